Source: an optimization exercise on an open RTL-to-GDS flow (aim: small area and a short achievable clock period). Production flows keep margins and buffers that such runs may drop. The RTL was checked by simulation tests, not by an equivalence proof against the original design. Order is by start time. A run may have started before the one above it ended, and the first run may already hold edits. Some runs may be left out. An edit can pass the tests and still lose a function that they never use.

<file path="flow/run.sh">
#!/bin/bash
# synth_recipe.tcl (not shown) runs the flow's synth.tcl, then flattens the netlist and writes it again
# the make line also repeats each setting of config.mk as NAME=value (left out here)
make -C /OpenROAD-flow-scripts/flow DESIGN_CONFIG=/design/flow/config.mk WORK_HOME=/design/flow/orfs CLKGATE_MAP_FILE= SYNTH_SCRIPT=/design/flow/synth_recipe.tcl finish
</file>
<file path="flow/config.mk">
export PLATFORM = sky130hd
export DESIGN_NAME = switch_router_dsb
export DESIGN_NICKNAME = switch_router_dsb
export VERILOG_FILES = /design/flow/design.v
export SDC_FILE = /design/flow/constraint.sdc
export NUM_CORES = 8
export LEC_CHECK = 0
export CAP_MARGIN = 20
export CORE_MARGIN = 2
export CORE_UTILIZATION = 40
export SLEW_MARGIN = 20
</file>
<file path="flow/constraint.sdc">
create_clock -name core_clock -period 10.0 [get_ports {clk}]
set_input_delay 2.0000 -clock core_clock [delete_from_list [all_inputs] [get_ports {clk}]]
set_output_delay 2.0000 -clock core_clock [all_outputs]
set_load 0.01 [all_outputs]
</file>
<file path="flow/design.v">
`timescale 1ns/10ps
 `timescale 1ns/10ps
module switch_router_dsb (
    clk, rst, lx, ly,
    P_datain, P_dataout, P_reqin, P_ackout, P_ackin, P_reqout,
    S_datain, S_dataout, S_reqin, S_ackout, S_ackin, S_reqout,
    W_datain, W_dataout, W_reqin, W_ackout, W_ackin, W_reqout,
    N_datain, N_dataout, N_reqin, N_ackout, N_ackin, N_reqout,
    E_datain, E_dataout, E_reqin, E_ackout, E_ackin, E_reqout
);
input clk, rst;
input [2:0] lx, ly;
input P_reqin, P_ackout;
input S_reqin, S_ackout;
input W_reqin, W_ackout;
input N_reqin, N_ackout;
input E_reqin, E_ackout;
output P_ackin, P_reqout;
output S_ackin, S_reqout;
output W_ackin, W_reqout;
output N_ackin, N_reqout;
output E_ackin, E_reqout;
input [72-1:0] P_datain;
input [72-1:0] S_datain;
input [72-1:0] W_datain;
input [72-1:0] N_datain;
input [72-1:0] E_datain;
output [72-1:0] P_dataout;
output [72-1:0] S_dataout;
output [72-1:0] W_dataout;
output [72-1:0] N_dataout;
output [72-1:0] E_dataout;
localparam DW = 70;    
function [4:0] route;
    input [5:0] dest;
    input [2:0] x0, y0;
    begin
        if (dest[2:0] == x0) begin
            if (dest[5:3] == y0)     route = 5'b10000;
            else if (dest[5:3] > y0) route = 5'b00001;
            else                     route = 5'b00100;
        end else if (dest[2:0] > x0) route = 5'b01000;
        else                         route = 5'b00010;
    end
endfunction
function [4:0] rr;
    input [4:0] req, mask;
    reg [4:0] m, u;
    begin
        m  = req & mask;
        u  = (|m) ? m : req;
        rr = u & ~{|u[3:0], |u[2:0], |u[1:0], u[0], 1'b0};
    end
endfunction
function [4:0] above;
    input [4:0] g;
    begin
        above = {|g[3:0], |g[2:0], |g[1:0], g[0], 1'b0};
    end
endfunction
wire [5*72-1:0] din = {P_datain, E_datain, N_datain, W_datain, S_datain};
wire [4:0] reqin  = {P_reqin, E_reqin, N_reqin, W_reqin, S_reqin};
wire [4:0] ackout = {P_ackout, E_ackout, N_ackout, W_ackout, S_ackout};
wire [24:0]     hroute;    
wire [4:0]      ifull;
wire [5*DW-1:0] ihead;     
wire [24:0]     occ;       
wire [4:0]      mfull;
wire [5*DW-1:0] mhead;
reg  [24:0]     gnt;       
reg  [24:0]     omask;     
reg  [24:0]     imask;     
reg  [24:0] compat, ig, fin;
reg  [4:0]  taken, ipop, mpush;
reg  [24:0] wroute;        
reg  [5*DW-1:0] wdata;     
integer i, j, k;
always @* begin
    for (i = 0; i < 5; i = i + 1)
        for (j = 0; j < 5; j = j + 1)
            compat[i*5+j] = ~mfull[j] & (|hroute[i*5+:5]) &
                            ((~|occ[j*5+:5]) | (|(occ[j*5+:5] & hroute[i*5+:5])));
    for (i = 0; i < 5; i = i + 1)
        ig[i*5+:5] = rr(compat[i*5+:5], imask[i*5+:5]);
    taken = 5'b0;
    for (i = 0; i < 5; i = i + 1) begin
        fin[i*5+:5] = ig[i*5+:5] & ~taken;
        taken = taken | ig[i*5+:5];
    end
    for (i = 0; i < 5; i = i + 1)
        ipop[i] = |fin[i*5+:5];
    for (j = 0; j < 5; j = j + 1) begin
        mpush[j] = 1'b0;
        wroute[j*5+:5] = 5'b0;
        wdata[j*DW+:DW] = {DW{1'b0}};
        for (i = 0; i < 5; i = i + 1) begin
            mpush[j] = mpush[j] | fin[i*5+j];
            wroute[j*5+:5] = wroute[j*5+:5] | ({5{fin[i*5+j]}} & hroute[i*5+:5]);
            wdata[j*DW+:DW] = wdata[j*DW+:DW] | ({DW{fin[i*5+j]}} & ihead[i*DW+:DW]);
        end
    end
end
always @(posedge clk or posedge rst) begin
    if (rst) imask <= 25'b0;
    else
        for (i = 0; i < 5; i = i + 1)
            if (|compat[i*5+:5]) imask[i*5+:5] <= above(ig[i*5+:5]);
end
genvar gi, gr;
generate
for (gi = 0; gi < 5; gi = gi + 1) begin : IN
    reg [3:0] cnt;
    reg [7:0] rp, wp;        
    reg [4:0] hr;
    wire push = reqin[gi] & ~cnt[3];
    wire pop  = ipop[gi];
    wire [DW-1:0] d = din[gi*72 +: DW];
    wire [7:0] rpn = {rp[6:0], rp[7]};
    reg [DW-1:0] head;
    reg [5:0] nxt;           
    wire [DW*8-1:0] mem;
    for (gr = 0; gr < 8; gr = gr + 1) begin : ROW
        reg [DW-1:0] q;
        always @(posedge clk)
            if (wp[gr] & ~cnt[3]) q <= d;
        assign mem[gr*DW +: DW] = q;
    end
    integer r;
    always @* begin
        head = {DW{1'b0}};
        nxt  = 6'b0;
        for (r = 0; r < 8; r = r + 1) begin
            head = head | ({DW{rp[r]}}  & mem[r*DW +: DW]);
            nxt  = nxt  | ({6{rpn[r]}}  & mem[r*DW+58 +: 6]);
        end
    end
    always @(posedge clk or posedge rst) begin
        if (rst) begin
            cnt <= 4'd0;
            rp  <= 8'b1;
            wp  <= 8'b1;
            hr  <= 5'b0;
        end else begin
            cnt <= cnt + {3'b0, push} - {3'b0, pop};
            if (push) wp <= {wp[6:0], wp[7]};
            if (pop)  rp <= rpn;
            if (pop) begin
                if (cnt == 4'd1) hr <= push ? route(d[63:58], lx, ly) : 5'b0;
                else             hr <= route(nxt, lx, ly);
            end else if (cnt == 4'd0)
                hr <= push ? route(d[63:58], lx, ly) : 5'b0;
        end
    end
    assign hroute[gi*5+:5]  = hr;
    assign ifull[gi]        = cnt[3];
    assign ihead[gi*DW+:DW] = head;
end
endgenerate
assign S_ackin = S_reqin & ~ifull[0];
assign W_ackin = W_reqin & ~ifull[1];
assign N_ackin = N_reqin & ~ifull[2];
assign E_ackin = E_reqin & ~ifull[3];
assign P_ackin = P_reqin & ~ifull[4];
reg [4:0] mpop;
always @* begin
    for (j = 0; j < 5; j = j + 1) begin
        mpop[j] = 1'b0;
        for (k = 0; k < 5; k = k + 1)
            mpop[j] = mpop[j] | (gnt[k*5+j] & ackout[k]);
    end
end
wire [24:0] occ_n;
generate
for (gi = 0; gi < 5; gi = gi + 1) begin : MM
    reg [3:0] cnt;
    reg [7:0] rp, wp;
    reg [4:0] oc;
    wire push = mpush[gi];
    wire pop  = mpop[gi];
    reg [DW-1:0] head;
    wire [DW*8-1:0] mem;
    wire [4:0] oc_n = push ? ((|oc) ? oc : wroute[gi*5+:5])
                           : ((pop && cnt == 4'd1) ? 5'b0 : oc);
    for (gr = 0; gr < 8; gr = gr + 1) begin : ROW
        reg [DW-1:0] q;
        always @(posedge clk)
            if (wp[gr] & ~cnt[3]) q <= wdata[gi*DW +: DW];
        assign mem[gr*DW +: DW] = q;
    end
    integer r;
    always @* begin
        head = {DW{1'b0}};
        for (r = 0; r < 8; r = r + 1)
            head = head | ({DW{rp[r]}} & mem[r*DW +: DW]);
    end
    always @(posedge clk or posedge rst) begin
        if (rst) begin
            cnt <= 4'd0;
            rp  <= 8'b1;
            wp  <= 8'b1;
            oc  <= 5'b0;
        end else begin
            cnt <= cnt + {3'b0, push} - {3'b0, pop};
            if (push) wp <= {wp[6:0], wp[7]};
            if (pop)  rp <= {rp[6:0], rp[7]};
            oc <= oc_n;
        end
    end
    assign occ[gi*5+:5]     = oc;
    assign occ_n[gi*5+:5]   = oc_n;
    assign mfull[gi]        = cnt[3];
    assign mhead[gi*DW+:DW] = head;
end
endgenerate
reg [4:0]  oreq_n, omask_n;
reg [24:0] gnt_n, omask_nx;
always @* begin
    for (k = 0; k < 5; k = k + 1) begin
        for (j = 0; j < 5; j = j + 1)
            oreq_n[j] = occ_n[j*5+k];
        omask_n = (|gnt[k*5+:5]) ? above(gnt[k*5+:5]) : omask[k*5+:5];
        omask_nx[k*5+:5] = omask_n;
        gnt_n[k*5+:5] = rr(oreq_n, omask_n);
    end
end
always @(posedge clk or posedge rst) begin
    if (rst) begin
        gnt   <= 25'b0;
        omask <= 25'b0;
    end else begin
        gnt   <= gnt_n;
        omask <= omask_nx;
    end
end
reg [5*DW-1:0] odata;
always @* begin
    for (k = 0; k < 5; k = k + 1) begin
        odata[k*DW+:DW] = {DW{1'b0}};
        for (j = 0; j < 5; j = j + 1)
            odata[k*DW+:DW] = odata[k*DW+:DW] | ({DW{gnt[k*5+j]}} & mhead[j*DW+:DW]);
    end
end
assign S_dataout = {2'b10, odata[0*DW+:DW]};
assign W_dataout = {2'b10, odata[1*DW+:DW]};
assign N_dataout = {2'b10, odata[2*DW+:DW]};
assign E_dataout = {2'b10, odata[3*DW+:DW]};
assign P_dataout = {2'b10, odata[4*DW+:DW]};
assign S_reqout = |gnt[0*5+:5];
assign W_reqout = |gnt[1*5+:5];
assign N_reqout = |gnt[2*5+:5];
assign E_reqout = |gnt[3*5+:5];
assign P_reqout = |gnt[4*5+:5];
endmodule
</file>
==> flow_summary.yaml, run 1 <==
grt:
  track_usage: 0.326
  busiest_layer: "met2"
  grt_first_pass_wirelength_mm: 1330
  grt_start_max_net_pins: 86
  met3_usage: 0.180
  use_met2: 0.436
  overflow: 0
  antenna_found_initial: 246
  grt_use_met1: 0.406
  grt_pass1_vias: 149852
critical_path:
  path_cells: "buf_4 -> a22oi_1 -> nand4_1 -> a222oi_1 -> nand2_1 -> clkdlybuf4s50_1"
  cp-start-kind: "register"
  slowest_stage: "a222oi_1"
  worstPathArrival_ps: 5620
  slowest_delay_ps: 980
  worstSetupPathType: "register to output pin"
  crit_fanout: 44
  required_ps: 8000
  setup.worst_path.end_class: "output pin"
yosys:
  synthArstFlopShare: 0.0541
  synth_cells: 14718
  synth_seq_area_share: 0.753
  syn-cell-area_um2: 234000
  synth_edf_count: 5600
  synth-seq-cells: 5920
  syn_avg_cell_area_um2: 15.9
  synth-main-ff-cell: "edfxtp_1"
  yosys_warnings: 1
  ys_types: 88
placed_design:
  gp_congestion: 1.02
  placed_cell_area_um2: 252000
  portBuffers: 727
  dp_hpwl_mm: 651
finish:
  fin_area_um2: 272000
  nNetsFinal: 15912
  layout_commonest_cell: "edfxtp_1"
  final_cell_mix: "edfxtp_1 (5,600), a22oi_1 (3,666), nand4_1 (731), clkdlybuf4s50_1 (727), clkbuf_16 (620)"
  area_growth_pct: 16.2
  drive_above_1_share: 0.112
  fillCellCount: 49821
routing:
  via_count: 164778
  drt_wl_total_mm: 1010
  drtPass1Iterations: 22
  routedWlPerCell_um: 42.3
  drt_iter0_drc: 35845
  postRouteAntennaNets: 0
  via_per_inst: 6.93
  drc: 0
sta:
  rsz0062_at_grt: "false"
  period_minus_slack_ps: 7620
  hold_violations: 0
  worst_pin_slew_ps: 1350
  fmax_ghz: 0.131
  final.setup.tns_ps: 0
  finalSetupViolCount: 0
  skew_ps: 114
  slew_viol_final: 0
  slew_headroom: 0.100
  fin_crit_sh: 0.762
  hold_ws_ps: 467
flow_run:
  maxCapViolCount: 0
die:
  core_um2: 582000
  die_w_um: 769
  die_area_um2: 591000
  rows: 280
  ios: 748
  initial_core_util: 0.402
  die_h_um: 769
clock_tree:
  cts_buffers: 613
  cts-root-buf: "clkbuf_16"
  cts_tree: "done"
  hold_buffers: 0
  cts.sinks: 5920
  cts_htree_levels: 6
  ctsResizeCount: 0
  clk_pin_slew_worst_paths_ps: 60
  insertion_delay_ps: 1230
  cts_setup_buffers: 0
  clock_path_buffers: 4
hold_path:
  hp-class: "register to register"
status:
  status: "finished clean"
-- per-layer routing --
layer  share of wire  vias up  wire [um]
met5          0.0014        -       1440
met4           0.079      158      80000
met3            0.18     3085     180000
met2            0.40    14299     400000
met1            0.34    83476     346000
li1                -    63760          -
-- through the flow --
| stage | util | cells | setup slack [ps] |
|---|---|---|---|
| 2_1_floorplan | - | 14726 | 3750 |
| 3_3_place_gp | 0.432 | 22516 | 3440 |
| 3_5_place_dp | 0.432 | 22524 | 3500 |
| 4_1_cts | 0.466 | 23634 | 2770 |
| 5_1_grt | 0.467 | 23730 | 2540 |
| 6_report | 0.467 | 23791 | 2380 |
-- logic make-up (layout without fill, tap and decap cells) --
| group | count (synthesis) | count (layout) | synth area share |
|---|---|---|---|
| compound gates | 5156 | 5156 | 0.168 |
| xor+xnor | 22 | 22 | 0.000823 |
| fa+ha+maj | 120 | 120 | 0.00674 |
| buf+inv | 1360 | 2543 | 0.0221 |
| flops | 5920 | 5920 | 0.753 |
| mux | 139 | 139 | 0.00666 |
| other cells | 2 | 137 | 0.0000321 |
| simple gates | 1999 | 1999 | 0.0432 |
-- synthesized netlist by cell type (133+ instances only) --
| library cell | n | area share |
|---|---|---|
| edfxtp_1 | 5600 | 0.72 |
| a22oi_1 | 3666 | 0.12 |
| clkbuf_1 | 1107 | 0.018 |
| nand4_1 | 731 | 0.020 |
| nand2_1 | 600 | 0.0096 |
| o21ai_0 | 398 | 0.0085 |
| a222oi_1 | 386 | 0.017 |
| nor2_1 | 358 | 0.0057 |
| dfrtp_1 | 300 | 0.032 |
| a221oi_1 | 294 | 0.011 |
| inv_1 | 167 | 0.0027 |
| mux2_2 | 133 | 0.0064 |
-- registers in the layout, indices dropped and copies added, names as in the netlist, 40 cells and up --
register and flops:
IN.ROW.q 2800, MM.ROW.q 2800, IN.rp 40, IN.wp 40, MM.rp 40, MM.wp 40
-- worst paths after layout --
check                      slack (ps)  cells past startpoint       endpoint         from
setup / recovery                 2380                      6  W_dataout[18]  MM[0].rp[2]
hold / removal                    470                      2    IN[2].wp[0]  IN[2].wp[0]
setup reg to reg                 2970                     14   IN[4].cnt[2]  IN[1].hr[1]
hold reg to reg                   470                      2    IN[2].wp[0]  IN[2].wp[0]
max in group asynchronous        6660                      4    IN[3].rp[5]          rst
min in group asynchronous        1380                      2    MM[0].oc[1]          rst
-- worst max-delay path: cells and delay by family, from the launching register on --
kind | cells | cell delay [ps]
buf+inv | 2 | 1050
compound gates | 2 | 1260
simple gates | 2 | 1220
flops | 1 | 760
-- cell type report --
type                    count  area, um^2  share of cell area
clock inverters           328        3360              0.0123
inverters                 168         634             0.00233
repair buffers           1265       11600              0.0427
multi-input cells        7446       53600               0.197
well taps                7755        9700              0.0357
clock buffers             782       16200              0.0596
diodes                    127         318             0.00117
flip-flops and latches   5920      177000               0.649
Power of run 1 is not shown: the default activity estimate is doubtful for this run.
==> run 2: changes to the inputs <==
==> flow/design.v (replaced) <==
`timescale 1ns/10ps
 `timescale 1ns/10ps
module switch_router_dsb (
    clk, rst, lx, ly,
    P_datain, P_dataout, P_reqin, P_ackout, P_ackin, P_reqout,
    S_datain, S_dataout, S_reqin, S_ackout, S_ackin, S_reqout,
    W_datain, W_dataout, W_reqin, W_ackout, W_ackin, W_reqout,
    N_datain, N_dataout, N_reqin, N_ackout, N_ackin, N_reqout,
    E_datain, E_dataout, E_reqin, E_ackout, E_ackin, E_reqout
);
input clk, rst;
input [2:0] lx, ly;
input P_reqin, P_ackout;
input S_reqin, S_ackout;
input W_reqin, W_ackout;
input N_reqin, N_ackout;
input E_reqin, E_ackout;
output P_ackin, P_reqout;
output S_ackin, S_reqout;
output W_ackin, W_reqout;
output N_ackin, N_reqout;
output E_ackin, E_reqout;
input [72-1:0] P_datain;
input [72-1:0] S_datain;
input [72-1:0] W_datain;
input [72-1:0] N_datain;
input [72-1:0] E_datain;
output [72-1:0] P_dataout;
output [72-1:0] S_dataout;
output [72-1:0] W_dataout;
output [72-1:0] N_dataout;
output [72-1:0] E_dataout;
localparam DW = 70;    
function [4:0] route;
    input [5:0] dest;
    input [2:0] x0, y0;
    begin
        if (dest[2:0] == x0) begin
            if (dest[5:3] == y0)     route = 5'b10000;
            else if (dest[5:3] > y0) route = 5'b00001;
            else                     route = 5'b00100;
        end else if (dest[2:0] > x0) route = 5'b01000;
        else                         route = 5'b00010;
    end
endfunction
function [4:0] rr;
    input [4:0] req, mask;
    reg [4:0] m, u;
    begin
        m  = req & mask;
        u  = (|m) ? m : req;
        rr = u & ~{|u[3:0], |u[2:0], |u[1:0], u[0], 1'b0};
    end
endfunction
function [4:0] above;
    input [4:0] g;
    begin
        above = {|g[3:0], |g[2:0], |g[1:0], g[0], 1'b0};
    end
endfunction
wire [5*72-1:0] din = {P_datain, E_datain, N_datain, W_datain, S_datain};
wire [4:0] reqin  = {P_reqin, E_reqin, N_reqin, W_reqin, S_reqin};
wire [4:0] ackout = {P_ackout, E_ackout, N_ackout, W_ackout, S_ackout};
wire [24:0]     hroute;    
wire [24:0]     hroute_n;  
wire [5*DW-1:0] ihead;     
wire [24:0]     occ;       
wire [24:0]     occ_n;     
wire [4:0]      mfull_n;   
wire [5*DW-1:0] mhead_n;   
wire [4:0]      ackin_w;
reg  [24:0] ig;            
reg  [24:0] imask;         
reg  [24:0] gnt;           
reg  [24:0] omask;         
reg  [24:0] fin;           
reg  [4:0]  taken, ipop, mpush;
reg  [5*DW-1:0] wdata;     
integer i, j, k;
always @* begin
    taken = 5'b0;
    for (i = 0; i < 5; i = i + 1) begin
        fin[i*5+:5] = ig[i*5+:5] & ~taken;
        taken = taken | ig[i*5+:5];
    end
    mpush = taken;
    for (i = 0; i < 5; i = i + 1)
        ipop[i] = |fin[i*5+:5];
    for (j = 0; j < 5; j = j + 1) begin
        wdata[j*DW+:DW] = {DW{1'b0}};
        for (i = 0; i < 5; i = i + 1)
            wdata[j*DW+:DW] = wdata[j*DW+:DW] | ({DW{fin[i*5+j]}} & ihead[i*DW+:DW]);
    end
end
reg [24:0] compat_n, ig_n, imask_n;
always @* begin
    for (i = 0; i < 5; i = i + 1) begin
        imask_n[i*5+:5] = (|ig[i*5+:5]) ? above(ig[i*5+:5]) : imask[i*5+:5];
        for (j = 0; j < 5; j = j + 1)
            compat_n[i*5+j] = ~mfull_n[j] & (|hroute_n[i*5+:5]) &
                              ((~|occ_n[j*5+:5]) | (|(occ_n[j*5+:5] & hroute_n[i*5+:5])));
        ig_n[i*5+:5] = rr(compat_n[i*5+:5], imask_n[i*5+:5]);
    end
end
always @(posedge clk or posedge rst) begin
    if (rst) begin
        ig    <= 25'b0;
        imask <= 25'b0;
    end else begin
        ig    <= ig_n;
        imask <= imask_n;
    end
end
genvar gi, gr;
generate
for (gi = 0; gi < 5; gi = gi + 1) begin : IN
    reg [7:0] th;            
    reg [6:0] rp, wp;        
    reg [DW-1:0] hi;         
    reg [4:0] hr;            
    reg [4:0] nr;            
    wire push = reqin[gi] & ~th[7];
    wire pop  = ipop[gi];
    wire [DW-1:0] d = din[gi*72 +: DW];
    wire [6:0] rpn = {rp[5:0], rp[6]};
    reg [DW-1:0] fhead;
    reg [5:0] nxt;           
    wire [DW*7-1:0] mem;
    for (gr = 0; gr < 7; gr = gr + 1) begin : ROW
        reg [DW-1:0] q;
        always @(posedge clk)
            if (wp[gr] & ~th[7]) q <= d;
        assign mem[gr*DW +: DW] = q;
    end
    integer r;
    always @* begin
        fhead = {DW{1'b0}};
        nxt   = 6'b0;
        for (r = 0; r < 7; r = r + 1) begin
            fhead = fhead | ({DW{rp[r]}}  & mem[r*DW +: DW]);
            nxt   = nxt   | ({6{rpn[r]}}  & mem[r*DW+58 +: 6]);
        end
    end
    wire [4:0] rin  = route(d[63:58], lx, ly);
    wire [4:0] rnxt = route(nxt, lx, ly);
    wire [4:0] hr_n = (pop ? th[1] : th[0]) ? (pop ? nr : hr) : (push ? rin : 5'b0);
    wire [4:0] nr_n = (pop ? th[2] : th[1]) ? (pop ? rnxt : nr) : rin;
    wire fpush = push & (th[1] | th[0] & ~pop);
    wire fpop  = pop & th[1];
    always @(posedge clk)
        if (pop | ~th[0]) hi <= th[1] ? fhead : d;
    always @(posedge clk or posedge rst) begin
        if (rst) begin
            th <= 8'b0;
            rp <= 7'b1;
            wp <= 7'b1;
            hr <= 5'b0;
            nr <= 5'b0;
        end else begin
            if (push & ~pop)      th <= {th[6:0], 1'b1};
            else if (pop & ~push) th <= {1'b0, th[7:1]};
            if (fpush) wp <= {wp[5:0], wp[6]};
            if (fpop)  rp <= rpn;
            hr <= hr_n;
            nr <= nr_n;
        end
    end
    assign hroute[gi*5+:5]   = hr;
    assign hroute_n[gi*5+:5] = hr_n;
    assign ihead[gi*DW+:DW]  = hi;
    assign ackin_w[gi]       = reqin[gi] & ~th[7];
end
endgenerate
assign S_ackin = ackin_w[0];
assign W_ackin = ackin_w[1];
assign N_ackin = ackin_w[2];
assign E_ackin = ackin_w[3];
assign P_ackin = ackin_w[4];
reg [4:0] mpop;
always @* begin
    for (j = 0; j < 5; j = j + 1) begin
        mpop[j] = 1'b0;
        for (k = 0; k < 5; k = k + 1)
            mpop[j] = mpop[j] | (gnt[k*5+j] & ackout[k]);
    end
end
generate
for (gi = 0; gi < 5; gi = gi + 1) begin : MM
    reg [7:0] th;            
    reg [6:0] rp, wp;        
    reg [4:0] oc;
    reg [DW-1:0] hd;
    wire push = mpush[gi];
    wire pop  = mpop[gi];
    wire many = th[1];
    wire lastpop = pop & ~many;
    reg [DW-1:0] fhead;
    wire [DW*7-1:0] mem;
    reg [4:0] wr;
    wire [DW-1:0] w = wdata[gi*DW +: DW];
    always @* begin
        wr = 5'b0;
        for (i = 0; i < 5; i = i + 1)
            wr = wr | ({5{fin[i*5+gi]}} & hroute[i*5+:5]);
    end
    wire [4:0] oc_n = (oc & {5{~lastpop}}) | wr;
    for (gr = 0; gr < 7; gr = gr + 1) begin : ROW
        reg [DW-1:0] q;
        always @(posedge clk)
            if (wp[gr] & ~th[7]) q <= w;
        assign mem[gr*DW +: DW] = q;
    end
    integer r;
    always @* begin
        fhead = {DW{1'b0}};
        for (r = 0; r < 7; r = r + 1)
            fhead = fhead | ({DW{rp[r]}} & mem[r*DW +: DW]);
    end
    wire fpush = push & many | push & th[0] & ~pop;
    wire fpop  = pop & many;
    wire [7:0] th_n = (push & ~pop) ? {th[6:0], 1'b1} :
                      (pop & ~push) ? {1'b0, th[7:1]} : th;
    wire [DW-1:0] hd_n = (many & pop) ? fhead :
                         (push & (~th[0] | pop)) ? w : hd;
    always @(posedge clk) hd <= hd_n;
    always @(posedge clk or posedge rst) begin
        if (rst) begin
            th <= 8'b0;
            rp <= 7'b1;
            wp <= 7'b1;
            oc <= 5'b0;
        end else begin
            th <= th_n;
            if (fpush) wp <= {wp[5:0], wp[6]};
            if (fpop)  rp <= {rp[5:0], rp[6]};
            oc <= oc_n;
        end
    end
    assign occ[gi*5+:5]       = oc;
    assign occ_n[gi*5+:5]     = oc_n;
    assign mfull_n[gi]        = th_n[7];
    assign mhead_n[gi*DW+:DW] = hd_n;
end
endgenerate
reg [4:0]  oreq_n, omask_n;
reg [24:0] gnt_n, omask_nx;
reg [4:0]  oreq, oreq_nx;
reg [5*DW-1:0] odata, odata_n;
always @* begin
    for (k = 0; k < 5; k = k + 1) begin
        for (j = 0; j < 5; j = j + 1)
            oreq_n[j] = occ_n[j*5+k];
        omask_n = (|gnt[k*5+:5]) ? above(gnt[k*5+:5]) : omask[k*5+:5];
        omask_nx[k*5+:5] = omask_n;
        gnt_n[k*5+:5] = rr(oreq_n, omask_n);
        oreq_nx[k] = |oreq_n;
        odata_n[k*DW+:DW] = {DW{1'b0}};
        for (j = 0; j < 5; j = j + 1)
            odata_n[k*DW+:DW] = odata_n[k*DW+:DW] | ({DW{gnt_n[k*5+j]}} & mhead_n[j*DW+:DW]);
    end
end
always @(posedge clk or posedge rst) begin
    if (rst) begin
        gnt   <= 25'b0;
        omask <= 25'b0;
        oreq  <= 5'b0;
    end else begin
        gnt   <= gnt_n;
        omask <= omask_nx;
        oreq  <= oreq_nx;
    end
end
always @(posedge clk) odata <= odata_n;
assign S_dataout = {2'b10, odata[0*DW+:DW]};
assign W_dataout = {2'b10, odata[1*DW+:DW]};
assign N_dataout = {2'b10, odata[2*DW+:DW]};
assign E_dataout = {2'b10, odata[3*DW+:DW]};
assign P_dataout = {2'b10, odata[4*DW+:DW]};
assign S_reqout = oreq[0];
assign W_reqout = oreq[1];
assign N_reqout = oreq[2];
assign E_reqout = oreq[3];
assign P_reqout = oreq[4];
endmodule
==> flow/flow/run.sh (new file) <==
#!/bin/bash
# Layout flow: the standard synthesis, then the standard ORFS flow with a few
# extra make settings that only change how the layout is optimised:
#  - gate sizing is not limited to cells of the same footprint,
#  - ports are buffered with buf_2 instead of the delay cell buffer_ports picks.
# Each step's output goes to a log file of its own in this folder.
set -euo pipefail
SETUP_MARGIN=${SETUP_MARGIN:-5.6}
bash standard.sh synth > synth.log 2>&1
sed 's|"\${@:-finish}"|SETUP_SLACK_MARGIN='"$SETUP_MARGIN"' MATCH_CELL_FOOTPRINT=0 "BUFFER_PORTS_ARGS=-buffer_cell sky130_fd_sc_hd__buf_2" "${@:-finish}"|' standard.sh > layout.sh
grep -q 'MATCH_CELL_FOOTPRINT=0' layout.sh
bash layout.sh finish > layout.log 2>&1
test -s out/final.def
==> flow/standard.sh (new file) <==
#!/bin/bash
# synth_recipe.tcl (not shown) runs the flow's synth.tcl, then flattens the netlist and writes it again
# the make line also repeats each setting of config.mk as NAME=value (left out here)
make -C /OpenROAD-flow-scripts/flow DESIGN_CONFIG=/design/flow/config.mk WORK_HOME=/design/flow/orfs CLKGATE_MAP_FILE= SYNTH_SCRIPT=/design/flow/synth_recipe.tcl "${@:-finish}"
--- a/flow/config.mk
+++ b/flow/config.mk
@@ -8,4 +8,7 @@
 export CAP_MARGIN = 20
 export CORE_MARGIN = 2
 export CORE_UTILIZATION = 40
+export CTS_BUF_LIST = sky130_fd_sc_hd__clkbuf_16
+export CTS_CLUSTER_DIAMETER = 60
+export CTS_CLUSTER_SIZE = 30
 export SLEW_MARGIN = 20
removed: flow/run.sh
==> run 2 against run 1 <==
  * Worst setup slack improved by 3100 ps
  * Critical path type is now input pin to output pin
  * Final cell count up 8.4%
  * Via count grew 3.0%
==> flow_summary.yaml, run 2 <==
clock_tree:
  cts-root-buf: "clkbuf_16"
  cts_htree_levels: 5
  clock_path_buffers: 4
  cts_tree: "done"
  cts_buffers: 415
  clk_pin_slew_worst_paths_ps: 80
  cts.sinks: 6350
  hold_buffers: 0
  insertion_delay_ps: 1140
hold_path:
  hp-class: "register to register"
  hold-path-endpoint: "IN[4].wp[4]"
  holdPathStages: 1
  min_from: "IN[4].wp[3]"
sta:
  slew_viol_final: 0
  slew_headroom: 0.0222
  period_minus_slack_ps: 4560
  hold_ws_ps: 506
  final.setup.tns_ps: 0
  fin_crit_sh: 0.456
  fmax_ghz: 0.220
  worst_pin_slew_ps: 1450
  rsz0062_at_grt: "true"
  finalSetupViolCount: 0
  skew_ps: 105
  hold_violations: 0
critical_path:
  slowest_delay_ps: 290
  critical_path_buf_inv_count: 2
  reg2reg_from: "ig[0]"
  critPathTopFamily: "simple AND/OR/NAND/NOR gates"
  required_ps: 8000
  r2r_end: "odata[298]"
  worstPathArrival_ps: 2560
  crit_fanout: 2
  worstSetupPathType: "input pin to output pin"
  slowest_stage: "nor2b_4"
  path_cells: "buf_12 -> nor2b_4 -> buf_6"
  cp-start-kind: "input pin"
  r2r_slack_ps: 5470
  setup.worst_path.end_class: "output pin"
  rr_worst_depth: 9
yosys:
  synth_top_family_by_area: "compound AO/OA/AOI/OAI gates"
  syn-cell-area_um2: 248000
  synth-main-ff-cell: "edfxtp_1"
  synth_edf_count: 5250
  ys_top_cells_by_count: "edfxtp_1 (5,250), a22oi_1 (1,846), clkbuf_1 (1,091), a222oi_1 (889), nor2_1 (732)"
  synth_cells: 16413
  synth_seq_area_share: 0.734
  yosys_warnings: 1
  synth_xor_area_frac: 0.000106
  syn_avg_cell_area_um2: 15.1
  synth_top_area_frac: 0.637
  ys_types: 110
  synth-compound-area-share: 0.170
  synthMuxAreaShare: 0.0248
  yosys.area.top_type: "edfxtp_1"
  synth_adder_area_share: 0.00364
  synth-simple-area-share: 0.0400
  synth-seq-cells: 6350
  synth_area_leaders: "edfxtp_1 (64%), dfxtp_1 (5.7%), a22oi_1 (5.6%)"
  yosysMostFrequentCell: "edfxtp_1"
  synthArstFlopShare: 0.0630
die:
  die_w_um: 791
  initial_core_util: 0.401
  rows: 289
  die_h_um: 791
  core_um2: 618000
  ios: 748
  die_area_um2: 625000
finish:
  drive_above_1_share: 0.174
  area_growth_pct: 14.4
  nNetsFinal: 17320
  final_cell_mix: "edfxtp_1 (5,250), a22oi_1 (1,839), a222oi_1 (889), nor2_1 (724), buf_2 (713)"
  reg_top3: "IN.ROW.q x2450, MM.ROW.q x2450"
  layout_commonest_cell: "edfxtp_1"
grt:
  grt_pass1_vias: 150236
  grt_start_max_net_pins: 155
  antenna_found_initial: 356
  grt_first_pass_wirelength_mm: 1280
  overflow: 0
  track_usage: 0.293
flow_run:
  maxCapViolCount: 0
routing:
  via_count: 169764
  drtPass1Iterations: 12
  via_per_inst: 6.58
  routedWlPerCell_um: 37.5
  postRouteAntennaNets: 0
  drt_iter0_drc: 32024
  drt_wl_total_mm: 967
  drc: 0
placed_design:
  gp_congestion: 0.984
  portBuffers: 727
  dp_hpwl_mm: 637
status:
  status: "finished clean"
## run 2: changes by cell type after synthesis, sizes merged, moves of 378 or more
cell and delta:
a22oi -1823, nor2 +378, mux2i +440, dfxtp +700
nand4 -720, nand3 +395, a222oi +503, o221ai +429
o21ai +394
## run 2: worst reg2reg max path: cells and delay by family, from the launching register on
family                 cells  cell delay, ps
AO/OA/AOI/OAI              4            1530
buffers and inverters      2            1050
flip-flops                 1             650
multiplexers               1             170
AND/OR/NAND/NOR            2            1030
## run 2: kinds of logic (layout without fill, tap and decap cells)
| kind of cell | Yosys count | in the layout |
|---|---|---|
| muxes | 591 | 591 |
| other | 2 | 413 |
| DFF | 6350 | 6350 |
| AOI/OAI and AO/OA | 5453 | 5453 |
| and+or+nand+nor | 2187 | 2195 |
| xor gates and xnor gates | 3 | 3 |
| buffers and inverters | 1755 | 2565 |
| adders and majority gates | 72 | 72 |
## run 2: through the flow
stage / area, um^2 / cells / util / worst slack, ps
finish: 283000 / 25790 / 0.458 / 5440
global route: 283000 / 25638 / 0.458 / 5460
CTS: 280000 / 25294 / 0.453 / 5480
detailed placement: 262000 / 24411 / 0.424 / 2960
global placement: 262000 / 24409 / 0.424 / 3010
floorplan: 249000 / 16421 / - / 2630
## run 2: per-layer routing
metal | track usage | up-vias | share of wire
met3 | 0.127 | 2271 | 0.16
met2 | 0.419 | 12424 | 0.42
li1 | - | 69039 | -
met1 | 0.380 | 85878 | 0.36
met5 | 0 | - | 0.0014
met4 | 0.146 | 152 | 0.064
## run 2: worst max path at each step
stage	start	cells after the start	end	slack [ps]
final	S_reqin	3	S_ackin	5440
after floorplan	rst	1	IN[0].hr[0]	2630
after global placement	N_ackout	13	odata[187]	3010
after global routing	S_reqin	3	S_ackin	5460
after detailed placement	N_ackout	13	odata[187]	2960
after CTS	P_ackout	14	odata[187]	5480
## run 2: area by class of cell
type	instances	area, um^2
clock inverters	361	4910
multi-input cells	8324	63300
inverters	445	1770
flip-flops and latches	6350	182000
repair buffers	1333	9660
fillers	53407	335000
clock buffers	425	10600
diodes	403	1010
well taps	8148	10200
repair inverters	1	8.76
## run 2: repair_timing
item / 4_1_cts / 5_1_grt
endpoints found under the hold margin: 0 / 0
buffers inserted: 86 / 76
cloned: 11 / 16
pin swaps: 43 / 66
gates resized for setup: 314 / 250
endpoints found under the setup margin: 506 / 371
Power of run 2 is not shown: the default activity estimate is doubtful for this run.
==> run 3: changes to the inputs <==
--- a/flow/design.v
+++ b/flow/design.v
@@ -114,61 +114,76 @@
 genvar gi, gr;
 generate
 for (gi = 0; gi < 5; gi = gi + 1) begin : IN
-    reg [7:0] th;            
-    reg [6:0] rp, wp;        
+    reg [3:0] cnt;           
+    reg       room;          
+    reg [6:0] rp;            
+    reg [2:0] wp;            
     reg [DW-1:0] hi;         
     reg [4:0] hr;            
     reg [4:0] nr;            
-    wire push = reqin[gi] & ~th[7];
+    wire full = cnt[3];
+    wire ne   = |cnt;                                    
+    wire ge2  = cnt[3] | cnt[2] | cnt[1];                
+    wire ge3  = cnt[3] | cnt[2] | (cnt[1] & cnt[0]);     
+    wire push = reqin[gi] & room;
     wire pop  = ipop[gi];
     wire [DW-1:0] d = din[gi*72 +: DW];
     wire [6:0] rpn = {rp[5:0], rp[6]};
-    reg [DW-1:0] fhead;
+    wire [2:0] wpn = (wp == 3'd6) ? 3'd0 : wp + 3'd1;
     reg [5:0] nxt;           
     wire [DW*7-1:0] mem;
     for (gr = 0; gr < 7; gr = gr + 1) begin : ROW
         reg [DW-1:0] q;
         always @(posedge clk)
-            if (wp[gr] & ~th[7]) q <= d;
+            if (wp == gr && !full) q <= d;
         assign mem[gr*DW +: DW] = q;
     end
     integer r;
     always @* begin
-        fhead = {DW{1'b0}};
         nxt   = 6'b0;
         for (r = 0; r < 7; r = r + 1) begin
-            fhead = fhead | ({DW{rp[r]}}  & mem[r*DW +: DW]);
             nxt   = nxt   | ({6{rpn[r]}}  & mem[r*DW+58 +: 6]);
         end
     end
     wire [4:0] rin  = route(d[63:58], lx, ly);
     wire [4:0] rnxt = route(nxt, lx, ly);
-    wire [4:0] hr_n = (pop ? th[1] : th[0]) ? (pop ? nr : hr) : (push ? rin : 5'b0);
-    wire [4:0] nr_n = (pop ? th[2] : th[1]) ? (pop ? rnxt : nr) : rin;
-    wire fpush = push & (th[1] | th[0] & ~pop);
-    wire fpop  = pop & th[1];
+    wire [4:0] hr_n = (pop ? ge2 : ne) ? (pop ? nr : hr) : (push ? rin : 5'b0);
+    wire [4:0] nr_n = (pop ? ge3 : ge2) ? (pop ? rnxt : nr) : rin;
+    wire fpush = push & (ge2 | ne & ~pop);
+    wire fpop  = pop & ge2;
+    reg [DW-1:0] hi_n;
+    always @* begin
+        hi_n = {DW{~ge2}} & d;
+        for (r = 0; r < 7; r = r + 1)
+            hi_n = hi_n | ({DW{rp[r] & ge2}} & mem[r*DW +: DW]);
+    end
     always @(posedge clk)
-        if (pop | ~th[0]) hi <= th[1] ? fhead : d;
+        if (pop | ~ne) hi <= hi_n;
+    always @(posedge clk) nr <= nr_n;
     always @(posedge clk or posedge rst) begin
         if (rst) begin
-            th <= 8'b0;
-            rp <= 7'b1;
-            wp <= 7'b1;
-            hr <= 5'b0;
-            nr <= 5'b0;
+            cnt  <= 4'd0;
+            room <= 1'b1;
+            rp   <= 7'b1;
+            wp   <= 3'd0;
+            hr   <= 5'b0;
         end else begin
-            if (push & ~pop)      th <= {th[6:0], 1'b1};
-            else if (pop & ~push) th <= {1'b0, th[7:1]};
-            if (fpush) wp <= {wp[5:0], wp[6]};
+            if (push & ~pop) begin
+                cnt  <= cnt + 4'd1;
+                room <= (cnt != 4'd7);
+            end else if (pop & ~push) begin
+                cnt  <= cnt - 4'd1;
+                room <= 1'b1;
+            end
+            if (fpush) wp <= wpn;
             if (fpop)  rp <= rpn;
             hr <= hr_n;
-            nr <= nr_n;
         end
     end
     assign hroute[gi*5+:5]   = hr;
     assign hroute_n[gi*5+:5] = hr_n;
     assign ihead[gi*DW+:DW]  = hi;
-    assign ackin_w[gi]       = reqin[gi] & ~th[7];
+    assign ackin_w[gi]       = reqin[gi] & room;
 end
 endgenerate
 assign S_ackin = ackin_w[0];
@@ -186,15 +201,19 @@
 end
 generate
 for (gi = 0; gi < 5; gi = gi + 1) begin : MM
-    reg [7:0] th;            
-    reg [6:0] rp, wp;        
+    reg [3:0] cnt;           
+    reg [6:0] rp;            
+    reg [2:0] wp;            
     reg [4:0] oc;
     reg [DW-1:0] hd;
+    wire full = cnt[3];
+    wire ne   = |cnt;
+    wire many = cnt[3] | cnt[2] | cnt[1];                
     wire push = mpush[gi];
     wire pop  = mpop[gi];
-    wire many = th[1];
     wire lastpop = pop & ~many;
-    reg [DW-1:0] fhead;
+    wire [6:0] rpn = {rp[5:0], rp[6]};
+    wire [2:0] wpn = (wp == 3'd6) ? 3'd0 : wp + 3'd1;
     wire [DW*7-1:0] mem;
     reg [4:0] wr;
     wire [DW-1:0] w = wdata[gi*DW +: DW];
@@ -207,38 +226,39 @@
     for (gr = 0; gr < 7; gr = gr + 1) begin : ROW
         reg [DW-1:0] q;
         always @(posedge clk)
-            if (wp[gr] & ~th[7]) q <= w;
+            if (wp == gr && !full) q <= w;
         assign mem[gr*DW +: DW] = q;
     end
+    wire fpush = push & many | push & ne & ~pop;
+    wire fpop  = pop & many;
+    wire full_n = (push & ~pop) ? (cnt == 4'd7) : (pop & ~push) ? 1'b0 : full;
+    wire sf = many & pop;
+    wire sw = ~sf & push & (~ne | pop);
+    reg [DW-1:0] hd_n;
     integer r;
     always @* begin
-        fhead = {DW{1'b0}};
+        hd_n = ({DW{sw}} & w) | ({DW{~sf & ~sw}} & hd);
         for (r = 0; r < 7; r = r + 1)
-            fhead = fhead | ({DW{rp[r]}} & mem[r*DW +: DW]);
-    end
-    wire fpush = push & many | push & th[0] & ~pop;
-    wire fpop  = pop & many;
-    wire [7:0] th_n = (push & ~pop) ? {th[6:0], 1'b1} :
-                      (pop & ~push) ? {1'b0, th[7:1]} : th;
-    wire [DW-1:0] hd_n = (many & pop) ? fhead :
-                         (push & (~th[0] | pop)) ? w : hd;
+            hd_n = hd_n | ({DW{rp[r] & sf}} & mem[r*DW +: DW]);
+    end
     always @(posedge clk) hd <= hd_n;
     always @(posedge clk or posedge rst) begin
         if (rst) begin
-            th <= 8'b0;
-            rp <= 7'b1;
-            wp <= 7'b1;
-            oc <= 5'b0;
+            cnt <= 4'd0;
+            rp  <= 7'b1;
+            wp  <= 3'd0;
+            oc  <= 5'b0;
         end else begin
-            th <= th_n;
-            if (fpush) wp <= {wp[5:0], wp[6]};
-            if (fpop)  rp <= {rp[5:0], rp[6]};
+            if (push & ~pop)      cnt <= cnt + 4'd1;
+            else if (pop & ~push) cnt <= cnt - 4'd1;
+            if (fpush) wp <= wpn;
+            if (fpop)  rp <= rpn;
             oc <= oc_n;
         end
     end
     assign occ[gi*5+:5]       = oc;
     assign occ_n[gi*5+:5]     = oc_n;
-    assign mfull_n[gi]        = th_n[7];
+    assign mfull_n[gi]        = full_n;
     assign mhead_n[gi*DW+:DW] = hd_n;
 end
 endgenerate
==> run 3 against run 2 <==
  * Highest routed layer unchanged
  * Register-to-register slack better by 30 ps
  * Global-route usage is 1.9 points higher
  * First-iteration DRC count rose by 2.1%
  * Sequential share of layout area decreased by 0.39 points
  * Die area shrank 0.42%
  * Critical endpoint is now odata[329]
  * Final cell count up 2.1%
  * Sequential cell count decreased by 75
  * Clock-buffer cell count is 1 lower
  * Maximum frequency grew 1.2%
==> flow_summary.yaml, run 3 <==
status:
  status: "finished clean"
yosys:
  synth_top_area_frac: 0.642
  syn_avg_cell_area_um2: 14.7
  synth_cells: 16817
  synth-main-ff-cell: "edfxtp_1"
  syn-cell-area_um2: 247000
  ys_top_cells_by_count: "edfxtp_1 (5,275), a22oi_1 (1,557), clkbuf_1 (1,142), nand2_1 (953), nor2_1 (859)"
  synth-seq-cells: 6275
  yosys_warnings: 1
  ys_types: 98
  yosysMostFrequentCell: "edfxtp_1"
  synth_area_leaders: "edfxtp_1 (64%), dfxtp_1 (5.7%), a22oi_1 (4.7%)"
  synthArstFlopShare: 0.0478
  yosys.area.top_type: "edfxtp_1"
  synth_edf_count: 5275
  synth_seq_area_share: 0.730
finish:
  layout_commonest_cell: "edfxtp_1"
  final_cell_mix: "edfxtp_1 (5,275), a22oi_1 (1,553), nand2_1 (939), nor2_1 (828), a21oi_1 (795)"
  fillCellCount: 53572
  drive_above_1_share: 0.164
  reg_top3: "IN.ROW.q x2450, MM.ROW.q x2450"
  nNetsFinal: 17786
  area_growth_pct: 14.5
  fin_area_um2: 282000
  multiInputGateArea_um2: 63200
  regArea_um2: 180000
sta:
  final.setup.tns_ps: 0
  slew_viol_final: 0
  worst_pin_slew_ps: 1250
  skew_ps: 127
  finalSetupViolCount: 0
  fin_crit_sh: 0.450
  period_minus_slack_ps: 4500
  slew_headroom: 0.163
  hold_violations: 0
  fmax_ghz: 0.222
  rsz0062_at_grt: "true"
placed_design:
  dp_hpwl_mm: 666
  gp_congestion: 0.998
  portBuffers: 727
  placed_cell_area_um2: 260000
routing:
  postRouteAntennaNets: 0
  via_count: 174994
  drtPass1Iterations: 11
  drc: 0
  drt_iter0_drc: 32696
  routedWlPerCell_um: 39.3
  via_per_inst: 6.65
  drt_wl_total_mm: 1030
grt:
  track_usage: 0.312
  overflow: 0
  grt_start_max_net_pins: 144
  grt_first_pass_wirelength_mm: 1350
  antenna_found_initial: 390
  grt_pass1_vias: 153689
clock_tree:
  insertion_delay_ps: 1120
  cts_buffers: 419
  clock_path_buffers: 4
  cts.sinks: 6275
  cts_tree: "done"
  clk_pin_slew_worst_paths_ps: 90
  cts_htree_levels: 5
  cts-root-buf: "clkbuf_16"
  hold_buffers: 0
die:
  die_w_um: 789
  initial_core_util: 0.401
  rows: 288
  die_h_um: 789
  core_um2: 615000
  ios: 748
  die_area_um2: 623000
critical_path:
  slowest_delay_ps: 1020
  path_cells: "nor3_2 -> and2_4 -> buf_4 -> a221o_1 -> a221oi_2 -> o221ai_1"
  slowest_stage: "a221o_1"
  required_ps: 11000
  cp-start-kind: "register"
  worstPathArrival_ps: 5500
  crit_start: "ig[14]"
  worstSetupPathType: "register to register"
  rr_worst_depth: 6
  reg2reg_from: "ig[14]"
  crit_fanout: 45
  r2r_slack_ps: 5500
  setup.worst_path.end_class: "register"
hold_path:
  hp-class: "register to register"
  min_from: "MM[4].hd[4]"
  holdPathStages: 2
flow_run:
  maxCapViolCount: 0
==> run 3: cell count changes after synthesis, sizes merged, moves of 125 or more <==
cell | previous run | this run
mux2i | 446 | 2
a221oi | 22 | 443
a21oi | 430 | 814
a31oi | 20 | 373
a41oi | 352 | 2
a222oi | 889 | 586
a22oi | 1847 | 1557
o21ai | 796 | 506
a221o | 356 | 630
nand2 | 685 | 953
and3 | 27 | 166
nor2 | 736 | 861
==> run 3: layout make-up <==
cell class,instances,area share
Sequential cell,6275,0.638
Multi-Input combinational cell,8890,0.224
Clock buffer,424,0.0376
Timing Repair Buffer,1383,0.0370
Tap cell,8120,0.0360
Clock inverter,369,0.0183
Antenna cell,541,0.00480
Inverter,324,0.00449
==> run 3: per-layer routing <==
| metal | GRT usage | wire, um | vias up |
|---|---|---|---|
| met1 | 0.401 | 366000 | 88199 |
| met4 | 0.179 | 74900 | 198 |
| met3 | 0.150 | 173000 | 2615 |
| met2 | 0.428 | 418000 | 13386 |
| met5 | 0.00298 | 1630 | - |
| li1 | - | - | 70596 |
==> run 3: worst paths after layout <==
kind                               endpoint
worst max-delay path             odata[329]
min in group asynchronous       MM[4].rp[4]
worst min-delay path            MM[4].hd[4]
worst min register to register  MM[4].hd[4]
worst max register to register   odata[329]
max in group asynchronous             ig[8]
==> run 3: cells by family after synthesis <==
logic type	after synthesis	share of synthesized area
flops	6275	0.730
compound gates	5767	0.180
simple gates	2852	0.0522
buf+inv	1672	0.0263
fa+ha+maj	115	0.00614
mux	94	0.00428
xor+xnor	40	0.00142
other cells	2	0.0000305
==> run 3: stage by stage <==
stage,hold WS [ps],worst slack (ps),utilization,std cells
after detailed placement,455,2570,0.423,24766
after CTS,484,5320,0.453,25672
after global routing,502,5470,0.458,26167
after floorplan,441,3450,-,16825
final,480,5500,0.459,26326
after global placement,456,2580,0.423,24764
==> run 3: critical path: cells and delay by family (launching register included) <==
kind / cells / cell delay, ps
simple gates: 2 / 1240
flops: 1 / 650
compound gates: 3 / 1650
buf+inv: 1 / 770
==> run 3: what timing repair did <==
item                       in CTS  in global routing
gates cloned                   23                 26
hold endpoints to repair        0                  0
setup endpoints to repair     654                380
buffers inserted               90                 84
gates resized for setup       381                267
pin swaps                      43                 55
Power of run 3 is not shown: the default activity estimate is doubtful for this run.
==> run 4: changes to the inputs <==
==> flow/flow/run.sh (replaced) <==
#!/bin/bash
# Layout flow: the standard synthesis, then the standard ORFS flow with a few
# extra make settings that only change how the layout is optimised:
#  - gate sizing is not limited to cells of the same footprint,
#  - ports are buffered with buf_2 instead of the delay cell buffer_ports picks,
#  - clock tree: clusters of up to 30 sinks within 60 um, clkbuf_16 only, and no
#    dummy loads (the tree is not padded with extra load cells for balancing).
# Each step's output goes to a log file of its own in this folder.
set -euo pipefail
SETUP_MARGIN=${SETUP_MARGIN:-5.6}
CTS="-sink_clustering_enable -repair_clock_nets -sink_clustering_size 30 -sink_clustering_max_diameter 60 -buf_list sky130_fd_sc_hd__clkbuf_16 -dont_use_dummy_load"
bash standard.sh synth > synth.log 2>&1
sed 's|"\${@:-finish}"|SETUP_SLACK_MARGIN='"$SETUP_MARGIN"' MATCH_CELL_FOOTPRINT=0 "BUFFER_PORTS_ARGS=-buffer_cell sky130_fd_sc_hd__buf_2" "CTS_ARGS='"$CTS"'" "${@:-finish}"|' standard.sh > layout.sh
grep -q 'dont_use_dummy_load' layout.sh
bash layout.sh finish > layout.log 2>&1
test -s out/final.def
--- a/flow/config.mk
+++ b/flow/config.mk
@@ -8,7 +8,4 @@
 export CAP_MARGIN = 20
 export CORE_MARGIN = 2
 export CORE_UTILIZATION = 40
-export CTS_BUF_LIST = sky130_fd_sc_hd__clkbuf_16
-export CTS_CLUSTER_DIAMETER = 60
-export CTS_CLUSTER_SIZE = 30
 export SLEW_MARGIN = 20
==> run 4 against run 3 <==
  * Sequential share of layout area rose by 1.1 points
  * Critical endpoint is now odata[153]
  * Hold slack improved by 0.71 ps
  * First-iteration DRC count rose by 2.1%
  * Still clean
  * Clock skew rose by 64 ps
  * Cell area fell by 1.6%
  * Maximum frequency rose by 0.37%
  * Largest cell class unchanged
==> flow_summary.yaml, run 4 <==
critical_path:
  r2r_end: "odata[153]"
  worstSetupPathType: "register to register"
  rr_worst_depth: 6
  setup.worst_path.end_class: "register"
  reg2reg_from: "ig[14]"
  r2r_slack_ps: 5510
  required_ps: 10980
  crit_fanout: 45
  cp-start-kind: "register"
  worstPathArrival_ps: 5470
yosys:
  synth-seq-cells: 6275
  synth-main-ff-cell: "edfxtp_1"
  yosys.area.top_type: "edfxtp_1"
  syn_avg_cell_area_um2: 14.7
  syn-cell-area_um2: 247000
  synth_area_leaders: "edfxtp_1 (64%), dfxtp_1 (5.7%), a22oi_1 (4.7%)"
  synth_seq_area_share: 0.730
  synthArstFlopShare: 0.0478
  yosysMostFrequentCell: "edfxtp_1"
  ys_top_cells_by_count: "edfxtp_1 (5,275), a22oi_1 (1,557), clkbuf_1 (1,142), nand2_1 (953), nor2_1 (859)"
  synth_edf_count: 5275
  yosys_warnings: 1
  synth_top_area_frac: 0.642
  synth_cells: 16817
  ys_types: 98
die:
  die_w_um: 789
  core_um2: 615000
  ios: 748
  initial_core_util: 0.401
  rows: 288
  die_h_um: 789
  die_area_um2: 623000
finish:
  drive_above_1_share: 0.152
  final_cells: 25998
  area_growth_pct: 12.6
  reg_top3: "IN.ROW.q x2450, MM.ROW.q x2450"
  layout_commonest_cell: "edfxtp_1"
  final_cell_mix: "edfxtp_1 (5,275), a22oi_1 (1,552), nand2_1 (933), nor2_1 (828), a21oi_1 (794)"
  fillCellCount: 53983
  nNetsFinal: 17812
routing:
  via_count: 175308
  routedWlPerCell_um: 40.2
  via_per_inst: 6.74
  drc: 0
  postRouteAntennaNets: 0
  drt_iter0_drc: 33373
  drtPass1Iterations: 17
  drt_wl_total_mm: 1040
clock_tree:
  cts_htree_levels: 5
  cts-root-buf: "clkbuf_16"
  hold_buffers: 0
  cts_buffers: 419
  cts_tree: "done"
  insertion_delay_ps: 1140
  clock_path_buffers: 4
  clk_pin_slew_worst_paths_ps: 80
  cts.sinks: 6275
placed_design:
  gp_congestion: 0.998
  dp_cells: 24766
  place_ws_ps: 2570
  portBuffers: 727
  dp_hpwl_mm: 666
hold_path:
  hold-path-endpoint: "MM[4].hd[4]"
  min_from: "MM[4].hd[4]"
  hp-class: "register to register"
  holdPathStages: 2
sta:
  period_minus_slack_ps: 4490
  finalSetupViolCount: 0
  setup_ws_ps: 5510
  final.setup.tns_ps: 0
  slew_viol_final: 0
  fin_crit_sh: 0.449
  rsz0062_at_grt: "true"
  skew_ps: 191
  hold_violations: 0
  worst_pin_slew_ps: 1170
  fmax_ghz: 0.223
  slew_headroom: 0.216
grt:
  overflow: 0
  grt_start_max_net_pins: 144
  grt_first_pass_wirelength_mm: 1350
  grt_pass1_vias: 153171
  antenna_found_initial: 395
  track_usage: 0.311
status:
  status: "finished clean"
flow_run:
  maxCapViolCount: 0
## run 4: cell count changes in the layout (fill, tap and decap cells not counted), moves of 25 or more
| cell | change |
|---|---|
| clkinv_8 | -65 |
| inv_8 | -58 |
| inv_16 | -28 |
| a221oi_2 | +25 |
| inv_6 | -51 |
| inv_12 | -36 |
## run 4: final cells by class
cell class,count,area [um^2],share of cell area
Inverter,324,1270,0.00458
Timing Repair Buffer,1409,10800,0.0390
Antenna cell,561,1400,0.00506
Tap cell,8120,10200,0.0366
Multi-Input combinational cell,8890,63400,0.229
Sequential cell,6275,180000,0.648
Clock buffer,419,10500,0.0378
## run 4: timing repair
| action | 4_1_cts | 5_1_grt |
|---|---|---|
| endpoints found under the setup margin | 622 | 433 |
| buffers inserted | 86 | 98 |
| cloned | 22 | 44 |
| gates resized for setup | 415 | 317 |
| hold endpoints to repair | 0 | 0 |
| pin swaps | 44 | 67 |
## run 4: critical path: stages, from the launching register on
cell and delay (ps):
dfrtp_1 650, nor3_2 680, and2_4 620, buf_4 770, a221o_1 1040, a221oi_2 290, o221ai_1 290
## run 4: how the worst max path moves through the flow
stage	start	to	slack, ps	depth (start not counted)
5_1_grt	ly[1]	ig[23]	5490	15
3_5_place_dp	S_ackout	odata[309]	2570	15
3_3_place_gp	P_ackout	odata[309]	2580	15
2_1_floorplan	IN[2].wp[0]	IN[2].ROW[5].q[0]	3450	3
4_1_cts	N_ackout	odata[268]	5360	19
6_report	ig[14]	odata[153]	5510	6
## run 4: kinds of logic after synthesis
| group | count (synthesis) | synth area share |
|---|---|---|
| other | 2 | 0.0000305 |
| buffers and inverters | 1672 | 0.0263 |
| xor gates and xnor gates | 40 | 0.00142 |
| muxes | 94 | 0.00428 |
| adders and majority gates | 115 | 0.00614 |
| DFF | 6275 | 0.730 |
| AOI/OAI and AO/OA | 5767 | 0.180 |
| and+or+nand+nor | 2852 | 0.0522 |
## run 4: stage by stage
step           utilization  instance area (um^2)  hold slack (ps)
2_1_floorplan            -                247000              441
3_3_place_gp         0.423                260000              456
3_5_place_dp         0.423                260000              455
4_1_cts              0.444                273000              482
5_1_grt              0.451                277000              500
6_report             0.452                278000              481
## run 4: metal layers
layer	part of all wire	up-vias	GRT usage
met5	0.0016	-	0.00298
met4	0.076	218	0.175
met3	0.17	2895	0.149
met2	0.40	13928	0.427
met1	0.35	88077	0.399
li1	-	70190	-
Power of run 4 is not shown: the default activity estimate is doubtful for this run.
==> run 5: changes to the inputs <==
==> flow/flow/run.sh (replaced) <==
#!/bin/bash
# Layout flow: the standard synthesis, then the standard ORFS flow with a few
# extra make settings that only change how the layout is optimised:
#  - gate sizing is not limited to cells of the same footprint,
#  - ports are buffered with buf_2 instead of the delay cell buffer_ports picks,
#  - clock tree: clusters of up to 30 sinks within 60 um, clkbuf_16 only, and no
#    dummy loads (the tree is not padded with extra load cells for balancing),
#  - before detailed routing, flow/pre_drt.tcl repairs max slew/capacitance again
#    (the timing repair after global routing can leave some behind).
# Each step's output goes to a log file of its own in this folder.
set -euo pipefail
SETUP_MARGIN=${SETUP_MARGIN:-5.7}
CTS="-sink_clustering_enable -repair_clock_nets -sink_clustering_size 30 -sink_clustering_max_diameter 60 -buf_list sky130_fd_sc_hd__clkbuf_16 -dont_use_dummy_load"
HOOK="$PWD/flow/pre_drt.tcl"
test -s "$HOOK"
bash standard.sh synth > synth.log 2>&1
sed 's|"\${@:-finish}"|SETUP_SLACK_MARGIN='"$SETUP_MARGIN"' MATCH_CELL_FOOTPRINT=0 "BUFFER_PORTS_ARGS=-buffer_cell sky130_fd_sc_hd__buf_2" "CTS_ARGS='"$CTS"'" PRE_DETAIL_ROUTE_TCL='"$HOOK"' "${@:-finish}"|' standard.sh > layout.sh
grep -q 'dont_use_dummy_load' layout.sh
grep -q 'PRE_DETAIL_ROUTE_TCL' layout.sh
bash layout.sh finish > layout.log 2>&1
test -s out/final.def
==> flow/flow/pre_drt.tcl (new file) <==
# Before detailed routing: repair max slew / max capacitance violations that
# the timing repair after global routing may have left (it upsizes loads),
# then legalize and update the global routes of the changed nets.
puts "pre-route repair_design"
if { [env_var_exists_and_non_empty DONT_USE_CELLS] } {
  set_dont_use $::env(DONT_USE_CELLS)
}
set_propagated_clock [all_clocks]
estimate_parasitics -global_routing
report_check_types -max_slew -max_capacitance -violators
repair_design -slew_margin 30 -cap_margin 30 -verbose
global_route -start_incremental
detailed_placement
global_route -end_incremental
estimate_parasitics -global_routing
report_check_types -max_slew -max_capacitance -violators
report_worst_slack -max
==> run 5 against run 4 <==
  * Wire length is 1.1% higher
  * Synthesized cell count stayed put
  * Synthesized area stayed put
  * Core utilization is 0.27 points higher
  * Register-to-register slack hardly changed
  * Global-route usage is 0.46 points higher
  * Still clean on timing, DRC and antenna
==> flow_summary.yaml, run 5 <==
clock_tree:
  clk_pin_slew_worst_paths_ps: 80
  cts_buffers: 419
  cts_tree: "done"
  clock_path_buffers: 4
  cts.sinks: 6275
  hold_buffers: 0
  cts_htree_levels: 5
  cts-root-buf: "clkbuf_16"
  insertion_delay_ps: 1120
critical_path:
  critPathTopFamily: "compound AO/OA/AOI/OAI gates"
  cp-start-kind: "input pin"
  critPathCapture: "odata[329]"
  rr_worst_depth: 8
  path_cells: "buf_2 -> a22oi_1 -> a21o_4 -> buf_6 -> a2111oi_4 -> inv_2 -> a222oi_1 -> buf_4 -> o211ai_1 -> a21oi_4 -> buf_6 -> buf_12 -> nor2_4 -> buf_12 -> buf_12 -> buf_16 -> a221o_1 -> o31ai_2 -> o221ai_1"
  worstPathArrival_ps: 5440
  slowest_stage: "a2111oi_4"
  reg2reg_from: "ig[14]"
  r2r_end: "odata[234]"
  crit_top_cell: "buf_12"
  cp_num_cells: 19
  slowest_delay_ps: 400
  setup.worst_path.end_class: "register"
  crit_fanout: 8
  critical_path_buf_inv_count: 9
  required_ps: 10910
  r2r_slack_ps: 5520
  crit_start: "P_ackout"
  worstSetupPathType: "input pin to register"
placed_design:
  dp_cells: 24766
  dp_hpwl_mm: 666
  portBuffers: 727
  gp_congestion: 0.998
die:
  die_area_um2: 623000
  rows: 288
  core_um2: 615000
  die_w_um: 789
  ios: 748
  initial_core_util: 0.401
  die_h_um: 789
sta:
  finalSetupViolCount: 0
  fmax_ghz: 0.221
  slew_headroom: 0.234
  hold_violations: 0
  worst_pin_slew_ps: 1150
  slew_viol_final: 0
  skew_ps: 186
  final.setup.tns_ps: 0
  fin_crit_sh: 0.452
  period_minus_slack_ps: 4520
  rsz0062_at_grt: "true"
grt:
  antenna_found_initial: 397
  overflow: 0
  grt_pass1_vias: 153943
  grt_first_pass_wirelength_mm: 1360
  grt_start_max_net_pins: 144
  track_usage: 0.315
hold_path:
  hp-class: "register to register"
yosys:
  synth_area_leaders: "edfxtp_1 (64%), dfxtp_1 (5.7%), a22oi_1 (4.7%)"
  syn_avg_cell_area_um2: 14.7
  synth-main-ff-cell: "edfxtp_1"
  yosysMostFrequentCell: "edfxtp_1"
  syn-cell-area_um2: 247000
  yosys_warnings: 1
  synth_seq_area_share: 0.730
  synth_cells: 16817
  synth_edf_count: 5275
  yosys.area.top_type: "edfxtp_1"
  synth-seq-cells: 6275
  synthArstFlopShare: 0.0478
  synth_top_area_frac: 0.642
  ys_types: 98
  ys_top_cells_by_count: "edfxtp_1 (5,275), a22oi_1 (1,557), clkbuf_1 (1,142), nand2_1 (953), nor2_1 (859)"
routing:
  via_per_inst: 6.77
  routedWlPerCell_um: 40.5
  via_count: 176574
  drc: 0
  drt_wl_total_mm: 1060
  postRouteAntennaNets: 0
  drt_iter0_drc: 34163
  drtPass1Iterations: 17
finish:
  final_cells: 26087
  nNetsFinal: 17884
  reg_top3: "IN.ROW.q x2450, MM.ROW.q x2450"
  area_growth_pct: 13.2
  final_cell_mix: "edfxtp_1 (5,275), a22oi_1 (1,552), nand2_1 (934), nor2_1 (827), a21oi_1 (792)"
  drive_above_1_share: 0.159
  layout_commonest_cell: "edfxtp_1"
flow_run:
  maxCapViolCount: 0
status:
  status: "finished clean"
## run 5: changes by cell type in the layout (fill, tap and decap cells not counted), moves of 6 or more
cell | previous run | this run
diode_2 | 561 | 578
buf_16 | 13 | 23
a221o_2 | 74 | 106
o31ai_2 | 6 | 12
buf_12 | 58 | 75
clkbuf_16 | 458 | 469
buf_6 | 60 | 71
a221o_1 | 544 | 511
buf_8 | 19 | 29
buf_4 | 499 | 516
## run 5: timing repair
item                                    4_1_cts  5_1_grt
endpoints found under the setup margin      713      407
gates resized for setup                     511      362
cloned                                       41       47
buffers inserted                            129      104
pin swaps                                    64       93
## run 5: worst reg2reg max path: cells and delay by family (launching register included)
kind / cells / cell delay [ps]
AND/OR/NAND/NOR: 1 / 290
AO/OA/AOI/OAI: 5 / 2090
flip-flops: 1 / 830
buffers and inverters: 2 / 1190
## run 5: area by class of cell
cell class / count / area, um^2
fill: 53801 / 335000
sequential: 6275 / 180000
multi-input combinational: 8891 / 63700
timing repair buffer: 1480 / 12100
clock buffer: 419 / 10500
tap: 8120 / 10200
antenna: 578 / 1450
inverter: 324 / 1300
## run 5: routing by layer
layer | vias up | global-route usage | wire length, um
met5 | - | 0.00298 | 2100
met4 | 222 | 0.185 | 80900
met3 | 3062 | 0.155 | 180000
met2 | 14250 | 0.432 | 426000
met1 | 88665 | 0.401 | 367000
li1 | 70375 | - | -
## run 5: worst min path at each step
stage | endpoint | cells after the start | start
after floorplan | imask[23] | 2 | imask[23]
after CTS | MM[4].hd[4] | 2 | MM[4].hd[4]
after global placement | IN[3].room | 2 | IN[3].room
final | MM[4].hd[4] | 2 | MM[4].hd[4]
after global routing | MM[4].hd[4] | 2 | MM[4].hd[4]
after detailed placement | IN[3].room | 2 | IN[3].room
## run 5: cells by family (layout without fill, tap and decap cells)
logic type      Yosys count  count (layout)  synth area share
fa+ha+maj               115             115           0.00614
compound gates         5767            5769             0.180
other cells               2             588         0.0000305
buf+inv                1672            2223            0.0263
mux                      94              94           0.00428
xor+xnor                 40              40           0.00142
simple gates           2852            2863            0.0522
flops                  6275            6275             0.730
## run 5: stage by stage
step / utilization / cell area, um^2 / worst slack (ps) / hold slack [ps]
floorplan: - / 247000 / 3450 / 441
global placement: 0.423 / 260000 / 2580 / 456
detailed placement: 0.423 / 260000 / 2570 / 455
CTS: 0.446 / 274000 / 5540 / 482
global route: 0.453 / 279000 / 5420 / 500
finish: 0.454 / 279000 / 5480 / 480
Power of run 5 is not shown: the default activity estimate is doubtful for this run.
==> run 6: changes to the inputs <==
==> flow/flow/run.sh (replaced) <==
#!/bin/bash
# Layout flow: the standard synthesis, then the standard ORFS flow with a few
# extra make settings that only change how the layout is optimised:
#  - gate sizing is not limited to cells of the same footprint,
#  - ports are buffered with buf_1 instead of the delay cell buffer_ports picks,
#  - clock tree: clusters of up to 30 sinks within 60 um, clkbuf_16 only, and no
#    dummy loads (the tree is not padded with extra load cells for balancing),
#  - before detailed routing, flow/pre_drt.tcl repairs max slew/capacitance again
#    (the timing repair after global routing can leave some behind).
# Each step's output goes to a log file of its own in this folder.
set -euo pipefail
SETUP_MARGIN=${SETUP_MARGIN:-5.6}
CTS="-sink_clustering_enable -repair_clock_nets -sink_clustering_size 30 -sink_clustering_max_diameter 60 -buf_list sky130_fd_sc_hd__clkbuf_16 -dont_use_dummy_load"
HOOK="$PWD/flow/pre_drt.tcl"
test -s "$HOOK"
bash standard.sh synth > synth.log 2>&1
sed 's|"\${@:-finish}"|SETUP_SLACK_MARGIN='"$SETUP_MARGIN"' MATCH_CELL_FOOTPRINT=0 "BUFFER_PORTS_ARGS=-buffer_cell sky130_fd_sc_hd__buf_1" "CTS_ARGS='"$CTS"'" PRE_DETAIL_ROUTE_TCL='"$HOOK"' "${@:-finish}"|' standard.sh > layout.sh
grep -q 'dont_use_dummy_load' layout.sh
grep -q 'PRE_DETAIL_ROUTE_TCL' layout.sh
bash layout.sh finish > layout.log 2>&1
test -s out/final.def
==> run 6 against run 5 <==
  * Now fails the layout checks on antenna violations
  * Non-clock buffer count is 103 lower
  * First-iteration DRC count is 2.1% lower
  * Maximum frequency is 3.4% lower
  * Synthesized cell count stayed put
  * Critical path type is now register to register
  * Wire length is 3.6% lower
  * Core utilization is 0.57 points lower
  * Cell area is 1.2% lower
  * Register-to-register slack worse by 200 ps
  * Critical path depth is 4 lower
  * Sequential cell count stayed put
  * Sequential share of layout area is 0.82 points higher
==> flow_summary.yaml, run 6 <==
status:
  status: "complete, but fails checks"
  so_faults: "antenna violations"
sta:
  final.setup.tns_ps: 0
  slew_viol_final: 0
  fmax_ghz: 0.213
  hold_violations: 0
  setup_ws_ps: 5320
  slew_headroom: 0.180
  hold_ws_ps: 467
  rsz0062_at_grt: "true"
  skew_ps: 170
  period_minus_slack_ps: 4680
  finalSetupViolCount: 0
  fin_crit_sh: 0.468
  worst_pin_slew_ps: 1230
yosys:
  synth-seq-cells: 6275
  yosys.area.top_type: "edfxtp_1"
  synthArstFlopShare: 0.0478
  synth_edf_count: 5275
  synth_area_leaders: "edfxtp_1 (64%), dfxtp_1 (5.7%), a22oi_1 (4.7%)"
  yosys_warnings: 1
  syn_avg_cell_area_um2: 14.7
  synth_cells: 16817
  synth_seq_area_share: 0.730
  synth-main-ff-cell: "edfxtp_1"
  ys_top_cells_by_count: "edfxtp_1 (5,275), a22oi_1 (1,557), clkbuf_1 (1,142), nand2_1 (953), nor2_1 (859)"
  synth_top_area_frac: 0.642
  syn-cell-area_um2: 247000
  yosysMostFrequentCell: "edfxtp_1"
  ys_types: 98
critical_path:
  crit_fanout: 71
  critical_path_buf_inv_count: 5
  crit_start: "ig[6]"
  slowest_stage: "a222oi_1"
  slowest_delay_ps: 600
  critPathTopFamily: "compound AO/OA/AOI/OAI gates"
  worstSetupPathType: "register to register"
  cp-start-kind: "register"
  setup.worst_path.end_class: "register"
  reg2reg_from: "ig[6]"
  required_ps: 10910
  r2r_slack_ps: 5320
  worstPathArrival_ps: 5590
  path_cells: "buf_12 -> inv_4 -> a31oi_1 -> o211ai_1 -> a21oi_1 -> o22ai_1 -> a211o_1 -> nand2_1 -> nand2_1 -> clkinv_2 -> buf_12 -> nor3b_2 -> clkbuf_16 -> a222oi_1 -> o221ai_1"
finish:
  area_growth_pct: 11.8
  nNetsFinal: 17766
  drive_above_1_share: 0.107
  reg_top3: "IN.ROW.q x2450, MM.ROW.q x2450"
  fin_area_um2: 276000
  final_cell_mix: "edfxtp_1 (5,275), a22oi_1 (1,553), nand2_1 (940), nor2_1 (829), a21oi_1 (795)"
  layout_commonest_cell: "edfxtp_1"
grt:
  grt_first_pass_wirelength_mm: 1340
  grt_pass1_vias: 153489
  track_usage: 0.308
  overflow: 0
  antenna_found_initial: 363
  grt_start_max_net_pins: 144
clock_tree:
  clk_pin_slew_worst_paths_ps: 100
  cts-root-buf: "clkbuf_16"
  cts_tree: "done"
  insertion_delay_ps: 1130
  clock_path_buffers: 4
  cts_buffers: 411
  cts_htree_levels: 5
  hold_buffers: 0
  cts.sinks: 6275
die:
  die_area_um2: 623000
  initial_core_util: 0.401
  core_um2: 615000
  ios: 748
  die_w_um: 789
  rows: 288
  die_h_um: 789
placed_design:
  dp_hpwl_mm: 663
  gp_congestion: 1.01
  place_ws_ps: 2450
  placed_cell_area_um2: 259000
  portBuffers: 727
routing:
  via_count: 173452
  drt_iter0_drc: 33449
  drt_wl_total_mm: 1020
  drc: 0
  via_per_inst: 6.73
  routedWlPerCell_um: 39.5
  postRouteAntennaNets: 1
  drtPass1Iterations: 14
flow_run:
  maxCapViolCount: 0
hold_path:
  min_from: "MM[3].hd[64]"
  hp-class: "register to register"
run 6: repair_timing:
action	4_1_cts	5_1_grt
endpoints found under the setup margin	641	379
setup buffers	90	66
gates resized for setup	482	268
pin swaps	48	62
cloned	22	27
run 6: worst register-to-register path: cells and delay by family, from the launching register on:
family	cells	cell delay, ps
DFF	1	550
buffers and inverters	5	1150
AOI/OAI and AO/OA	7	2550
and+or+nand+nor	3	290
run 6: logic make-up after synthesis:
| kind of cell | share of synthesized area |
|---|---|
| muxes | 0.00428 |
| and+or+nand+nor | 0.0522 |
| other | 0.0000305 |
| adders and majority gates | 0.00614 |
| xor gates and xnor gates | 0.00142 |
| AOI/OAI and AO/OA | 0.180 |
| buffers and inverters | 0.0263 |
| DFF | 0.730 |
run 6: cell type report:
type / instances / area (um^2)
flip-flops and latches: 6275 / 180000
fillers: 54103 / 339000
repair buffers: 1377 / 9780
multi-input cells: 8884 / 63300
diodes: 399 / 998
inverters: 324 / 1260
clock buffers: 411 / 10300
well taps: 8120 / 10200
run 6: worst paths after layout:
check | cells past startpoint | endpoint
worst max-delay path | 15 | odata[169]
worst min-delay path | 2 | MM[3].hd[64]
worst max register to register | 15 | odata[169]
worst min register to register | 2 | MM[3].hd[64]
max in group asynchronous | 4 | ig[0]
min in group asynchronous | 2 | IN[4].cnt[2]
run 6: per-stage QoR:
stage | instances | util
after floorplan | 16825 | -
after global placement | 24754 | 0.421
after global routing | 25634 | 0.448
after detailed placement | 24760 | 0.421
final | 25790 | 0.449
after CTS | 25283 | 0.443
run 6: layer usage:
metal  part of all wire  vias to the layer above  track usage
li1                   -                    69901            -
met1               0.35                    86971        0.396
met2               0.41                    13619        0.428
met3               0.17                     2765        0.143
met4              0.073                      196        0.170
met5             0.0015                        -      0.00328
Power of run 6 is not shown: the default activity estimate is doubtful for this run.
==> run 7: changes to the inputs <==
==> flow/flow/run.sh (replaced) <==
#!/bin/bash
# Layout flow: the standard synthesis, then the standard ORFS flow with a few
# extra make settings that only change how the layout is optimised:
#  - gate sizing is not limited to cells of the same footprint,
#  - ports are buffered with PORT_BUF instead of the delay cell buffer_ports picks,
#  - clock tree: clusters of up to 30 sinks within 60 um, clkbuf_16 only, and no
#    dummy loads (the tree is not padded with extra load cells for balancing),
#  - after global routing, flow/post_grt.tcl runs one more timing repair pass
#    (aiming for POST_GRT_MARGIN) and repairs max slew/capacitance again.
#  - up to 10 antenna repair rounds after detailed routing (ORFS default 5).
# Each step's output goes to a log file of its own in this folder.
set -euo pipefail
SETUP_MARGIN=5.6
POST_GRT_MARGIN=5.75
PORT_BUF=sky130_fd_sc_hd__buf_2
CTS="-sink_clustering_enable -repair_clock_nets -sink_clustering_size 30 -sink_clustering_max_diameter 60 -buf_list sky130_fd_sc_hd__clkbuf_16 -dont_use_dummy_load"
HOOK="$PWD/flow/post_grt.tcl"
test -s "$HOOK"
bash standard.sh synth > synth.log 2>&1
sed 's|"\${@:-finish}"|SETUP_SLACK_MARGIN='"$SETUP_MARGIN"' MATCH_CELL_FOOTPRINT=0 "BUFFER_PORTS_ARGS=-buffer_cell '"$PORT_BUF"'" "CTS_ARGS='"$CTS"'" POST_GLOBAL_ROUTE_TCL='"$HOOK"' POST_GRT_SETUP_MARGIN='"$POST_GRT_MARGIN"' MAX_REPAIR_ANTENNAS_ITER_DRT=10 "${@:-finish}"|' standard.sh > layout.sh
grep -q 'dont_use_dummy_load' layout.sh
grep -q 'POST_GLOBAL_ROUTE_TCL' layout.sh
bash layout.sh finish > layout.log 2>&1
test -s out/final.def
==> flow/flow/post_grt.tcl (new file) <==
# After global routing (and its own repairs): one more timing repair pass with
# the global-route parasitics, then repair max slew / max capacitance
# violations that timing repair may leave (it upsizes loads). After each,
# legalize and update the global routes of the changed nets, as
# global_route.tcl does.
if { [env_var_exists_and_non_empty DONT_USE_CELLS] } {
  set_dont_use $::env(DONT_USE_CELLS)
}
set_propagated_clock [all_clocks]
estimate_parasitics -global_routing
puts "post-grt: worst slack before [worst_slack -max]"
repair_timing -setup -setup_margin $::env(POST_GRT_SETUP_MARGIN) -repair_tns 100 -verbose
global_route -start_incremental
detailed_placement
global_route -end_incremental
estimate_parasitics -global_routing
repair_design -slew_margin 30 -cap_margin 30 -verbose
global_route -start_incremental
detailed_placement
global_route -end_incremental
estimate_parasitics -global_routing
report_check_types -max_slew -max_capacitance -violators
puts "post-grt: worst slack after [worst_slack -max]"
removed: flow/flow/pre_drt.tcl
==> run 7 against run 6 <==
  * Now clean on timing, DRC and antenna
  * Non-clock buffer count grew 142
  * Wire length up 4.1%
  * Maximum frequency rose by 5.5%
  * Highest routed layer unchanged
  * Synthesized cell count did not move
  * Sequential share of layout area is 1.0 points lower
  * Clock skew grew 26 ps
  * Register-to-register slack improved by 250 ps
  * First-iteration DRC count rose by 0.29%
  * Via count up 2.0%
  * Hold slack better by 16 ps
==> flow_summary.yaml, run 7 <==
clock_tree:
  hold_buffers: 0
  cts_tree: "done"
  cts_setup_buffers: 86
  cts.sinks: 6275
  clk_pin_slew_worst_paths_ps: 80
  insertion_delay_ps: 1130
  cts_htree_levels: 5
  cts-root-buf: "clkbuf_16"
  ctsResizeCount: 415
  clock_path_buffers: 4
  cts_buffers: 419
yosys:
  ys_top_cells_by_count: "edfxtp_1 (5,275), a22oi_1 (1,557), clkbuf_1 (1,142), nand2_1 (953), nor2_1 (859)"
  synth-seq-cells: 6275
  syn-cell-area_um2: 247000
  synth_edf_count: 5275
  yosys.area.top_type: "edfxtp_1"
  synth_seq_area_share: 0.730
  synth_top_area_frac: 0.642
  synth_area_leaders: "edfxtp_1 (64%), dfxtp_1 (5.7%), a22oi_1 (4.7%)"
  synth-main-ff-cell: "edfxtp_1"
  synth_cells: 16817
  syn_avg_cell_area_um2: 14.7
  yosys_warnings: 1
  synthArstFlopShare: 0.0478
  yosysMostFrequentCell: "edfxtp_1"
  ys_types: 98
sta:
  skew_ps: 197
  fmax_ghz: 0.225
  slew_viol_final: 0
  hold_violations: 0
  period_minus_slack_ps: 4440
  final.setup.tns_ps: 0
  worst_pin_slew_ps: 1240
  fin_crit_sh: 0.444
  finalSetupViolCount: 0
  hold_ws_ps: 483
  slew_headroom: 0.174
finish:
  area_growth_pct: 13.6
  fillCellCount: 53704
  regArea_um2: 180000
  reg_top3: "IN.ROW.q x2450, MM.ROW.q x2450"
  multiInputGateArea_um2: 64400
  fin_area_um2: 280000
  final_cell_mix: "edfxtp_1 (5,275), a22oi_1 (1,551), nand2_1 (930), nor2_1 (823), a21oi_1 (791)"
  nNetsFinal: 17924
  layout_commonest_cell: "edfxtp_1"
  final_cells: 26101
  drive_above_1_share: 0.165
critical_path:
  setup.worst_path.end_class: "register"
  cp-start-kind: "register"
  required_ps: 10970
  reg2reg_from: "ig[14]"
  r2r_end: "odata[168]"
  worstPathArrival_ps: 5410
  worstSetupPathType: "register to register"
  crit_start: "ig[14]"
  crit_fanout: 45
  r2r_slack_ps: 5560
  rr_worst_depth: 6
grt:
  track_usage: 0.311
  antenna_found_initial: 395
  grt_first_pass_wirelength_mm: 1350
  grt_start_max_net_pins: 144
  overflow: 0
  grt_pass1_vias: 153171
die:
  initial_core_util: 0.401
  die_area_um2: 623000
  die_h_um: 789
  core_um2: 615000
  ios: 748
  die_w_um: 789
  rows: 288
status:
  status: "finished clean"
routing:
  drt_iter0_drc: 33546
  drt_wl_total_mm: 1060
  drtPass1Iterations: 20
  via_count: 176889
  routedWlPerCell_um: 40.6
  via_per_inst: 6.78
  drc: 0
  postRouteAntennaNets: 0
hold_path:
  hp-class: "register to register"
  hold-path-endpoint: "MM[4].hd[4]"
  holdPathStages: 2
  min_from: "MM[4].hd[4]"
placed_design:
  gp_congestion: 0.998
  dp_hpwl_mm: 666
  placed_cell_area_um2: 260000
  dp_cells: 24766
  portBuffers: 727
flow_run:
  maxCapViolCount: 0
[run 7: cell counts after synthesis]
No cell type changed its count.
[run 7: worst max-delay path by stage]
stage	endpoint	slack (ps)	cells after the start
after floorplan	IN[2].ROW[5].q[0]	3450	3
after global placement	odata[309]	2580	15
after detailed placement	odata[309]	2570	15
after CTS	odata[268]	5360	19
final	odata[168]	5560	6
[run 7: area by class of cell]
class | count | area share
antenna | 552 | 0.00493
clock buffer | 419 | 0.0374
inverter | 324 | 0.00460
multi-input combinational | 8892 | 0.230
sequential | 6275 | 0.643
tap | 8120 | 0.0363
timing repair buffer | 1519 | 0.0442
[run 7: metal layers]
| layer | wire length (um) | part of all wire | track usage | vias to the layer above |
|---|---|---|---|---|
| met1 | 368000 | 0.35 | 0.399 | 88814 |
| met2 | 425000 | 0.40 | 0.427 | 14355 |
| li1 | - | - | - | 70405 |
| met5 | 1590 | 0.0015 | 0.00298 | - |
| met3 | 179000 | 0.17 | 0.149 | 3107 |
| met4 | 86400 | 0.081 | 0.175 | 208 |
[run 7: critical path, stage by stage, from the launching register on]
cell      delay [ps]
dfrtp_1          640
nor3_2           640
and2_4           610
buf_4            770
a221o_1          910
a221oi_2         270
o221ai_2         370
[run 7: through the flow]
| stage | util | setup slack (ps) |
|---|---|---|
| after global placement | 0.423 | 2580 |
| final | 0.456 | 5560 |
| after floorplan | - | 3450 |
| after CTS | 0.444 | 5360 |
| after detailed placement | 0.423 | 2570 |
[run 7: kinds of logic (layout without fill, tap and decap cells)]
kind of cell	count (synthesis)	in the layout	synth area share
simple gates	2852	2864	0.0522
compound gates	5767	5769	0.180
xor+xnor	40	40	0.00142
other cells	2	562	0.0000305
mux	94	94	0.00428
flops	6275	6275	0.730
buf+inv	1672	2262	0.0263
fa+ha+maj	115	115	0.00614
Power of run 7 is not shown: the default activity estimate is doubtful for this run.
==> run 8: changes to the inputs <==
==> flow/flow/run.sh (replaced) <==
#!/bin/bash
# Layout flow: the standard synthesis, then the standard ORFS flow with a few
# extra make settings that only change how the layout is optimised:
#  - gate sizing is not limited to cells of the same footprint,
#  - ports are buffered with buf_2 instead of the delay cell buffer_ports picks,
#  - clock tree: clusters of up to 30 sinks within 60 um, clkbuf_16 only, and no
#    dummy loads (the tree is not padded with extra load cells for balancing),
#  - before detailed routing, flow/pre_drt.tcl repairs max slew/capacitance again
#    (the timing repair after global routing can leave some behind).
#  - up to 10 antenna repair rounds after detailed routing (ORFS default 5).
# Each step's output goes to a log file of its own in this folder.
set -euo pipefail
SETUP_MARGIN=${SETUP_MARGIN:-5.6}
CTS="-sink_clustering_enable -repair_clock_nets -sink_clustering_size 30 -sink_clustering_max_diameter 60 -buf_list sky130_fd_sc_hd__clkbuf_16 -dont_use_dummy_load"
HOOK="$PWD/flow/pre_drt.tcl"
test -s "$HOOK"
bash standard.sh synth > synth.log 2>&1
sed 's|"\${@:-finish}"|SETUP_SLACK_MARGIN='"$SETUP_MARGIN"' MATCH_CELL_FOOTPRINT=0 "BUFFER_PORTS_ARGS=-buffer_cell sky130_fd_sc_hd__buf_2" "CTS_ARGS='"$CTS"'" PRE_DETAIL_ROUTE_TCL='"$HOOK"' MAX_REPAIR_ANTENNAS_ITER_DRT=10 "${@:-finish}"|' standard.sh > layout.sh
grep -q 'dont_use_dummy_load' layout.sh
grep -q 'PRE_DETAIL_ROUTE_TCL' layout.sh
bash layout.sh finish > layout.log 2>&1
test -s out/final.def
==> flow/flow/pre_drt.tcl (new file) <==
# Before detailed routing: repair max slew / max capacitance violations that
# the timing repair after global routing may have left (it upsizes loads),
# then legalize and update the global routes of the changed nets.
puts "pre-route repair_design"
if { [env_var_exists_and_non_empty DONT_USE_CELLS] } {
  set_dont_use $::env(DONT_USE_CELLS)
}
set_propagated_clock [all_clocks]
estimate_parasitics -global_routing
report_check_types -max_slew -max_capacitance -violators
repair_design -slew_margin 30 -cap_margin 30 -verbose
global_route -start_incremental
detailed_placement
global_route -end_incremental
estimate_parasitics -global_routing
report_check_types -max_slew -max_capacitance -violators
report_worst_slack -max
--- a/flow/config.mk
+++ b/flow/config.mk
@@ -8,4 +8,5 @@
 export CAP_MARGIN = 20
 export CORE_MARGIN = 2
 export CORE_UTILIZATION = 40
+export PLACE_DENSITY = 0.7
 export SLEW_MARGIN = 20
removed: flow/flow/post_grt.tcl
==> run 8 against run 7 <==
  * Sequential cell count did not move
  * Clock-buffer cell count fell by 44
  * Maximum frequency fell by 3.4%
  * Worst setup slack got worse by 160 ps
  * Synthesized cell count did not move
  * Final cell count fell by 0.76%
  * Die area did not move
  * Core utilization fell by 0.58 points
  * Via count rose by 0.34%
  * Sequential share of layout area rose by 0.83 points
  * Hold slack improved by 4.9 ps
  * Non-clock buffer count fell by 151
  * Largest cell class unchanged
==> flow_summary.yaml, run 8 <==
yosys:
  synth_area_leaders: "edfxtp_1 (64%), dfxtp_1 (5.7%), a22oi_1 (4.7%)"
  synth-compound-area-share: 0.180
  synth_xor_area_frac: 0.00142
  syn-cell-area_um2: 247000
  synth-seq-cells: 6275
  synth-main-ff-cell: "edfxtp_1"
  synth_edf_count: 5275
  synth-simple-area-share: 0.0522
  synthMuxAreaShare: 0.00428
  yosys.area.top_type: "edfxtp_1"
  yosys_warnings: 1
  ys_types: 98
  ys_top_cells_by_count: "edfxtp_1 (5,275), a22oi_1 (1,557), clkbuf_1 (1,142), nand2_1 (953), nor2_1 (859)"
  synth_seq_area_share: 0.730
  synthArstFlopShare: 0.0478
  syn_avg_cell_area_um2: 14.7
  yosysMostFrequentCell: "edfxtp_1"
  synth_top_family_by_area: "compound AO/OA/AOI/OAI gates"
  synth_top_area_frac: 0.642
  synth_cells: 16817
  synth_adder_area_share: 0.00614
die:
  core_um2: 615000
  die_h_um: 789
  rows: 288
  die_w_um: 789
  ios: 748
  die_area_um2: 623000
  initial_core_util: 0.401
grt:
  grt_start_max_net_pins: 144
  grt_first_pass_wirelength_mm: 1320
  antenna_found_initial: 409
  track_usage: 0.302
  overflow: 0
  grt_pass1_vias: 155588
sta:
  worst_pin_slew_ps: 1200
  skew_ps: 138
  hold_violations: 0
  final.setup.tns_ps: 0
  fmax_ghz: 0.218
  slew_viol_final: 0
  period_minus_slack_ps: 4600
  rsz0062_at_grt: "true"
  fin_crit_sh: 0.460
  slew_headroom: 0.200
  finalSetupViolCount: 0
critical_path:
  worstSetupPathType: "register to register"
  r2r_end: "odata[210]"
  cp-start-kind: "register"
  crit_fanout: 38
  crit_top_cell: "buf_4"
  worstPathArrival_ps: 5580
  setup.worst_path.end_class: "register"
  critical_path_buf_inv_count: 2
  slowest_delay_ps: 970
  path_cells: "or4_1 -> nor2_4 -> buf_4 -> buf_4 -> a221o_1 -> a221oi_1 -> o221ai_1"
  rr_worst_depth: 7
  reg2reg_from: "ig[3]"
  crit_start: "ig[3]"
  critPathTopFamily: "compound AO/OA/AOI/OAI gates"
  slowest_stage: "a221o_1"
  cp_num_cells: 7
  r2r_slack_ps: 5400
  required_ps: 10980
  critPathCapture: "odata[210]"
placed_design:
  dp_hpwl_mm: 643
  portBuffers: 727
  gp_congestion: 1.02
hold_path:
  hp-class: "register to register"
  holdPathStages: 1
clock_tree:
  insertion_delay_ps: 1120
  cts-root-buf: "clkbuf_16"
  clk_pin_slew_worst_paths_ps: 70
  cts_htree_levels: 5
  cts_tree: "done"
  cts.sinks: 6275
  clock_path_buffers: 4
  cts_buffers: 375
  hold_buffers: 0
finish:
  reg_top3: "IN.ROW.q x2450, MM.ROW.q x2450"
  nNetsFinal: 17732
  final_cell_mix: "edfxtp_1 (5,275), a22oi_1 (1,554), nand2_1 (940), nor2_1 (826), a21oi_1 (793)"
  drive_above_1_share: 0.149
  area_growth_pct: 12.2
  layout_commonest_cell: "edfxtp_1"
status:
  status: "finished clean"
routing:
  drc: 0
  drt_wl_total_mm: 1010
  via_per_inst: 6.85
  drt_iter0_drc: 38824
  postRouteAntennaNets: 0
  drtPass1Iterations: 22
  via_count: 177484
  routedWlPerCell_um: 39.2
flow_run:
  maxCapViolCount: 0
[run 8: logic make-up after synthesis]
family | after synthesis
multiplexers | 94
AND/OR/NAND/NOR | 2852
other | 2
flip-flops | 6275
buffers and inverters | 1672
AO/OA/AOI/OAI | 5767
XOR/XNOR | 40
adder cells (fa/ha/maj) | 115
[run 8: repair_timing]
item | in CTS | in global routing
gates cloned | 24 | 47
setup endpoints to repair | 594 | 390
setup buffers | 95 | 85
hold endpoints to repair | 0 | 0
gates resized for setup | 486 | 283
pin swaps | 51 | 81
[run 8: per-layer routing]
layer | wire (um) | GRT usage | vias to the layer above
li1 | - | - | 70010
met1 | 324000 | 0.362 | 87239
met2 | 401000 | 0.406 | 16336
met3 | 201000 | 0.182 | 3663
met4 | 86800 | 0.192 | 236
met5 | 2530 | 0.0101 | -
[run 8: how the worst min path moves through the flow]
stage                     startpoint         end  slack, ps
final                      imask[13]   imask[13]        490
after global routing       omask[12]   omask[12]        520
after CTS                  imask[13]   imask[13]        490
after detailed placement  IN[3].room  IN[3].room        450
after global placement    IN[3].room  IN[3].room        460
after floorplan            imask[23]   imask[23]        440
[run 8: area by class of cell]
type                       instances  area, um^2
antenna                          545        1360
clock buffer                     375        9380
fill                           53180      338000
inverter                         324        1280
multi-input combinational       8895       63600
sequential                      6275      180000
tap                             8120       10200
timing repair buffer            1368       10700
[run 8: worst register-to-register path, delay by kind of cell (launching register included)]
kind	cells	cell delay (ps)
compound gates	3	1780
flops	1	660
simple gates	2	830
buf+inv	2	1260
[run 8: metrics by stage]
step           setup slack (ps)  cell area, um^2   util  instances  hold WS (ps)
2_1_floorplan              3450           247000      -      16825           441
3_3_place_gp               2870           259000  0.422      24726           457
3_5_place_dp               2820           259000  0.422      24726           454
4_1_cts                    5500           272000  0.443      25220           493
5_1_grt                    5420           276000  0.449      25724           516
6_report                   5400           277000  0.450      25902           488
Power of run 8 is not shown: the default activity estimate is doubtful for this run.

## port drivers added, routing unchanged
No port has a modelled driver above. Below, the same layouts with a new extraction and two added sets of constraints. Step 1 assumes that a clkbuf_16 drives the clock port and a buf_2 every other input. Step 2 times the ports against the registers' clock, not the clock port: input delays grow and output delays shrink by t, the midpoint of the rising clock arrivals with the driver on. Three values: ideal ports, drivers, drivers and shift; two values: the first two.
run | t, ns | setup WS [ns] | worst hold slack (ns) | clock arrival spread, ns
run 1 | 1.286 | 2.383 / 2.277 / 2.974 | 0.467 / 0.467 / 0.467 | 0.126 / 0.125
run 2 | 1.225 | 5.444 / 5.377 / 4.276 | 0.506 / 0.506 / 0.506 | 0.107 / 0.107
run 3 | 1.202 | 5.498 / 5.498 / 4.317 | 0.480 / 0.480 / 0.480 | 0.150 / 0.150
run 4 | 1.182 | 5.514 / 5.514 / 4.367 | 0.481 / 0.481 / 0.481 | 0.206 / 0.206
run 5 | 1.179 | 5.476 / 5.488 / 4.309 | 0.480 / 0.480 / 0.480 | 0.208 / 0.209
run 6 | 1.187 | 5.315 / 5.315 / 4.145 | 0.467 / 0.467 / 0.467 | 0.178 / 0.178
run 7 | 1.175 | 5.560 / 5.560 / 4.451 | 0.483 / 0.483 / 0.483 | 0.205 / 0.205
run 8 | 1.169 | 5.404 / 5.404 / 4.264 | 0.488 / 0.488 / 0.488 | 0.163 / 0.164
For run 3, which loses most, drivers alone change the setup slack by 0.000 ns; drivers and shift together by -1.181 ns.
